This is an optimization exercise on Yosys and OpenROAD, whose aim is small area, not a production implementation. RTL that was checked went through simulation tests only; none was proved equivalent to the original. The runs stand in the order in which they began. Some may have run side by side, so a run need not build on the results above it, and the first need not be the original design. Not every run is shown, and edits may drop behaviour that the tests do not exercise. For run 5, only the layout was checked, not whether the RTL still works. Power is estimated from default activity; no workload was simulated.

==> design/flow/design.v <==
`timescale 1ns / 1ns
module CPU (
    input [15:0] inst,
    input clk,
    input rst,
    input enable,
    input [15:0] data_in_memory,
    output reg read_write_memory,
    output reg [15:0] data_out_memory,
    output reg [8:0] addr,
    output reg [7:0] PC
);
    reg Z, N, C;
    reg [15:0] register_A;
    reg [15:0] register_B;
    reg Z_n, N_n, C_n;
    reg [15:0] A_n;
    reg [15:0] B_n;
    reg [7:0] PC_n;
    reg [15:0] register_temp;
    reg TempBranch;  
    wire [7:0] carry_matrix = 8'b11010100;
    always @(*) begin
        A_n = register_A;
        B_n = register_B;
        Z_n = Z;
        N_n = N;
        C_n = C;
        PC_n = PC + 1;
        register_temp = register_A;
        TempBranch = 0;
        read_write_memory = 0;
        addr = inst[8:0];
        data_out_memory = inst[11] ? register_B : register_A;
        case(inst[15:12])
            4'b0010:  
            begin
                if(inst[11]) begin
                    B_n = B_n + inst[7:0];
                end
                else begin
                    A_n = A_n + inst[7:0];
                end
                Z_n = A_n == 0;
                N_n = A_n[15];
                C_n = carry_matrix[{register_temp[15], B_n[15], A_n[15]}];
            end
            4'b0100:  
            begin
                A_n = A_n + B_n;
                Z_n = A_n == 0;
                N_n = A_n[15];
                C_n = carry_matrix[{register_temp[15], B_n[15], A_n[15]}];
            end
            4'b0101:  
            begin
                A_n = A_n - B_n;
                Z_n = A_n == 0;
                N_n = A_n[15];
                C_n = carry_matrix[{register_temp[15], B_n[15], A_n[15]}];
            end
            4'b0110:  
            begin
                A_n = A_n | B_n;
                Z_n = A_n == 0;
                N_n = A_n[15];
                C_n = carry_matrix[{register_temp[15], B_n[15], A_n[15]}];
            end
            4'b0111:  
            begin
                A_n = A_n & B_n;
                Z_n = A_n == 0;
                N_n = A_n[15];
                C_n = carry_matrix[{register_temp[15], B_n[15], A_n[15]}];
            end
            4'b1000:  
            begin
                A_n = A_n ^ B_n;
                Z_n = A_n == 0;
                N_n = A_n[15];
                C_n = carry_matrix[{register_temp[15], B_n[15], A_n[15]}];
            end
            4'b1001:  
            begin
                C_n = A_n[0];
                A_n = {1'b0, A_n[15:1]};
            end
            4'b1010:  
            begin
                B_n = A_n;
            end
            4'b1011:  
            begin
                A_n = B_n;
                B_n = register_temp;
            end
            4'b1100:  
            begin
                register_temp = A_n - B_n;
                Z_n = register_temp == 0;
                N_n = register_temp[15];
                C_n = carry_matrix[{A_n[15], B_n[15], register_temp[15]}];
            end
            4'b1101:  
            begin
                Z_n = inst[10] ? 1'b1 : Z_n;
                N_n = inst[9] ? 1'b1 : N_n;
                C_n = inst[8] ? 1'b1 : C_n;
            end
            4'b1110:  
            begin
                Z_n = inst[10] ? 1'b0 : Z_n;
                N_n = inst[9] ? 1'b0 : N_n;
                C_n = inst[8] ? 1'b0 : C_n;
            end
            4'b0000:  
            begin
                if(inst[11]) begin
                    if(inst[10]) begin
                        B_n = inst[9] ? {inst[7:0], 8'b00000000} : {8'b00000000, inst[7:0]};
                    end
                    else begin
                        B_n = data_in_memory;
                    end
                end
                else begin
                    if(inst[10]) begin
                        A_n = inst[9] ? {inst[7:0], 8'b00000000} : {8'b00000000, inst[7:0]};
                    end
                    else begin
                        A_n = data_in_memory;
                    end
                end
            end
            4'b0001:  
            begin
                read_write_memory = enable;
            end
            4'b0011:  
            begin
                if (inst[11] == 0) begin
                    if (inst[10] == Z |
                        inst[9] == N |
                        inst[8] == C) begin
                        TempBranch = 1;
                    end
                    else
                    if (inst[10] == 0 &&
                        inst[9] == 0 &&
                        inst[8] == 0) begin
                        TempBranch = 1;
                    end
                end
                else begin
                    if ((inst[10] == 1 && Z == 0) |
                        (inst[9] == 1 && N == 0) |
                        (inst[8] == 1 && C == 0)) begin
                        TempBranch = 1;
                    end
                    if (inst[10] == 1 &&
                        inst[9] == 1 &&
                        inst[8] == 1) begin
                        TempBranch = 1;
                    end
                end
                if (TempBranch == 1) begin
                    PC_n = inst[7:0];
                end
            end
            default: ;
        endcase
    end
    always @(posedge clk) begin
        if (rst) begin
            PC <= 0;
            register_A <= 0;
            register_B <= 0;
            Z <= 0;
            N <= 0;
            C <= 0;
        end
        else if (enable == 1'b1) begin
            PC <= PC_n;
            register_A <= A_n;
            register_B <= B_n;
            Z <= Z_n;
            N <= N_n;
            C <= C_n;
        end
    end
endmodule
==> design/flow/run.sh <==
#!/bin/bash
# synth_recipe.tcl (not shown) runs the flow's synth.tcl, then flattens the netlist and writes it again
# the make line also repeats each setting of config.mk as NAME=value (left out here)
make -C /OpenROAD-flow-scripts/flow DESIGN_CONFIG=/design/flow/config.mk WORK_HOME=/design/flow/orfs CLKGATE_MAP_FILE= SYNTH_SCRIPT=/design/flow/synth_recipe.tcl finish
==> design/flow/config.mk <==
export PLATFORM = sky130hd
export DESIGN_NAME = CPU
export DESIGN_NICKNAME = CPU
export VERILOG_FILES = /design/flow/design.v
export SDC_FILE = /design/flow/constraint.sdc
export NUM_CORES = 4
export LEC_CHECK = 0
export CAP_MARGIN = 20
export CORE_MARGIN = 2
export CORE_UTILIZATION = 40
export SLEW_MARGIN = 20
==> design/flow/constraint.sdc <==
create_clock -name core_clock -period 5.0 [get_ports {clk}]
set_input_delay 1.0000 -clock core_clock [delete_from_list [all_inputs] [get_ports {clk}]]
set_output_delay 1.0000 -clock core_clock [all_outputs]
set_load 0.01 [all_outputs]
==> impl_metrics.json, run 1 <==
{
  "drtIter0Drc": 1134,
  "slowest_delay_ns": 0.86,
  "yosysSeqAreaShare_pct": 12.22,
  "cts_resized": 0,
  "synth_edf_count": 0,
  "p_leak_nw": 2.836,
  "syn2layout_area_growth_pct": 13.46,
  "tightest_slew_ns": 0.9144,
  "first_pass_iters": 6,
  "routabilityCongestion": 1.041,
  "rsz0062_at_grt": "no",
  "outcome": "timing/DRC/antenna clean",
  "portBuffers": 68,
  "start_util_pct": 40.88,
  "worstPathMaxFanout": 18,
  "synthArstFlopShare_pct": 0,
  "root_buffer": "clkbuf_16",
  "synth_common_cells": "104 x nor2_1, 88 x o21ai_0, 81 x a21oi_1",
  "die_h_um": 136.7,
  "fin_tns_setup_ns": 0,
  "yosysUniqueCellTypes": 75,
  "worst_setup_path_end_kind": "output port",
  "path_cells": "clkdlybuf4s50_1 > inv_1 > nor2_1 > and3_1 > clkdlybuf4s50_1",
  "dieArea_mm2": 0.01870,
  "syn_inst": 1020,
  "grt_max_degree": 43,
  "cts_buffers": 5,
  "period_needed_ns": 4.104,
  "synth.most_common_cell": "nor2_1",
  "hold_violations": 0,
  "antenna_found_initial": 0,
  "wl_per_cell_um": 22.13,
  "ant_nets": 0,
  "nets": 1154,
  "setup.worst_path.start": "inst[12]",
  "worstPathArrival_ns": 3.10,
  "cts_sinks": 43,
  "synth_area_leaders": "ha_1 12%, dfxtp_1 12%, o21ai_0 6.3%",
  "vias_per_cell": 6.483,
  "cts_setup_buffers": 0,
  "gr-total-overflow": 0,
  "core_mm2": 0.01724,
  "power_density_mw_per_mm2": 181.9,
  "setup_viol": 0,
  "ys_warn_count": 1,
  "hold_path_startpoint": "PC[1]",
  "grt_pass1_wl_mm": 43.52,
  "min_path_type": "reg2reg",
  "cp_slowest_cell": "clkdlybuf4s50_1",
  "max_freq_mhz": 243.7,
  "n_antenna_cell": 0,
  "path_class": "in2out",
  "vias": 8246,
  "crit_path_start_kind": "input port",
  "dieWidth_um": 136.7,
  "placementRows": 48,
  "fin_util_pct": 46.39,
  "r2r_start": "register_A[2]",
  "dp_hpwl_mm": 21.87,
  "synth_top_area_share_pct": 12.25,
  "synth-main-ff-cell": "dfxtp_1",
  "relSlewSlack_pct": 37.46,
  "drt-total-wl_mm": 28.15,
  "synth_area_per_cell_um2": 6.909,
  "fin_worst_skew_ns": 0.007778,
  "post-route-period-util_pct": 82.09,
  "yosysTopAreaCell": "ha_1",
  "num-fill-cells": 1786,
  "crit_top_cell": "clkdlybuf4s50_1",
  "cts_buffer_depth": 2,
  "drv_slew": 0,
  "cp.required_ns": 4.00,
  "drc": 0,
  "io_pins": 69,
  "synth_area_mm2": 0.007047,
  "htree_levels": 2,
  "clock_latency_ns": 0.29,
  "clk_pin_slew_ns": 0.07,
  "ys_seq_elements": 43,
  "hold_buffers": 0,
  "grt_pass1_vias": 7465,
  "peakVddDrop_uv": 127.2,
  "cap_violations": 0,
  "drive_gt1_share_pct": 4.680,
  "p_total_mw": 1.455,
  "grtUsageTotal_pct": 30.10,
  "cts_tree": "yes"
}
[area by class of cell]
cell class	instances	area, um2	area share (%)
clock buffers	6	128.9	1.612
flip-flops and latches	43	860.8	10.77
multi-input cells	846	5630	70.42
clock inverters	2	12.51	0.1565
well taps	225	281.5	3.521
inverters	56	210.2	2.629
repair buffers	94	870.8	10.89
[per-stage QoR]
| stage | std cells | worst slack (ns) | instance area [um2] | hold slack (ns) |
|---|---|---|---|---|
| finish | 1272 | 0.8957 | 7995 | 0.5236 |
| global route | 1272 | 0.7543 | 7995 | 0.5415 |
| CTS | 1272 | 0.9122 | 7995 | 0.5223 |
| detailed placement | 1264 | 0.7477 | 7854 | 0.5092 |
| global placement | 1264 | 0.7703 | 7854 | 0.5085 |
| floorplan | 1020 | 1.663 | 7047 | 0.5054 |
[worst max-delay path: cells and delay by family]
kind / cells / cell delay, ns
buf+inv: 3 / 1.60
simple gates: 2 / 0.50
[worst paths after layout]
check | endpoint | slack, ns | cells after the start
worst min-delay path | PC[1] | 0.52 | 2
worst max register to register | register_A[14] | 0.91 | 10
worst min register to register | PC[1] | 0.52 | 2
worst max-delay path | read_write_memory | 0.90 | 5
[state kept, by name, summed over array words and instances, names as in the netlist]
register / cells
C: 1
register_A: 16
register_B: 16
N: 1
PC: 8
Z: 1
[metal layers]
metal	share of wire, %	up-vias	GRT usage [%]
met5	0	-	0
li1	-	3850	-
met3	9.5	54	5.741
met4	2.7	0	8.565
met2	44	460	46.50
met1	44	3882	42.41
[logic make-up (layout without fill, tap and decap cells)]
| kind of cell | Yosys count | in the layout | synth area share (%) |
|---|---|---|---|
| AOI/OAI and AO/OA | 386 | 386 | 37.04 |
| adders and majority gates | 73 | 73 | 13.39 |
| buffers and inverters | 131 | 158 | 7.972 |
| muxes | 6 | 6 | 0.8523 |
| and+or+nand+nor | 348 | 348 | 24.43 |
| DFF | 43 | 43 | 12.22 |
| xor gates and xnor gates | 33 | 33 | 4.102 |
[where the power goes]
| part | switching, mW | internal [mW] | leakage, nW |
|---|---|---|---|
| combinational | 0.439 | 0.281 | 2.42 |
| sequential | 0.0366 | 0.359 | 0.350 |
| clock | 0.154 | 0.185 | 0.0669 |
[cells in the final DEF (no fill, tap or decap), types with 8 or more instances in the layout]
| cell type | count |
|---|---|
| o211ai_1 | 18 |
| ha_1 | 69 |
| a221oi_1 | 17 |
| and3_1 | 9 |
| a21o_1 | 10 |
| a22oi_1 | 14 |
| o21a_1 | 8 |
| nand4_1 | 12 |
| o31ai_1 | 8 |
| nor4_1 | 10 |
| o21bai_1 | 11 |
| dfxtp_1 | 43 |
| clkdlybuf4s50_1 | 67 |
| xor2_1 | 8 |
| a31oi_1 | 14 |
| inv_1 | 56 |
| buf_4 | 26 |
| o21ai_0 | 88 |
| nor3_1 | 22 |
| a2111oi_0 | 14 |
| nand3_1 | 24 |
| nor2b_1 | 29 |
| nand2b_1 | 15 |
| a21oi_1 | 81 |
| nand2_1 | 80 |
| o22ai_1 | 9 |
| a211oi_1 | 29 |
| xnor2_1 | 25 |
| nor2_1 | 104 |
==> run 2: changes to the inputs <==
==> design/flow/design.v (replaced) <==
`timescale 1ns / 1ns
module CPU (
    input [15:0] inst,
    input clk,
    input rst,
    input enable,
    input [15:0] data_in_memory,
    output read_write_memory,
    output [15:0] data_out_memory,
    output [8:0] addr,
    output reg [7:0] PC
);
    reg Z, N, C;
    reg Z_lazy;
    reg [15:0] register_A;
    reg [15:0] register_B;
    wire [3:0] op = inst[15:12];
    wire [15:0] A = register_A;
    wire [15:0] B = register_B;
    wire is_ld   = op == 4'b0000;
    wire is_st   = op == 4'b0001;
    wire is_inc  = op == 4'b0010;
    wire is_br   = op == 4'b0011;
    wire is_add  = op == 4'b0100;
    wire is_sub  = op == 4'b0101;
    wire is_or   = op == 4'b0110;
    wire is_and  = op == 4'b0111;
    wire is_xor  = op == 4'b1000;
    wire is_shr  = op == 4'b1001;
    wire is_mov  = op == 4'b1010;
    wire is_exch = op == 4'b1011;
    wire is_cmp  = op == 4'b1100;
    wire is_set  = op == 4'b1101;
    wire is_clr  = op == 4'b1110;
    wire inc_b = is_inc & inst[11];
    wire arith = is_inc | is_add | is_sub | is_cmp;
    wire subm  = is_sub | is_cmp;
    wire logic_op = is_or | is_and | is_xor;
    wire flag_a = is_inc | is_add | is_sub | logic_op;    
    wire xB = ~rst & (is_st | is_inc) & inst[11];
    wire xS = ~rst & is_shr;
    wire xA = ~rst & ~(is_ld | is_exch | is_shr | ((is_st | is_inc) & inst[11]));
    wire [15:0] X = (B & {16{xB}}) | (A & {16{xA}}) | ({1'b0, A[15:1]} & {16{xS}});
    assign addr = inst[8:0];
    assign data_out_memory = X;
    assign read_write_memory = enable & is_st;
    wire yB  = ~rst & (is_add | logic_op | is_exch);
    wire yNB = ~rst & subm;
    wire yD  = ~rst & is_ld & ~inst[10];
    wire yIL = ~rst & (is_inc | is_ld & inst[10] & ~inst[9]);
    wire yIH = ~rst & is_ld & inst[10] & inst[9];
    wire [15:0] imm = {inst[7:0] & {8{yIH}}, inst[7:0] & {8{yIL}}};
    wire [15:0] Y = (B & {16{yB}}) | (~B & {16{yNB}}) | (data_in_memory & {16{yD}}) | imm;
    wire [15:0] p  = X ^ Y;
    wire [15:0] po = X | Y;       
    wire [15:0] g  = X & Y;       
    genvar i;
    wire [15:0] c;                
    wire [15:0] nc;               
    wire [8:0] cg;
    wire [8:0] ncg;
    assign cg[0] = yNB;
    generate for (i = 0; i < 8; i = i + 1) begin : gc
        wire gg = g[2*i+1] | (po[2*i+1] & g[2*i]);
        wire pp = po[2*i+1] & po[2*i];
        if (i % 2 == 0) begin
            if (i < 7) CPU_cy_e us (.p(pp), .g(gg), .ci(cg[i]), .nco(ncg[i+1]));
            CPU_cy_e ui (.p(po[2*i]), .g(g[2*i]), .ci(cg[i]), .nco(nc[2*i+1]));
            assign c[2*i] = cg[i];
        end else begin
            if (i < 7) CPU_cy_o us (.np(~pp), .ng(~gg), .nci(ncg[i]), .co(cg[i+1]));
            CPU_cy_o ui (.np(~po[2*i]), .ng(~g[2*i]), .nci(ncg[i]), .co(c[2*i+1]));
            assign nc[2*i] = ncg[i];
        end
    end endgenerate
    wire k_ar  = arith;
    wire k_or  = is_or;
    wire k_and = is_and;
    wire [15:0] F;
    generate for (i = 0; i < 16; i = i + 1) begin : gf
        if ((i % 4 == 0) || (i % 4 == 3))
            CPU_fb_e uf (.p(p[i]), .g(g[i]), .po(po[i]), .c(c[i]), .kar(k_ar), .kor(k_or), .kand(k_and), .f(F[i]));
        else
            CPU_fb_o uf (.p(p[i]), .g(g[i]), .po(po[i]), .nc(nc[i]), .kar(k_ar), .kor(k_or), .kand(k_and), .f(F[i]));
    end endgenerate
    wire wA = rst | enable & ((is_inc & ~inst[11]) | is_add | is_sub | logic_op | is_shr | is_exch | (is_ld & ~inst[11]));
    wire wB = rst | enable & (inc_b | is_mov | is_exch | (is_ld & inst[11]));
    wire [15:0] A_n = wA ? F : A;
    wire [15:0] B_n = wB ? ((is_exch & ~rst) ? A : F) : B;
    wire zA = A == 16'h0000;
    wire Zeff = Z_lazy ? zA : Z;
    wire zcmp = &p;                        
    wire s15 = F[15];
    wire a15 = A[15];
    wire b15 = B[15];
    reg Z_n, Zl_n, N0, N1, C0, C1;
    always @(*) begin
        Z_n = Z; Zl_n = Z_lazy;
        N0 = N; N1 = N; C0 = C; C1 = C;
        if (rst) begin
            Z_n = 1'b0; Zl_n = 1'b0;
            N0 = 1'b0; N1 = 1'b0; C0 = 1'b0; C1 = 1'b0;
        end
        else if (enable) begin
            Z_n = Zeff; Zl_n = 1'b0;
            if (flag_a) Zl_n = 1'b1;
            if (flag_a & ~inc_b | is_cmp) begin
                N0 = 1'b0; N1 = 1'b1;
                C0 = a15 | b15; C1 = a15 & b15;
            end
            if (inc_b) begin
                N0 = a15; N1 = a15;
                C0 = 1'b0; C1 = 1'b1;
            end
            if (is_cmp) Z_n = zcmp;
            if (is_shr) begin C0 = A[0]; C1 = A[0]; end
            if (is_set) begin
                if (inst[10]) Z_n = 1'b1;
                if (inst[9])  begin N0 = 1'b1; N1 = 1'b1; end
                if (inst[8])  begin C0 = 1'b1; C1 = 1'b1; end
            end
            if (is_clr) begin
                if (inst[10]) Z_n = 1'b0;
                if (inst[9])  begin N0 = 1'b0; N1 = 1'b0; end
                if (inst[8])  begin C0 = 1'b0; C1 = 1'b0; end
            end
        end
    end
    wire N_n, C_n;
    CPU_mx un (.s(s15), .a0(N0), .a1(N1), .y(N_n));
    CPU_mx uc (.s(s15), .a0(C0), .a1(C1), .y(C_n));
    wire t0 = (inst[10] == Zeff) | (inst[9] == N) | (inst[8] == C) | (inst[10:8] == 3'b000);
    wire t1 = (inst[10] & ~Zeff) | (inst[9] & ~N) | (inst[8] & ~C) | (inst[10:8] == 3'b111);
    wire taken = enable & is_br & (inst[11] ? t1 : t0);
    wire [7:0] pc_c;
    assign pc_c[0] = enable;
    generate for (i = 1; i < 8; i = i + 1) begin : gpc
        assign pc_c[i] = pc_c[i-1] & PC[i-1];
    end endgenerate
    wire [7:0] PC_n = rst ? 8'd0 : (taken ? inst[7:0] : PC ^ pc_c);
    always @(posedge clk) begin
        PC <= PC_n;
        register_A <= A_n;
        register_B <= B_n;
        Z <= Z_n;
        Z_lazy <= Zl_n;
        N <= N_n;
        C <= C_n;
    end
endmodule
module CPU_cy_e (input p, input g, input ci, output nco);
    assign nco = ~(g | (p & ci));
endmodule
module CPU_cy_o (input np, input ng, input nci, output co);
    assign co = ~(ng & (np | nci));
endmodule
module CPU_fb_e (input p, input g, input po, input c, input kar, input kor, input kand, output f);
    assign f = p ^ ((c & kar) | (g & kor) | (po & kand));
endmodule
module CPU_fb_o (input p, input g, input po, input nc, input kar, input kor, input kand, output f);
    assign f = p ^ ((~nc & kar) | (g & kor) | (po & kand));
endmodule
module CPU_mx (input s, input a0, input a1, output y);
    assign y = s ? a1 : a0;
endmodule
==> design/flow/flow/run.sh (new file) <==
#!/bin/bash
# Own layout flow: the standard flow (standard.sh) with
#  - synthesis through flow/synth.tcl (custom ABC script, no extract_fa),
#  - port buffers of sky130_fd_sc_hd__buf_1.
# Make's full output goes to flow_make.log; each ORFS step keeps its own log
# under orfs/logs/.
set -euo pipefail
W=$(pwd)
bash standard.sh "SYNTH_SCRIPT=$W/flow/synth.tcl" \
  "BUFFER_PORTS_ARGS=-buffer_cell sky130_fd_sc_hd__buf_1" \
  finish > "$W/flow_make.log" 2>&1
==> design/flow/flow/abc.script (new file) <==
strash; &get -n; &fraig -x; &put; scorr; dc2; dretime; strash; &get -n; &dch -f; &nf -R 1000; &put; dnsize
==> design/flow/flow/synth.tcl (new file) <==
# The standard synthesis (synth_recipe.tcl) with two changes: ABC maps
# with this folder's abc.script, and Yosys's extract_fa is skipped, so the
# adders stay plain gates for ABC to map.
set flow_dir [file dirname [file normalize [info script]]]
proc abc {args} {
  global flow_dir
  set i [lsearch -exact $args -script]
  if { $i >= 0 } { lset args [expr {$i + 1}] $flow_dir/abc.script }
  yosys abc {*}$args
}
proc extract_fa {args} {}
source [file dirname $flow_dir]/synth_recipe.tcl
==> design/flow/standard.sh (new file) <==
#!/bin/bash
# synth_recipe.tcl (not shown) runs the flow's synth.tcl, then flattens the netlist and writes it again
# the make line also repeats each setting of config.mk as NAME=value (left out here)
make -C /OpenROAD-flow-scripts/flow DESIGN_CONFIG=/design/flow/config.mk WORK_HOME=/design/flow/orfs CLKGATE_MAP_FILE= SYNTH_SCRIPT=/design/flow/synth_recipe.tcl "${@:-finish}"
--- a/design/flow/config.mk
+++ b/design/flow/config.mk
@@ -5,7 +5,10 @@
 export SDC_FILE = /design/flow/constraint.sdc
 export NUM_CORES = 4
 export LEC_CHECK = 0
+export ABC_AREA = 1
 export CAP_MARGIN = 20
 export CORE_MARGIN = 2
 export CORE_UTILIZATION = 40
+export GPL_TIMING_DRIVEN = 0
 export SLEW_MARGIN = 20
+export SYNTH_HIERARCHICAL = 1
removed: design/flow/run.sh
==> run 2 against run 1 <==
Net effect:
- maximum frequency down 14%
- non-clock buffer count up 5
- first-iteration DRC count down 67%
- design area down 44%
- power down 24%
- cell count down 49%
- register-to-register slack better by 0.42 ns
- synthesized cell count down 56%
- area after synthesis down 49%
==> impl_metrics.json, run 2 <==
{
  "ys_seq_elements": 44,
  "reg.largest.list": "register_A (16), register_B (16), PC (8)",
  "vias_per_cell": 6.021,
  "crit_top_cell": "a21oi_2",
  "first_pass_iters": 6,
  "antenna_found_initial": 0,
  "p_leak_nw": 1.600,
  "htree_levels": 2,
  "power_frac_seq_pct": 45.7,
  "yosysTopAreaCell": "edfxtp_1",
  "r2r_start": "register_A[1]",
  "min_path_type": "reg2reg",
  "grt_pass1_vias": 3571,
  "synth-main-ff-cell": "edfxtp_1",
  "cp_num_buf_inv": 2,
  "fin_worst_skew_ns": 0.01541,
  "worst_setup_path_end_kind": "flop",
  "post-route-period-util_pct": 95.79,
  "ant_nets": 0,
  "synth_area_leaders": "edfxtp_1 27%, dfxtp_1 6.7%, mux2_1 6.2%",
  "cp.required_ns": 5.07,
  "vias": 3926,
  "drive_gt1_share_pct": 13.60,
  "cap_violations": 0,
  "synth_common_cells": "56 x nand2_1, 56 x nor2_1, 40 x clkinv_1",
  "clkPwrFrac_pct": 24.3,
  "setup_viol": 0,
  "hold_violations": 0,
  "synth_area_per_cell_um2": 8.088,
  "period_needed_ns": 4.790,
  "placementRows": 34,
  "final_cell_mix": "62 x buf_1, 55 x nand2_1, 50 x nor2_1",
  "rsz0062_at_grt": "no",
  "gr-total-overflow": 0,
  "fin_util_pct": 51.45,
  "worstPathArrival_ns": 4.86,
  "ys_warn_count": 7,
  "cp_slowest_cell": "a222oi_1",
  "n_antenna_cell": 0,
  "grt_max_degree": 24,
  "drtIter0Drc": 377,
  "synthArstFlopShare_pct": 0,
  "synth_top_area_share_pct": 26.64,
  "peakVddDrop_uv": 157.1,
  "p_total_mw": 1.105,
  "synth_edf_count": 32,
  "io_pins": 69,
  "cts_tree": "yes",
  "setup.worst_path.start": "inst[15]",
  "power.switching_mw": 0.3885,
  "syn2layout_area_growth_pct": 24.38,
  "power_density_mw_per_mm2": 246.2,
  "final_common_cell": "buf_1",
  "start_util_pct": 41.36,
  "dp_hpwl_mm": 8.282,
  "cts_buffers": 5,
  "root_buffer": "clkbuf_8",
  "clk_pin_slew_ns": 0.10,
  "max_freq_mhz": 208.8,
  "die_h_um": 98.97,
  "grt_pass1_wl_mm": 18.71,
  "cts_buffer_depth": 2,
  "wl_per_cell_um": 18.60,
  "cp_top_family": "compound AO/OA/AOI/OAI gates",
  "routabilityCongestion": 0.8552,
  "cts_sinks": 44,
  "p_int_mw": 0.7161,
  "core_mm2": 0.008721,
  "yosysSeqAreaShare_pct": 33.30,
  "hold_path_startpoint": "Z_lazy",
  "grtUsageTotal_pct": 24.08,
  "hold_buffers": 0,
  "worstPathMaxFanout": 8,
  "outcome": "timing/DRC/antenna clean",
  "portBuffers": 68,
  "drv_slew": 0,
  "synth_area_mm2": 0.003607,
  "timing.hold.ws_ns": 0.5459,
  "tightest_slew_ns": 0.9711,
  "drc": 0,
  "drt-total-wl_mm": 12.13,
  "clock_latency_ns": 0.31,
  "relSlewSlack_pct": 35.22,
  "comb_power_share_pct": 30.0,
  "path_class": "in2reg",
  "yosysUniqueCellTypes": 41,
  "dieArea_mm2": 0.009794,
  "nets": 578,
  "crit_path_start_kind": "input port",
  "syn_inst": 446,
  "swShare_pct": 35.17,
  "path_cells": "buf_2 > nor2b_4 > a22oi_1 > a31oi_4 > buf_4 > a221o_1 > and2_0 > o21ai_0 > o21ai_1 > a21oi_2 > o21ai_1 > a21oi_2 > o21ai_2 > a21oi_2 > o21ai_0 > a222oi_1 > xnor2_2 > mux2_1",
  "dieWidth_um": 98.97,
  "slowest_delay_ns": 0.46
}
[run 2: changes by cell type in the layout (fill, tap and decap cells not counted), sizes merged, moves of 23 or more]
cell,change
clkdlybuf4s50,-67
a21oi,-57
inv,-55
nor2,-48
edfxtp,+32
buf,+69
a211oi,-23
clkinv,+39
dfxtp,-31
nand2,-24
o21ai,-64
ha,-69
[run 2: cell families after synthesis]
group / count (synthesis) / synth area share [%]
buf+inv: 49 / 6.035
mux: 21 / 6.521
simple gates: 175 / 22.44
flops: 44 / 33.30
xor+xnor: 23 / 5.585
compound gates: 134 / 26.12
[run 2: path summary, 6_finish.rpt]
check / endpoint / slack, ns / cells past startpoint
hold reg to reg: Z_lazy / 0.55 / 2
hold / removal: Z_lazy / 0.55 / 2
setup / recovery: register_B[15] / 0.21 / 18
setup reg to reg: register_B[15] / 1.33 / 15
[run 2: cell type report]
class                      count  area (um2)
sequential                    44        1201
clock inverter                 2       12.51
timing repair buffer          90       439.2
inverter                      40       150.1
buffer                         9       67.56
multi-input combinational    353        2387
clock buffer                   6       93.84
fill                         865        4234
tap                          108       135.1
[run 2: what timing repair did]
item / 4_1_cts / 5_1_grt
pin swaps: 10 / 7
setup endpoints to repair: 18 / 6
resized for setup: 32 / 15
buffers inserted: 18 / 3
[run 2: metrics by stage]
step	setup WS, ns	TNS (ns)	cells	area [um2]
after floorplan	0.01182	0	446	3642
after global placement	-1.469	-14.81	622	4033
after detailed placement	-1.515	-16.18	623	4056
after CTS	0.02924	0	649	4425
after global routing	0.005363	0	652	4487
final	0.2103	0	652	4487
[run 2: power by group through the flow]
stage	registers [mW]	logic, mW	clock network (mW)
global placement	0.511	0.294	0
detailed placement	0.513	0.300	0
finish	0.505	0.332	0.268
global route	0.513	0.366	0.283
CTS	0.504	0.322	0.269
floorplan	0.497	0.209	0
[run 2: layer usage]
layer / vias up / global-route usage [%] / wire length [um]
met3: 17 / 3.262 / 1058
li1: 1873 / - / -
met2: 181 / 38.72 / 5515
met1: 1855 / 34.04 / 5357
met4: 0 / 6.533 / 197
met5: - / 0 / 0
[run 2: per-module statistics from Yosys, one instance, submodules excluded]
module	times used	flip-flops and latches	cells
CPU_fb_o	8	0	3
CPU_cy_o	7	0	1
CPU_fb_e	8	0	2
CPU_cy_e	8	0	1
CPU	1	44	389
CPU_mx	2	0	1
[run 2: worst min-delay path, stage by stage (launching register included)]
cell and delay [ns]:
dfxtp_1 0.34, nor2_1 0.11, a311oi_1 0.06
==> run 3: changes to the inputs <==
==> design/flow/flow/run.sh (replaced) <==
#!/bin/bash
# Own layout flow: the standard flow (standard.sh) with
#  - synthesis through flow/synth.tcl (ABC script flow/abc.script, no
#    extract_fa),
#  - port buffers and pass-through buffers of sky130_fd_sc_hd__buf_1.
# Make's full output goes to flow_make.log; each ORFS step keeps its own log
# under orfs/logs/.
set -euo pipefail
W=$(pwd)
bash standard.sh "SYNTH_SCRIPT=$W/flow/synth.tcl" \
  "BUFFER_PORTS_ARGS=-buffer_cell sky130_fd_sc_hd__buf_1" \
  "MIN_BUF_CELL_AND_PORTS=sky130_fd_sc_hd__buf_1 A X" \
  finish > "$W/flow_make.log" 2>&1
==> design/flow/flow/abc.script (replaced) <==
strash
&get -n
&deepsyn -T 10
&put
dch -f
&get -n
&nf -R 1000
&put
--- a/design/flow/config.mk
+++ b/design/flow/config.mk
@@ -8,7 +8,8 @@
 export ABC_AREA = 1
 export CAP_MARGIN = 20
 export CORE_MARGIN = 2
-export CORE_UTILIZATION = 40
+export CORE_UTILIZATION = 60
 export GPL_TIMING_DRIVEN = 0
+export PLACE_DENSITY = 0.8
 export SLEW_MARGIN = 20
 export SYNTH_HIERARCHICAL = 1
==> run 3 against run 2 <==
Net effect:
- via count decreased by 1.2%
- design area decreased by 6.3%
- clock skew about the same
- sequential power about the same
- setup slack got worse by 0.10 ns
- largest cell class unchanged
- critical path depth increased by 3
- sequential share of layout area increased by 1.8 points
- global-route usage increased by 12 points
==> impl_metrics.json, run 3 <==
{
  "path_class": "in2reg",
  "crit_top_cell": "a21oi_2",
  "period_needed_ns": 4.894,
  "vias": 3879,
  "ys_seq_elements": 44,
  "setup_viol": 0,
  "wl_per_cell_um": 19.67,
  "synthArstFlopShare_pct": 0,
  "yosysUniqueCellTypes": 37,
  "worstPathMaxFanout": 8,
  "synth_top_area_share_pct": 28.09,
  "syn2layout_area_growth_pct": 22.90,
  "top_layer_used": "met4",
  "drt-total-wl_mm": 11.47,
  "relSlewSlack_pct": 32.96,
  "wl_met1_mm": 4.432,
  "timing.hold.ws_ns": 0.4698,
  "numPlacedInstances": 558,
  "pre_cts_slack_ns": -1.544,
  "worst_setup_path_end_kind": "flop",
  "vias_per_cell": 6.654,
  "reg.largest.list": "register_A (16), register_B (16), PC (8)",
  "die_h_um": 79.51,
  "min_path_cells": 1,
  "finalWorstSetupSlack_ns": 0.1055,
  "dieWidth_um": 79.51,
  "fin_tns_setup_ns": 0,
  "yosysTopAreaCell": "edfxtp_1",
  "timing.rr.end": "register_B[15]",
  "synth-main-ff-cell": "edfxtp_1",
  "tightest_slew_ns": 1.003,
  "io_pins": 69,
  "min_to": "Z",
  "start_util_pct": 62.12,
  "grt_max_degree": 18,
  "root_buffer": "clkbuf_8",
  "htree_levels": 2,
  "clock_latency_ns": 0.31,
  "final_common_cell": "buf_1",
  "antenna_found_initial": 0,
  "fin_worst_skew_ns": 0.01528,
  "grtUsageTotal_pct": 35.91,
  "crit_path_start_kind": "input port",
  "yosysSeqAreaShare_pct": 35.11,
  "worstRegToRegCells": 15,
  "synth_area_mm2": 0.003421,
  "ys_warn_count": 7,
  "synth.most_common_cell": "nor2_1",
  "portBuffers": 68,
  "drive_gt1_share_pct": 13.31,
  "syn_inst": 415,
  "n_antenna_cell": 0,
  "post-route-period-util_pct": 97.89,
  "dp_hpwl_mm": 7.727,
  "worstPathArrival_ns": 4.94,
  "nets": 545,
  "ff2ff_setup_slack_ns": 1.23,
  "final_cells": 583,
  "cp_slowest_cell": "a222oi_1",
  "gr-total-overflow": 0,
  "min_path_type": "reg2reg",
  "p_leak_nw": 1.478,
  "placementRows": 27,
  "outcome": "timing/DRC/antenna clean",
  "ant_nets": 0,
  "hold_path_startpoint": "Z",
  "synth_area_leaders": "edfxtp_1 28%, a222oi_1 7.0%, dfxtp_1 7.0%",
  "cts_buffers": 5,
  "clk_pin_slew_ns": 0.08,
  "cts_buffer_depth": 2,
  "max_freq_mhz": 204.3,
  "peakVddDrop_uv": 164.0,
  "dr_wl_met2_mm": 5.316,
  "synth_common_cells": "52 x nor2_1, 39 x clkinv_1, 39 x nand2_1",
  "synth_edf_count": 32,
  "routabilityCongestion": 0.9541,
  "core_mm2": 0.005507,
  "hold_violations": 0,
  "dieArea_mm2": 0.006321,
  "cap_violations": 0,
  "synth_area_per_cell_um2": 8.243,
  "drc": 0,
  "grt_pass1_vias": 3504,
  "cts_tree": "yes",
  "final_cell_mix": "71 x buf_1, 47 x nor2_1, 39 x clkinv_1",
  "cp.required_ns": 5.04,
  "first_pass_iters": 12,
  "cts_sinks": 44,
  "path_cells": "buf_2 > or2_4 > nor4_4 > a211o_1 > buf_4 > nor3b_4 > buf_4 > a22oi_1 > nand2_1 > and2_0 > nor2_1 > nor2_1 > a21oi_2 > o21ai_2 > a21oi_2 > o21ai_2 > a21oi_2 > o21ai_0 > a222oi_1 > xnor2_2 > mux2_1",
  "met3WireLength_mm": 1.338,
  "r2r_start": "register_A[1]",
  "grt_pass1_wl_mm": 17.52,
  "drv_slew": 0,
  "power_density_mw_per_mm2": 256.5,
  "slowest_delay_ns": 0.52,
  "drtIter0Drc": 598
}
run 3: cell count changes in the layout (fill, tap and decap cells not counted), sizes merged, moves of 4 or more:
cell / change
and2: +4
o211ai: -4
nand2: -17
nor2: -4
a211o: +5
a21o: -4
run 3: cells by family (layout without fill, tap and decap cells):
group | count (synthesis) | in the layout | share of synthesized area (%)
buf+inv | 48 | 144 | 5.267
simple gates | 155 | 155 | 21.32
mux | 18 | 18 | 5.925
compound gates | 127 | 127 | 26.48
flops | 44 | 44 | 35.11
xor+xnor | 23 | 23 | 5.889
run 3: Yosys stat by module, one instance, submodules excluded:
| module | flip-flops and latches | cell area [um2] |
|---|---|---|
| CPU_cy_o | 0 | 5.005 |
| CPU_fb_e | 0 | 18.77 |
| CPU_mx | 0 | 11.26 |
| CPU_fb_o | 0 | 22.52 |
| CPU | 44 | 2993 |
| CPU_cy_e | 0 | 5.005 |
run 3: worst max-delay path by stage:
stage,cells past startpoint,slack [ns],to,start
after floorplan,19,0.06,register_B[15],inst[14]
after global placement,19,-1.37,N,inst[15]
after detailed placement,20,-1.54,C,inst[12]
after CTS,20,0.03,register_B[15],inst[14]
after global routing,19,-0.03,register_B[15],inst[14]
final,21,0.11,register_B[15],inst[14]
run 3: power breakdown:
part	internal (mW)	switching (mW)	total (mW)
combinational	0.127	0.206	0.333
clock	0.100	0.140	0.240
sequential	0.458	0.0474	0.505
run 3: layout make-up:
class                      count  area, um2
tap                           72      90.09
multi-input combinational    323       2222
sequential                    44       1201
inverter                      39      146.4
fill                         418       1303
clock inverter                 3      20.02
buffer                         9      33.78
clock buffer                   5      68.82
timing repair buffer          88      421.7
run 3: repair_timing:
item | CTS | global route
gates resized for setup | 30 | 19
hold buffers | 0 | 0
setup buffers | 9 | 8
endpoints found under the setup margin | 16 | 6
hold endpoints to repair | 0 | 0
pin swaps | 8 | 11
run 3: per-stage QoR:
stage | cell area [um2] | util [%] | power, mW
finish | 4204 | 76.35 | 1.078
global route | 4204 | 76.35 | 1.123
CTS | 4089 | 74.26 | 1.055
detailed placement | 3851 | 69.94 | 0.8084
global placement | 3787 | 68.78 | 0.7883
floorplan | 3442 | - | 0.6989
run 3: worst max-delay path, delay by kind of cell:
kind	cells	cell delay (ns)
muxes	1	0.32
and+or+nand+nor	7	1.15
AOI/OAI and AO/OA	9	1.80
buffers and inverters	3	0.47
xor gates and xnor gates	1	0.19
run 3: layer usage:
metal | track usage (%) | vias up
met5 | 0 | -
met4 | 11.55 | 0
met3 | 7.692 | 42
met2 | 58.99 | 265
met1 | 47.18 | 1809
li1 | - | 1763
==> run 4: changes to the inputs <==
--- a/design/flow/design.v
+++ b/design/flow/design.v
@@ -37,24 +37,28 @@
     wire subm  = is_sub | is_cmp;
     wire logic_op = is_or | is_and | is_xor;
     wire flag_a = is_inc | is_add | is_sub | logic_op;    
-    wire xB = ~rst & (is_st | is_inc) & inst[11];
-    wire xS = ~rst & is_shr;
-    wire xA = ~rst & ~(is_ld | is_exch | is_shr | ((is_st | is_inc) & inst[11]));
-    wire [15:0] X = (B & {16{xB}}) | (A & {16{xA}}) | ({1'b0, A[15:1]} & {16{xS}});
+    wire xB = (is_st | is_inc) & inst[11];
+    wire xS = is_shr;
+    wire xA = ~(is_ld | is_exch | is_shr | ((is_st | is_inc) & inst[11]));
+    wire [15:0] X;
     assign addr = inst[8:0];
     assign data_out_memory = X;
     assign read_write_memory = enable & is_st;
-    wire yB  = ~rst & (is_add | logic_op | is_exch);
-    wire yNB = ~rst & subm;
-    wire yD  = ~rst & is_ld & ~inst[10];
-    wire yIL = ~rst & (is_inc | is_ld & inst[10] & ~inst[9]);
-    wire yIH = ~rst & is_ld & inst[10] & inst[9];
-    wire [15:0] imm = {inst[7:0] & {8{yIH}}, inst[7:0] & {8{yIL}}};
-    wire [15:0] Y = (B & {16{yB}}) | (~B & {16{yNB}}) | (data_in_memory & {16{yD}}) | imm;
-    wire [15:0] p  = X ^ Y;
-    wire [15:0] po = X | Y;       
-    wire [15:0] g  = X & Y;       
+    wire yB  = (is_add | logic_op | is_exch);
+    wire yNB = subm;
+    wire yD  = is_ld & ~inst[10];
+    wire yIL = (is_inc | is_ld & inst[10] & ~inst[9]);
+    wire yIH = is_ld & inst[10] & inst[9];
+    wire [15:0] imm = {inst[7:0], inst[7:0]};
+    wire [15:0] p, po, g;    
     genvar i;
+    generate for (i = 0; i < 16; i = i + 1) begin : gs
+        wire sh = (i == 15) ? 1'b0 : A[i+1];
+        wire yI = (i < 8) ? yIL : yIH;
+        CPU_op uo (.a(A[i]), .a1(sh), .b(B[i]), .d(data_in_memory[i]), .im(imm[i]),
+                   .xA(xA), .xB(xB), .yS(xS), .yB(yB), .yNB(yNB), .yD(yD), .yI(yI),
+                   .kill(rst), .x(X[i]), .p(p[i]), .po(po[i]), .g(g[i]));
+    end endgenerate
     wire [15:0] c;                
     wire [15:0] nc;               
     wire [8:0] cg;
@@ -73,9 +77,9 @@
             assign nc[2*i] = ncg[i];
         end
     end endgenerate
-    wire k_ar  = arith;
-    wire k_or  = is_or;
-    wire k_and = is_and;
+    wire k_ar  = arith & ~rst;
+    wire k_or  = is_or & ~rst;
+    wire k_and = is_and & ~rst;
     wire [15:0] F;
     generate for (i = 0; i < 16; i = i + 1) begin : gf
         if ((i % 4 == 0) || (i % 4 == 3))
@@ -129,15 +133,8 @@
     wire N_n, C_n;
     CPU_mx un (.s(s15), .a0(N0), .a1(N1), .y(N_n));
     CPU_mx uc (.s(s15), .a0(C0), .a1(C1), .y(C_n));
-    wire t0 = (inst[10] == Zeff) | (inst[9] == N) | (inst[8] == C) | (inst[10:8] == 3'b000);
-    wire t1 = (inst[10] & ~Zeff) | (inst[9] & ~N) | (inst[8] & ~C) | (inst[10:8] == 3'b111);
-    wire taken = enable & is_br & (inst[11] ? t1 : t0);
-    wire [7:0] pc_c;
-    assign pc_c[0] = enable;
-    generate for (i = 1; i < 8; i = i + 1) begin : gpc
-        assign pc_c[i] = pc_c[i-1] & PC[i-1];
-    end endgenerate
-    wire [7:0] PC_n = rst ? 8'd0 : (taken ? inst[7:0] : PC ^ pc_c);
+    wire [7:0] PC_n;
+    CPU_pcn upc (.PC(PC), .inst(inst), .Z(Zeff), .N(N), .C(C), .is_br(is_br), .enable(enable), .rst(rst), .PC_n(PC_n));
     always @(posedge clk) begin
         PC <= PC_n;
         register_A <= A_n;
@@ -163,3 +160,24 @@
 module CPU_mx (input s, input a0, input a1, output y);
     assign y = s ? a1 : a0;
 endmodule
+module CPU_pcn (input [7:0] PC, input [15:0] inst, input Z, input N, input C, input is_br, input enable, input rst, output [7:0] PC_n);
+    wire t0 = (inst[10] == Z) | (inst[9] == N) | (inst[8] == C) | (inst[10:8] == 3'b000);
+    wire t1 = (inst[10] & ~Z) | (inst[9] & ~N) | (inst[8] & ~C) | (inst[10:8] == 3'b111);
+    wire taken = enable & is_br & (inst[11] ? t1 : t0);
+    wire [7:0] pc_c;
+    assign pc_c[0] = enable;
+    genvar i;
+    generate for (i = 1; i < 8; i = i + 1) begin : gpc
+        assign pc_c[i] = pc_c[i-1] & PC[i-1];
+    end endgenerate
+    assign PC_n = rst ? 8'd0 : (taken ? inst[7:0] : PC ^ pc_c);
+endmodule
+module CPU_op (input a, input a1, input b, input d, input im,
+               input xA, input xB, input yS, input yB, input yNB, input yD, input yI,
+               input kill, output x, output p, output po, output g);
+    wire y = (b & yB) | (~b & yNB) | (d & yD) | (im & yI) | (a1 & yS);
+    assign x = (a & xA) | (b & xB);
+    assign p = (x ^ y) & ~kill;
+    assign po = x | y;
+    assign g = x & y;
+endmodule
--- a/design/flow/flow/synth.tcl
+++ b/design/flow/flow/synth.tcl
@@ -6,6 +6,8 @@
   global flow_dir
   set i [lsearch -exact $args -script]
   if { $i >= 0 } { lset args [expr {$i + 1}] $flow_dir/abc.script }
+  # weak _0 cells that have a _1 cell of the same area
+  foreach c {o21ai_0 and2_0 or2_0 a21boi_0} { lappend args -dont_use sky130_fd_sc_hd__$c }
   yosys abc {*}$args
 }
 proc extract_fa {args} {}
==> run 4 against run 3 <==
Net effect:
- sequential share of layout area fell by 0.39 points
- flip-flop and latch count did not move
- largest cell class unchanged
- critical endpoint unchanged
- still clean on timing, DRC and antenna
- non-clock buffer count rose by 3
- highest routed layer unchanged
==> impl_metrics.json, run 4 <==
{
  "ys_warn_count": 7,
  "core_mm2": 0.005507,
  "fin_worst_skew_ns": 0.01050,
  "timing.hold.ws_ns": 0.4963,
  "drc": 0,
  "routabilityCongestion": 0.9433,
  "multi_input_area_mm2": 0.002223,
  "synth_top_area_share_pct": 27.95,
  "clock_latency_ns": 0.30,
  "dp_hpwl_mm": 7.606,
  "antenna_found_initial": 0,
  "drt-total-wl_mm": 11.73,
  "period_needed_ns": 4.892,
  "yosysSeqAreaShare_pct": 34.93,
  "dieWidth_um": 79.70,
  "htree_levels": 2,
  "synth-main-ff-cell": "edfxtp_1",
  "n_antenna_cell": 0,
  "grt_max_degree": 25,
  "hold_violations": 0,
  "first_pass_iters": 10,
  "ys_seq_elements": 44,
  "max_freq_mhz": 204.4,
  "portBuffers": 68,
  "relSlewSlack_pct": 39.10,
  "fin_util_pct": 77.39,
  "worstRegToRegCells": 14,
  "tightest_slew_ns": 0.9058,
  "wl_per_cell_um": 21.03,
  "synth_area_mm2": 0.003438,
  "num-fill-cells": 398,
  "post-route-period-util_pct": 97.84,
  "start_util_pct": 62.44,
  "syn2layout_area_growth_pct": 23.94,
  "slowest_delay_ns": 0.46,
  "worstPathArrival_ns": 4.95,
  "root_buffer": "clkbuf_8",
  "synth_edf_count": 32,
  "cts_buffers": 5,
  "hold_buffers": 0,
  "grt_pass1_vias": 3502,
  "final_common_cell": "buf_1",
  "synth_common_cells": "38 x clkinv_1, 33 x a21oi_1, 32 x a222oi_1, 32 x edfxtp_1, 24 x nand2_1",
  "vias": 3933,
  "cp.depth": 19,
  "cts_buffer_depth": 2,
  "ant_nets": 0,
  "grtUsageTotal_pct": 35.29,
  "setup_viol": 0,
  "io_pins": 69,
  "drive_gt1_share_pct": 13.58,
  "drtIter0Drc": 780,
  "worstPathMaxFanout": 8,
  "power_density_mw_per_mm2": 279.3,
  "cp_num_buf_inv": 3,
  "regArea_mm2": 0.001201,
  "cp.required_ns": 5.05,
  "path_class": "in2reg",
  "nets": 520,
  "drv_slew": 0,
  "synth_area_per_cell_um2": 8.884,
  "yosysUniqueCellTypes": 39,
  "crit_path_start_kind": "input port",
  "peakVddDrop_uv": 239.6,
  "crit_top_cell": "a21oi_2",
  "p_leak_nw": 1.475,
  "die_h_um": 79.70,
  "cap_violations": 0,
  "synthArstFlopShare_pct": 0,
  "final_cell_mix": "72 x buf_1, 38 x clkinv_1, 32 x a222oi_1, 32 x edfxtp_1, 26 x a21oi_1",
  "grt_pass1_wl_mm": 17.35,
  "min_path_cells": 2,
  "yosysTopAreaCell": "edfxtp_1",
  "ff2ff_setup_slack_ns": 1.46,
  "outcome": "timing/DRC/antenna clean",
  "vias_per_cell": 7.048,
  "dieArea_mm2": 0.006352,
  "min_path_type": "reg2reg",
  "syn_inst": 387,
  "reg.largest.list": "register_A (16), register_B (16), PC (8)",
  "clk_pin_slew_ns": 0.09,
  "cts_sinks": 44,
  "gr-total-overflow": 0,
  "cp_top_family": "compound AO/OA/AOI/OAI gates",
  "cp_slowest_cell": "a222oi_1",
  "synth_area_leaders": "edfxtp_1 28%, a222oi_1 9.3%, dfxtp_1 7.0%",
  "path_cells": "buf_4 > or3_4 > buf_6 > nor3_4 > nor3_4 > buf_6 > a222oi_1 > nand3_1 > a21oi_2 > o21ai_2 > a21oi_2 > o21ai_2 > a21oi_2 > o21ai_2 > a21oi_2 > o21ai_1 > a222oi_1 > xnor2_2 > mux2_4",
  "cts_tree": "yes",
  "worst_setup_path_end_kind": "flop",
  "placementRows": 27,
  "synth.most_common_cell": "clkinv_1"
}
## run 4: path summary, 6_finish.rpt
| kind | startpoint | end |
|---|---|---|
| setup / recovery | inst[15] | register_B[15] |
| hold / removal | Z | Z |
| setup reg to reg | register_A[2] | register_B[15] |
| hold reg to reg | Z | Z |
## run 4: what timing repair did
action	4_1_cts	5_1_grt
setup buffers	7	13
pin swaps	9	19
setup endpoints to repair	20	6
gates resized for setup	15	19
hold endpoints to repair	0	0
## run 4: cells by family (layout without fill, tap and decap cells)
group / Yosys count / count (layout) / synth area share (%)
and+or+nand+nor: 113 / 113 / 17.40
DFF: 44 / 44 / 34.93
AOI/OAI and AO/OA: 126 / 126 / 26.27
other: 1 / 1 / 0.1091
xor gates and xnor gates: 22 / 22 / 5.604
muxes: 34 / 34 / 10.55
buffers and inverters: 47 / 146 / 5.131
## run 4: layout make-up
cell class	instances	area share [%]
plain buffers	9	0.7927
well taps	72	2.114
repair buffers	91	10.66
flip-flops and latches	44	28.19
clock inverters	1	0.2055
clock buffers	7	2.525
inverters	38	3.347
multi-input cells	296	52.17
## run 4: per-stage QoR
step           total power, mW  setup TNS [ns]  cell area (um2)  instances  setup WS (ns)
2_1_floorplan           0.7459               0             3471        387        0.02681
3_3_place_gp            0.8465          -18.44             3816        527         -1.473
3_5_place_dp            0.8638          -14.01             3875        530         -1.242
4_1_cts                  1.149               0             4100        545        0.01700
5_1_grt                  1.240         -0.3368             4262        558        -0.1150
6_report                 1.190               0             4262        558         0.1078
## run 4: metal layers
metal | up-vias | share of wire, % | global-route usage (%)
met3 | 67 | 12 | 5.656
met4 | 0 | 4.4 | 15.00
met5 | - | 0 | 0
met2 | 336 | 45 | 57.23
li1 | 1720 | - | -
met1 | 1810 | 38 | 46.73
## run 4: report_power, final
part / internal [mW] / switching (mW)
Combinational: 0.167 / 0.251
Sequential: 0.453 / 0.0435
Clock: 0.144 / 0.131
Total: 0.764 / 0.426
## run 4: worst min-delay path: stages, from the launching register on
cell and delay, ns:
dfxtp_1 0.33, nand2_1 0.06, o31ai_1 0.06
## run 4: per-module statistics from Yosys (local to each module, per instance)
module    flops+latches  times used
CPU_cy_o              0           7
CPU                  44           1
CPU_op                0          16
CPU_cy_e              0           8
CPU_fb_e              0           8
CPU_mx                0           2
CPU_pcn               0           1
CPU_fb_o              0           8
==> run 5: changes to the inputs <==
--- a/design/flow/design.v
+++ b/design/flow/design.v
@@ -94,7 +94,6 @@
     wire zA = A == 16'h0000;
     wire Zeff = Z_lazy ? zA : Z;
     wire zcmp = &p;                        
-    wire s15 = F[15];
     wire a15 = A[15];
     wire b15 = B[15];
     reg Z_n, Zl_n, N0, N1, C0, C1;
@@ -131,8 +130,13 @@
         end
     end
     wire N_n, C_n;
-    CPU_mx un (.s(s15), .a0(N0), .a1(N1), .y(N_n));
-    CPU_mx uc (.s(s15), .a0(C0), .a1(C1), .y(C_n));
+    wire q15 = p[15] ^ ((g[15] & k_or) | (po[15] & k_and));
+    wire Nq = q15 ? N1 : N0;
+    wire Cq = q15 ? C1 : C0;
+    wire Nk = (k_ar & q15) ? N0 : (k_ar ? N1 : Nq);
+    wire Ck = (k_ar & q15) ? C0 : (k_ar ? C1 : Cq);
+    CPU_mx un (.s(c[15]), .a0(Nq), .a1(Nk), .y(N_n));
+    CPU_mx uc (.s(c[15]), .a0(Cq), .a1(Ck), .y(C_n));
     wire [7:0] PC_n;
     CPU_pcn upc (.PC(PC), .inst(inst), .Z(Zeff), .N(N), .C(C), .is_br(is_br), .enable(enable), .rst(rst), .PC_n(PC_n));
     always @(posedge clk) begin
==> run 5 against run 4 <==
Net effect:
- still clean
- combinational power increased by 34%
- power increased by 15%
- setup slack improved by 0.0015 ns
- flip-flop and latch count stayed put
- die area increased by 1.9%
- clock-buffer cell count down 1
- first-iteration DRC count down 31%
- cell count increased by 1.3%
- clock power about the same
- clock skew increased by 0.0053 ns
- critical path type unchanged
- largest cell class unchanged
- highest routed layer unchanged
==> impl_metrics.json, run 5 <==
{
  "outcome": "timing/DRC/antenna clean",
  "reg.largest.list": "register_A (16), register_B (16), PC (8)",
  "grt_max_degree": 29,
  "relSlewSlack_pct": 35.12,
  "yosysTopAreaCell": "edfxtp_1",
  "post-route-period-util_pct": 97.81,
  "syn2layout_area_growth_pct": 22.82,
  "cap_violations": 0,
  "grt_pass1_wl_mm": 17.53,
  "first_pass_iters": 8,
  "cts_buffer_depth": 2,
  "endpoint": "register_B[14]",
  "start_util_pct": 62.94,
  "io_pins": 69,
  "cts_sinks": 44,
  "n_antenna_cell": 0,
  "clk_pin_slew_ns": 0.10,
  "core_mm2": 0.005574,
  "tightest_slew_ns": 0.9650,
  "drive_gt1_share_pct": 12.78,
  "crit_path_start_kind": "input port",
  "num-fill-cells": 404,
  "htree_levels": 2,
  "grtUsageTotal_pct": 35.92,
  "placementRows": 27,
  "vias_per_cell": 6.853,
  "p_leak_nw": 1.494,
  "vias": 3872,
  "hold_violations": 0,
  "setup.worst_path.start": "inst[15]",
  "wl_met1_mm": 4.371,
  "ant_nets": 0,
  "dieArea_mm2": 0.006475,
  "portBuffers": 68,
  "min_path_type": "reg2reg",
  "final_cell_mix": "72 x buf_1, 37 x clkinv_1, 32 x a222oi_1, 32 x edfxtp_1, 28 x a21oi_1",
  "yosysUniqueCellTypes": 41,
  "dieWidth_um": 80.47,
  "synth_area_leaders": "edfxtp_1 27%, a222oi_1 9.1%, dfxtp_1 6.8%",
  "clock_latency_ns": 0.32,
  "r2r_start": "register_A[2]",
  "nets": 527,
  "final_common_cell": "buf_1",
  "synth_common_cells": "38 x clkinv_1, 34 x a21oi_1, 32 x a222oi_1, 32 x edfxtp_1, 24 x nand2_1",
  "synth_top_area_share_pct": 27.39,
  "synth_area_mm2": 0.003508,
  "worstPathMaxFanout": 11,
  "fin_worst_skew_ns": 0.01576,
  "period_needed_ns": 4.891,
  "drv_slew": 0,
  "multi_input_area_mm2": 0.002286,
  "gr-total-overflow": 0,
  "synth.most_common_cell": "clkinv_1",
  "grt_pass1_vias": 3511,
  "path_class": "in2reg",
  "peakVddDrop_uv": 203.7,
  "met3WireLength_mm": 1.719,
  "wl_per_cell_um": 20.92,
  "routabilityCongestion": 0.9563,
  "worst_setup_path_end_kind": "flop",
  "root_buffer": "clkbuf_8",
  "max_freq_mhz": 204.5,
  "ys_seq_elements": 44,
  "top_layer_used": "met4",
  "synthArstFlopShare_pct": 0,
  "synth-main-ff-cell": "edfxtp_1",
  "power_density_mw_per_mm2": 318.1,
  "syn_inst": 395,
  "cp.required_ns": 5.08,
  "dp_hpwl_mm": 7.912,
  "worstRegToRegCells": 15,
  "timing.rr.end": "register_B[14]",
  "timing.hold.ws_ns": 0.4832,
  "hold_buffers": 0,
  "worstPathArrival_ns": 4.97,
  "ff2ff_setup_slack_ns": 1.46,
  "die_h_um": 80.47,
  "drtIter0Drc": 541,
  "ys_warn_count": 7,
  "setup_viol": 0,
  "regArea_mm2": 0.001201,
  "yosysSeqAreaShare_pct": 34.24,
  "antenna_found_initial": 0,
  "cts_tree": "yes",
  "synth_edf_count": 32,
  "synth_area_per_cell_um2": 8.882,
  "cts_buffers": 5,
  "fin_tns_setup_ns": 0,
  "drt-total-wl_mm": 11.82,
  "drc": 0,
  "min_path_cells": 2,
  "dr_wl_met2_mm": 5.190
}
==> run 5: per-layer routing <==
metal,vias to the layer above,GRT usage (%)
met1,1746,46.31
met4,0,17.63
met3,66,10.11
met5,-,0
met2,316,55.25
li1,1744,-
==> run 5: cell type report <==
class	count	area share, %
timing repair buffer	90	10.37
tap	72	2.091
sequential	44	27.87
clock buffer	6	2.178
multi-input combinational	304	53.05
buffer	9	0.7840
clock inverter	2	0.3484
inverter	38	3.310
==> run 5: logic make-up after synthesis <==
group / Yosys count / share of synthesized area (%)
AOI/OAI and AO/OA: 126 / 25.64
xor gates and xnor gates: 24 / 5.991
buffers and inverters: 47 / 5.029
DFF: 44 / 34.24
muxes: 37 / 11.27
other: 1 / 0.1069
and+or+nand+nor: 116 / 17.73
==> run 5: repair_timing <==
item                       CTS  global route
pin swaps                    6            20
setup endpoints to repair   17             7
setup buffers                8            10
gates resized for setup     14            15
==> run 5: per-module statistics from Yosys (local to each module, per instance) <==
module    flip-flops and latches  copies in the design  cell area (um2)  cells inside
CPU                           44                     1             2044           183
CPU_cy_e                       0                     8            5.005             1
CPU_cy_o                       0                     7            5.005             1
CPU_fb_e                       0                     8            18.77             2
CPU_fb_o                       0                     8            22.52             3
CPU_mx                         0                     2            11.26             1
CPU_op                         0                    16            48.80             7
CPU_pcn                        0                     1            255.2            43
==> run 5: where the power goes <==
group | internal [mW] | switching, mW | total (mW)
Sequential | 0.475 | 0.0591 | 0.534
Combinational | 0.231 | 0.331 | 0.562
Clock | 0.131 | 0.144 | 0.275
Total | 0.837 | 0.534 | 1.37
==> run 5: worst max-delay path: stages <==
cell	delay, ns
buf_4	0.15
or3_4	0.41
buf_4	0.16
nor3_4	0.23
nor3_4	0.10
a222oi_1	0.33
buf_4	0.18
nand3_2	0.09
a21o_1	0.24
a21oi_4	0.15
o21ai_2	0.09
a21oi_2	0.22
o21ai_2	0.10
a21oi_2	0.22
o21ai_2	0.11
a21oi_2	0.24
inv_2	0.04
a222oi_1	0.42
xnor2_1	0.17
mux2_1	0.30
==> run 5: how the worst min path moves through the flow <==
stage                     from  to  slack (ns)
after floorplan              Z   Z        0.44
after CTS                    Z   Z        0.48
after detailed placement     Z   Z        0.48
after global placement       Z   Z        0.46
after global routing         Z   Z        0.50
final                        Z   Z        0.48
==> run 5: per-stage QoR <==
stage	total power, mW	setup slack [ns]	cells	utilization, %	area [um2]
finish	1.371	0.1093	565	77.31	4309
global route	1.438	-0.05484	565	77.31	4309
CTS	1.318	0.009065	555	74.95	4178
detailed placement	1.030	-1.147	539	71.09	3963
global placement	1.008	-1.467	535	69.88	3895
floorplan	0.8811	0.03054	395	-	3550
==> run 6: changes to the inputs <==
--- a/design/flow/design.v
+++ b/design/flow/design.v
@@ -94,6 +94,7 @@
     wire zA = A == 16'h0000;
     wire Zeff = Z_lazy ? zA : Z;
     wire zcmp = &p;                        
+    wire s15 = F[15];
     wire a15 = A[15];
     wire b15 = B[15];
     reg Z_n, Zl_n, N0, N1, C0, C1;
@@ -130,13 +131,8 @@
         end
     end
     wire N_n, C_n;
-    wire q15 = p[15] ^ ((g[15] & k_or) | (po[15] & k_and));
-    wire Nq = q15 ? N1 : N0;
-    wire Cq = q15 ? C1 : C0;
-    wire Nk = (k_ar & q15) ? N0 : (k_ar ? N1 : Nq);
-    wire Ck = (k_ar & q15) ? C0 : (k_ar ? C1 : Cq);
-    CPU_mx un (.s(c[15]), .a0(Nq), .a1(Nk), .y(N_n));
-    CPU_mx uc (.s(c[15]), .a0(Cq), .a1(Ck), .y(C_n));
+    CPU_mx un (.s(s15), .a0(N0), .a1(N1), .y(N_n));
+    CPU_mx uc (.s(s15), .a0(C0), .a1(C1), .y(C_n));
     wire [7:0] PC_n;
     CPU_pcn upc (.PC(PC), .inst(inst), .Z(Zeff), .N(N), .C(C), .is_br(is_br), .enable(enable), .rst(rst), .PC_n(PC_n));
     always @(posedge clk) begin
==> design/flow/flow/run.sh (replaced) <==
#!/bin/bash
# Own layout flow: the standard flow (standard.sh) with
#  - synthesis through flow/synth.tcl (ABC script flow/abc.script, no
#    extract_fa),
#  - port buffers and pass-through buffers of sky130_fd_sc_hd__buf_1,
#  - synthesis buffers removed at floorplan instead of an early timing repair.
# Make's full output goes to flow_make.log; each ORFS step keeps its own log
# under orfs/logs/.
set -euo pipefail
W=$(pwd)
bash standard.sh "SYNTH_SCRIPT=$W/flow/synth.tcl" \
  "BUFFER_PORTS_ARGS=-buffer_cell sky130_fd_sc_hd__buf_1" \
  "MIN_BUF_CELL_AND_PORTS=sky130_fd_sc_hd__buf_1 A X" \
  REMOVE_ABC_BUFFERS=1 \
  finish > "$W/flow_make.log" 2>&1
==> run 6 against run 5 <==
Net effect:
- critical endpoint is now register_B[15]
- via count shrank 2.4%
- largest cell class unchanged
- clock-buffer cell count grew 1
- critical path type unchanged
- die area shrank 1.9%
==> impl_metrics.json, run 6 <==
{
  "dieWidth_um": 79.70,
  "post-route-period-util_pct": 96.55,
  "cts_sinks": 44,
  "path_class": "in2reg",
  "setup_viol": 0,
  "worst_setup_path_end_kind": "flop",
  "relSlewSlack_pct": 36.46,
  "clock_latency_ns": 0.31,
  "grtUsageTotal_pct": 34.93,
  "cts_buffer_depth": 2,
  "nets": 506,
  "worstPathArrival_ns": 4.89,
  "vias": 3778,
  "drv_slew": 0,
  "final_common_cell": "buf_1",
  "period_needed_ns": 4.828,
  "synth_area_mm2": 0.003438,
  "tightest_slew_ns": 0.9450,
  "worstPathMaxFanout": 8,
  "dp_hpwl_mm": 7.631,
  "vias_per_cell": 6.945,
  "min_path_type": "reg2reg",
  "reg.largest.list": "register_A (16), register_B (16), PC (8)",
  "final_cells": 544,
  "syn_inst": 387,
  "routabilityCongestion": 0.9397,
  "synth_area_leaders": "edfxtp_1 28%, a222oi_1 9.3%, dfxtp_1 7.0%",
  "max_freq_mhz": 207.1,
  "dieArea_mm2": 0.006352,
  "yosysUniqueCellTypes": 39,
  "start_util_pct": 62.44,
  "grt_pass1_vias": 3468,
  "wl_per_cell_um": 20.18,
  "ys_seq_elements": 44,
  "power_density_mw_per_mm2": 280.4,
  "antenna_found_initial": 0,
  "n_antenna_cell": 0,
  "htree_levels": 2,
  "synth_common_cells": "38 x clkinv_1, 33 x a21oi_1, 32 x a222oi_1, 32 x edfxtp_1, 24 x nand2_1",
  "gr-total-overflow": 0,
  "grt_pass1_wl_mm": 16.95,
  "die_h_um": 79.70,
  "yosysTopAreaCell": "edfxtp_1",
  "ant_nets": 0,
  "synthArstFlopShare_pct": 0,
  "drt-total-wl_mm": 10.98,
  "drc": 0,
  "cp.required_ns": 5.06,
  "hold_violations": 0,
  "drive_gt1_share_pct": 12.92,
  "numPlacedInstances": 524,
  "synth_edf_count": 32,
  "num-fill-cells": 382,
  "final_cell_mix": "63 x buf_1, 38 x clkinv_1, 32 x a222oi_1, 32 x edfxtp_1, 28 x a21oi_1",
  "ys_warn_count": 7,
  "yosysSeqAreaShare_pct": 34.93,
  "io_pins": 69,
  "placementRows": 27,
  "synth_area_per_cell_um2": 8.884,
  "core_mm2": 0.005507,
  "drtIter0Drc": 688,
  "p_leak_nw": 1.442,
  "fin_worst_skew_ns": 0.007406,
  "cts_tree": "yes",
  "crit_path_start_kind": "input port",
  "synth-main-ff-cell": "edfxtp_1",
  "clk_pin_slew_ns": 0.09,
  "portBuffers": 68,
  "cap_violations": 0,
  "syn2layout_area_growth_pct": 22.13,
  "outcome": "timing/DRC/antenna clean",
  "cts_buffers": 5,
  "peakVddDrop_uv": 230.0,
  "synth.most_common_cell": "clkinv_1",
  "root_buffer": "clkbuf_8",
  "synth_top_area_share_pct": 27.95,
  "final_area_mm2": 0.004199,
  "grt_max_degree": 25,
  "place_area_mm2": 0.003855,
  "first_pass_iters": 9
}
[run 6: cell types whose count changed in the layout (fill, tap and decap cells not counted), sizes merged, moves of 2 or more]
| cell | before | now |
|---|---|---|
| a211oi | 1 | 3 |
| a221oi | 3 | 0 |
| a31oi | 3 | 5 |
| and3 | 6 | 4 |
| buf | 98 | 85 |
| clkinv | 37 | 39 |
| inv | 3 | 0 |
| mux2 | 20 | 18 |
| nor3b | 18 | 16 |
| nor4 | 6 | 4 |
| o21ai | 19 | 16 |
| o31ai | 4 | 6 |
| xnor2 | 23 | 21 |
[run 6: power breakdown]
group	internal [mW]	leakage, nW	switching (mW)
logic	0.161	0.960	0.242
registers	0.453	0.423	0.0444
clock network	0.143	0.0596	0.134
total	0.758	1.44	0.420
[run 6: critical path, stage by stage]
cell and delay, ns:
buf_2 0.15, or3_4 0.42, nor2_4 0.15, and3_4 0.23
nor3_4 0.07, a222oi_1 0.36, nand3_1 0.21, a21o_1 0.24
a21oi_4 0.13, o21ai_2 0.08, a21oi_2 0.19, o21ai_2 0.10
a21oi_2 0.20, o21ai_2 0.10, a21oi_2 0.18, o21ai_1 0.09
a222oi_1 0.46, xnor2_2 0.20, mux2_4 0.31
[run 6: cells by family after synthesis]
logic type                share of synthesized area, %
AOI/OAI and AO/OA                                26.27
xor gates and xnor gates                         5.604
buffers and inverters                            5.131
DFF                                              34.93
muxes                                            10.55
other                                           0.1091
and+or+nand+nor                                  17.40
[run 6: what timing repair did]
item,in CTS,in global routing
buffers inserted,8,4
hold buffers,0,0
setup endpoints to repair,19,6
pin swaps,9,16
gates resized for setup,23,12
[run 6: routing by layer]
| metal | GRT usage [%] | routed length, um |
|---|---|---|
| met1 | 44.60 | 4049 |
| met2 | 55.63 | 4988 |
| met3 | 7.014 | 1413 |
| met4 | 18.62 | 527 |
| met5 | 0 | 0 |
[run 6: per-module statistics from Yosys, one instance, submodules excluded]
module | area [um2] | cells | copies in the design
CPU_fb_e | 18.77 | 2 | 8
CPU | 1974 | 175 | 1
CPU_mx | 11.26 | 1 | 2
CPU_pcn | 255.2 | 43 | 1
CPU_cy_o | 5.005 | 1 | 7
CPU_cy_e | 5.005 | 1 | 8
CPU_op | 48.80 | 7 | 16
CPU_fb_o | 22.52 | 3 | 8
[run 6: final cells by class]
cell class / instances / area (um2) / area share, %
flip-flops and latches: 44 / 1201 / 28.61
multi-input cells: 296 / 2223 / 52.95
clock inverters: 1 / 8.758 / 0.2086
inverters: 38 / 142.6 / 3.397
clock buffers: 7 / 107.6 / 2.563
repair buffers: 86 / 425.4 / 10.13
well taps: 72 / 90.09 / 2.145
[run 6: per-stage QoR]
step           utilization (%)  power, mW  setup TNS (ns)  hold slack, ns  worst slack (ns)
5_1_grt                  76.26      1.233        -0.02979          0.5389          -0.02979
6_report                 76.26      1.178               0          0.5182            0.1723
3_3_place_gp             68.10     0.8383          -55.05          0.4496            -2.366
2_1_floorplan                -     0.7379          -4.142          0.4331           -0.5884
4_1_cts                  74.71      1.153        -0.01153          0.4679          -0.01153
3_5_place_dp             70.01     0.8602          -16.57          0.4527            -1.377
[run 6: path summary, 6_finish.rpt]
path	from	cells past startpoint	slack [ns]	to
max	inst[14]	19	0.17	register_B[15]
min	Z	2	0.52	Z
max reg2reg	register_A[2]	14	1.45	register_B[15]
min reg2reg	Z	2	0.52	Z
==> run 7: changes to the inputs <==
--- a/design/flow/config.mk
+++ b/design/flow/config.mk
@@ -11,5 +11,6 @@
 export CORE_UTILIZATION = 60
 export GPL_TIMING_DRIVEN = 0
 export PLACE_DENSITY = 0.8
+export SETUP_SLACK_MARGIN = 0.03
 export SLEW_MARGIN = 20
 export SYNTH_HIERARCHICAL = 1
==> run 7 against run 6 <==
Net effect:
- clock power about the same
- maximum frequency down 0.33%
- cell count up 0.18%
- still clean on timing, DRC and antenna
- design area up 0.24%
- global-route usage unchanged
- clock skew down 0.0017 ns
- via count up 2.4%
==> impl_metrics.json, run 7 <==
{
  "outcome": "timing/DRC/antenna clean",
  "synthArstFlopShare_pct": 0,
  "cp.required_ns": 5.06,
  "synth_top_area_share_pct": 27.95,
  "grt_pass1_wl_mm": 16.95,
  "clkPwrFrac_pct": 23.5,
  "grt_pass1_vias": 3468,
  "synth_xor_xnor_area_share_pct": 5.604,
  "max_freq_mhz": 206.4,
  "power_frac_seq_pct": 42.1,
  "wl_per_cell_um": 20.77,
  "ff2ff_setup_slack_ns": 1.40,
  "vias_per_cell": 7.095,
  "yosysUniqueCellTypes": 39,
  "cts_tree": "yes",
  "tightest_slew_ns": 0.9382,
  "cts_buffer_depth": 2,
  "grtUsageTotal_pct": 34.93,
  "synth.most_common_cell": "clkinv_1",
  "n_antenna_cell": 0,
  "p_int_mw": 0.7588,
  "hold_buffers": 0,
  "first_pass_iters": 9,
  "die_h_um": 79.70,
  "drive_gt1_share_pct": 13.11,
  "syn2layout_area_growth_pct": 22.42,
  "synth_top_family_by_area": "compound AO/OA/AOI/OAI gates",
  "drtIter0Drc": 632,
  "setup_viol": 0,
  "core_mm2": 0.005507,
  "power.switching_mw": 0.4258,
  "syn_inst": 387,
  "nets": 507,
  "io_pins": 69,
  "antenna_found_initial": 0,
  "synth_compound_area_share_pct": 26.27,
  "synth_fa_ha_area_share_pct": 0,
  "timing.hold.ws_ns": 0.5235,
  "cap_violations": 0,
  "swShare_pct": 35.94,
  "crit_path_start_kind": "input port",
  "ys_warn_count": 7,
  "min_path_type": "reg2reg",
  "synth-simple-area-share_pct": 17.39,
  "synth_area_per_cell_um2": 8.884,
  "drt-total-wl_mm": 11.32,
  "ys_seq_elements": 44,
  "grt_max_degree": 25,
  "yosysSeqAreaShare_pct": 34.93,
  "hold_violations": 0,
  "htree_levels": 2,
  "dp_hpwl_mm": 7.631,
  "yosysTopAreaCell": "edfxtp_1",
  "synth_common_cells": "38 x clkinv_1, 33 x a21oi_1, 32 x a222oi_1, 32 x edfxtp_1, 24 x nand2_1",
  "gr-total-overflow": 0,
  "placementRows": 27,
  "relSlewSlack_pct": 36.92,
  "dieArea_mm2": 0.006352,
  "power_density_mw_per_mm2": 281.4,
  "dieWidth_um": 79.70,
  "final_common_cell": "buf_1",
  "drc": 0,
  "reg.largest.list": "register_A (16), register_B (16), PC (8)",
  "drv_slew": 0,
  "synth_edf_count": 32,
  "final_cell_mix": "63 x buf_1, 38 x clkinv_1, 32 x a222oi_1, 32 x edfxtp_1, 28 x a21oi_1",
  "fin_worst_skew_ns": 0.005719,
  "slowest_delay_ns": 0.46,
  "comb_power_share_pct": 34.4,
  "vias": 3867,
  "cts_sinks": 44,
  "period_needed_ns": 4.844,
  "fin_util_pct": 76.44,
  "path_class": "in2reg",
  "peakVddDrop_uv": 224.5,
  "worstPathArrival_ns": 4.91,
  "worstPathMaxFanout": 8,
  "path_cells": "buf_4 > or3_4 > nor2_4 > and3_4 > nor3_4 > a222oi_1 > nand3_1 > a21o_1 > a21oi_4 > o21ai_2 > a21oi_2 > o21ai_2 > a21oi_2 > o21ai_2 > a21oi_2 > o21ai_1 > a222oi_1 > xnor2_2 > mux2_4",
  "worst_setup_path_end_kind": "flop",
  "synth_area_mm2": 0.003438,
  "synth.area.mux_share_pct": 10.55,
  "ant_nets": 0,
  "cts_buffers": 5,
  "cp_slowest_cell": "a222oi_1",
  "root_buffer": "clkbuf_8",
  "clock_latency_ns": 0.31,
  "post-route-period-util_pct": 96.88,
  "clk_pin_slew_ns": 0.09,
  "synth_area_leaders": "edfxtp_1 28%, a222oi_1 9.3%, dfxtp_1 7.0%",
  "p_leak_nw": 1.448,
  "start_util_pct": 62.44,
  "synth-main-ff-cell": "edfxtp_1",
  "routabilityCongestion": 0.9397,
  "portBuffers": 68
}
==> run 7: cell types whose count changed in the layout (fill, tap and decap cells not counted), sizes merged <==
cell,change
buf,+1
==> run 7: stage by stage <==
| step | area [um2] | TNS [ns] | cells | power (mW) | worst slack (ns) |
|---|---|---|---|---|---|
| final | 4209 | 0 | 545 | 1.185 | 0.1561 |
| after CTS | 4114 | -0.01153 | 540 | 1.153 | -0.01153 |
| after global placement | 3750 | -55.05 | 518 | 0.8383 | -2.366 |
| after global routing | 4209 | -0.06318 | 545 | 1.237 | -0.05863 |
| after detailed placement | 3855 | -16.57 | 524 | 0.8602 | -1.377 |
| after floorplan | 3405 | -4.142 | 378 | 0.7379 | -0.5884 |
==> run 7: cell families (layout without fill, tap and decap cells) <==
kind of cell | Yosys count | in the layout
AOI/OAI and AO/OA | 126 | 126
other | 1 | 1
DFF | 44 | 44
and+or+nand+nor | 113 | 113
buffers and inverters | 47 | 133
muxes | 34 | 34
xor gates and xnor gates | 22 | 22
==> run 7: metal layers <==
metal	global-route usage [%]	vias up	share of wire [%]
met3	7.014	69	13
met1	44.60	1788	36
met4	18.62	0	5.4
li1	-	1696	-
met5	0	-	0
met2	55.63	314	46
==> run 7: final timing paths <==
kind,from,to,cells after the start
worst max-delay path,inst[14],register_B[15],19
worst min-delay path,PC[7],PC[7],2
worst max register to register,register_A[2],register_B[15],14
worst min register to register,PC[7],PC[7],2
==> run 7: power by group through the flow <==
| stage | sequential, mW | clock [mW] | combinational, mW |
|---|---|---|---|
| 3_5_place_dp | 0.505 | 0 | 0.355 |
| 5_1_grt | 0.504 | 0.293 | 0.439 |
| 2_1_floorplan | 0.492 | 0 | 0.246 |
| 6_report | 0.498 | 0.279 | 0.407 |
| 3_3_place_gp | 0.503 | 0 | 0.335 |
| 4_1_cts | 0.496 | 0.283 | 0.375 |
==> run 7: timing repair <==
action                     in CTS  in global routing
setup endpoints to repair      19                  6
resized for setup              23                 14
pin swaps                       9                 17
buffers inserted                8                  5
==> run 7: critical path: cells and delay by family <==
kind	cells	cell delay, ns
AOI/OAI and AO/OA	11	2.15
xor gates and xnor gates	1	0.20
buffers and inverters	1	0.15
muxes	1	0.31
and+or+nand+nor	5	1.07
==> run 7: area by class of cell <==
type,instances,area [um2]
Multi-Input combinational cell,296,2223
Clock inverter,1,8.758
Clock buffer,7,107.6
Sequential cell,44,1201
Timing Repair Buffer,87,435.4
Inverter,38,142.6
Fill cell,377,1297
Tap cell,72,90.09
==> run 7: Yosys stat by module (local to each module, per instance) <==
module    cell area [um2]  copies in the design  flip-flops and latches
CPU_cy_e            5.005                     8                       0
CPU_op              48.80                    16                       0
CPU_mx              11.26                     2                       0
CPU_fb_e            18.77                     8                       0
CPU_pcn             255.2                     1                       0
CPU_fb_o            22.52                     8                       0
CPU_cy_o            5.005                     7                       0
CPU                  1974                     1                      44
==> run 8: changes to the inputs <==
--- a/design/flow/config.mk
+++ b/design/flow/config.mk
@@ -8,9 +8,9 @@
 export ABC_AREA = 1
 export CAP_MARGIN = 20
 export CORE_MARGIN = 2
-export CORE_UTILIZATION = 60
+export CORE_UTILIZATION = 50
 export GPL_TIMING_DRIVEN = 0
-export PLACE_DENSITY = 0.8
+export PLACE_DENSITY = 0.7
 export SETUP_SLACK_MARGIN = 0.03
 export SLEW_MARGIN = 20
 export SYNTH_HIERARCHICAL = 1
==> run 8 against run 7 <==
Net effect:
- still clean on timing, DRC and antenna
- clock power rose by 9.0%
- clock skew rose by 0.0079 ns
- core utilization fell by 13 points
- critical path depth did not move
- die area rose by 19%
- setup slack got worse by 0.0056 ns
- first-iteration DRC count fell by 4.3%
- power rose by 4.7%
- critical endpoint unchanged
==> impl_metrics.json, run 8 <==
{
  "rsz0062_at_grt": "no",
  "hold_buffers": 0,
  "tightest_slew_ns": 0.9580,
  "dieWidth_um": 87.05,
  "dieArea_mm2": 0.007577,
  "ys_warn_count": 7,
  "clk_pin_slew_ns": 0.08,
  "n_antenna_cell": 0,
  "hold_violations": 0,
  "path_class": "in2reg",
  "outcome": "timing/DRC/antenna clean",
  "grt_pass1_wl_mm": 17.31,
  "vias_per_cell": 6.698,
  "wl_per_cell_um": 19.92,
  "regArea_mm2": 0.001201,
  "routabilityCongestion": 0.9137,
  "swShare_pct": 34.91,
  "crit_path_start_kind": "input port",
  "fin_tns_setup_ns": 0,
  "htree_levels": 2,
  "cp.required_ns": 5.06,
  "dp_hpwl_mm": 7.861,
  "worstPathArrival_ns": 4.91,
  "worst_setup_path_end_kind": "flop",
  "synthArstFlopShare_pct": 0,
  "yosysSeqAreaShare_pct": 34.83,
  "multi_input_area_mm2": 0.002256,
  "synth_area_mm2": 0.003448,
  "syn2layout_area_growth_pct": 23.22,
  "cts_sinks": 44,
  "placementRows": 30,
  "clkPwrFrac_pct": 24.5,
  "io_pins": 69,
  "grtUsageTotal_pct": 29.66,
  "period_needed_ns": 4.849,
  "drc": 0,
  "drtIter0Drc": 605,
  "synth.most_common_cell": "clkinv_1",
  "final_cell_mix": "64 x buf_1, 38 x clkinv_1, 33 x nand2_1",
  "relSlewSlack_pct": 36.13,
  "yosysUniqueCellTypes": 39,
  "fin_worst_skew_ns": 0.01362,
  "die_h_um": 87.05,
  "synth_common_cells": "38 x clkinv_1, 33 x nand2_1, 32 x a21oi_1, 32 x a222oi_1, 32 x edfxtp_1",
  "synth-main-ff-cell": "edfxtp_1",
  "cts_buffers": 5,
  "power_density_mw_per_mm2": 291.8,
  "yosysTopAreaCell": "edfxtp_1",
  "setup_viol": 0,
  "drv_slew": 0,
  "nets": 511,
  "min_path_type": "reg2reg",
  "clock_latency_ns": 0.31,
  "vias": 3731,
  "drt-total-wl_mm": 11.09,
  "root_buffer": "clkbuf_8",
  "place_area_mm2": 0.003876,
  "syn_inst": 391,
  "ant_nets": 0,
  "synth_area_per_cell_um2": 8.819,
  "first_pass_iters": 7,
  "ys_seq_elements": 44,
  "cts_buffer_depth": 2,
  "p_leak_nw": 1.480,
  "max_freq_mhz": 206.2,
  "synth_edf_count": 32,
  "comb_power_share_pct": 35.0,
  "peakVddDrop_uv": 133.3,
  "drive_gt1_share_pct": 12.37,
  "cts_tree": "yes",
  "p_int_mw": 0.8069,
  "final_area_mm2": 0.004249,
  "power.switching_mw": 0.4328,
  "grt_max_degree": 23,
  "core_mm2": 0.006719,
  "gr-total-overflow": 0,
  "synth_top_area_share_pct": 27.87,
  "power_frac_seq_pct": 40.5,
  "antenna_found_initial": 0,
  "p_total_mw": 1.240,
  "cap_violations": 0,
  "grt_pass1_vias": 3454,
  "reg.largest.list": "register_A (16), register_B (16), PC (8)",
  "synth_area_leaders": "edfxtp_1 28%, a222oi_1 9.3%, dfxtp_1 7.0%",
  "portBuffers": 68,
  "final_common_cell": "buf_1",
  "post-route-period-util_pct": 96.99,
  "start_util_pct": 51.32,
  "num-fill-cells": 582,
  "worstPathMaxFanout": 12
}
-- run 8: cell types whose count changed after synthesis, sizes merged, moves of 2 or more --
cell	previous run	this run
a31oi	5	3
and2	6	4
nand2	24	33
nand3	20	18
nor2	16	19
o21ai	16	13
-- run 8: final cells by class --
cell class / count / area share (%)
Multi-Input combinational cell: 300 / 53.09
Sequential cell: 44 / 28.27
Timing Repair Buffer: 87 / 9.953
Inverter: 38 / 3.357
Tap cell: 80 / 2.356
Clock buffer: 7 / 2.267
Clock inverter: 1 / 0.7067
-- run 8: cell families after synthesis --
kind of cell	after synthesis	share of synthesized area, %
AND/OR/NAND/NOR	124	18.72
AO/OA/AOI/OAI	119	25.11
buffers and inverters	47	5.116
flip-flops	44	34.83
multiplexers	34	10.52
XOR/XNOR	22	5.588
other	1	0.1087
-- run 8: power groups by stage --
stage	logic [mW]	registers, mW	clock network, mW
finish	0.434	0.502	0.304
global route	0.473	0.510	0.323
CTS	0.399	0.501	0.308
detailed placement	0.375	0.510	0
global placement	0.357	0.508	0
floorplan	0.262	0.495	0
-- run 8: routing by layer --
layer / share of wire (%) / GRT usage (%) / vias up
met5: 0 / 0 / -
met4: 3.5 / 12.36 / 0
met3: 12 / 8.057 / 45
met2: 46 / 48.51 / 246
met1: 39 / 36.83 / 1737
li1: - / - / 1703
-- run 8: what timing repair did --
item	in CTS	in global routing
hold endpoints to repair	0	0
gates resized for setup	22	12
setup buffers	8	5
pin swaps	11	15
setup endpoints to repair	20	8
-- run 8: critical path, cell delays in order --
cell	delay (ns)
clkbuf_4	0.17
or3_4	0.42
nor2_4	0.13
and3_4	0.20
nor3_2	0.09
a222oi_1	0.37
nand3_1	0.22
a21o_1	0.25
a21oi_4	0.16
o21ai_4	0.10
a21oi_4	0.18
o21ai_2	0.10
a21oi_2	0.20
o21ai_2	0.11
a21oi_2	0.18
o21ai_1	0.09
a222oi_1	0.46
xnor2_2	0.18
mux2_4	0.30
-- run 8: Yosys stat by module, one instance, submodules excluded, a selection --
module | times used | cell area [um2]
CPU_cy_o | 7 | 5.005
CPU_fb_e | 8 | 18.77
CPU_pcn | 1 | 255.2
CPU_op | 16 | 48.80
CPU_cy_e | 8 | 5.005
CPU | 1 | 1984
-- run 8: metrics by stage --
stage	util, %	cells	hold slack [ns]	setup WS (ns)
detailed placement	57.69	536	0.4535	-1.345
floorplan	-	382	0.4331	-0.5886
global route	63.24	557	0.5350	0.006072
finish	63.24	557	0.4741	0.1506
global placement	56.11	530	0.4496	-2.620
CTS	61.81	552	0.4665	0.07039
-- run 8: final timing paths --
path / to / from / slack, ns / cells after the start
worst max-delay path: register_B[15] / inst[12] / 0.15 / 19
worst min-delay path: Z / Z / 0.47 / 2
worst max register to register: register_B[15] / register_A[2] / 1.40 / 14
worst min register to register: Z / Z / 0.47 / 2
==> run 9: changes to the inputs <==
--- a/design/flow/design.v
+++ b/design/flow/design.v
@@ -73,7 +73,7 @@
             assign c[2*i] = cg[i];
         end else begin
             if (i < 7) CPU_cy_o us (.np(~pp), .ng(~gg), .nci(ncg[i]), .co(cg[i+1]));
-            CPU_cy_o ui (.np(~po[2*i]), .ng(~g[2*i]), .nci(ncg[i]), .co(c[2*i+1]));
+            CPU_ci_o ui (.p(po[2*i]), .g(g[2*i]), .nci(ncg[i]), .co(c[2*i+1]));
             assign nc[2*i] = ncg[i];
         end
     end endgenerate
@@ -157,6 +157,9 @@
 module CPU_fb_o (input p, input g, input po, input nc, input kar, input kor, input kand, output f);
     assign f = p ^ ((~nc & kar) | (g & kor) | (po & kand));
 endmodule
+module CPU_ci_o (input p, input g, input nci, output co);
+    assign co = g | (p & ~nci);
+endmodule
 module CPU_mx (input s, input a0, input a1, output y);
     assign y = s ? a1 : a0;
 endmodule
--- a/design/flow/config.mk
+++ b/design/flow/config.mk
@@ -8,9 +8,9 @@
 export ABC_AREA = 1
 export CAP_MARGIN = 20
 export CORE_MARGIN = 2
-export CORE_UTILIZATION = 50
+export CORE_UTILIZATION = 60
 export GPL_TIMING_DRIVEN = 0
-export PLACE_DENSITY = 0.7
+export PLACE_DENSITY = 0.8
 export SETUP_SLACK_MARGIN = 0.03
 export SLEW_MARGIN = 20
 export SYNTH_HIERARCHICAL = 1
==> run 9 against run 8 <==
Net effect:
- synthesized cell count decreased by 2.0%
- non-clock buffer count is 8 higher
- first-iteration DRC count rose by 12%
- still clean on timing, DRC and antenna
- clock skew decreased by 0.0016 ns
- area after synthesis is 0.29% lower
- design area up 0.15%
- power is 1.5% higher
- sequential power increased by 2%
- critical path depth up 2
- global-route usage is 6.5 points higher
- wire length up 4.4%
- clock power down about 10%
- critical path type unchanged
- critical endpoint unchanged
==> impl_metrics.json, run 9 <==
{
  "cts_sinks": 44,
  "final_area_mm2": 0.004255,
  "synth_edf_count": 32,
  "power.switching_mw": 0.4743,
  "drt-total-wl_mm": 11.58,
  "p_int_mw": 0.7846,
  "cap_violations": 0,
  "power_density_mw_per_mm2": 295.8,
  "timing.hold.ws_ns": 0.4887,
  "fin_tns_setup_ns": 0,
  "swShare_pct": 37.68,
  "synthArstFlopShare_pct": 0,
  "dieWidth_um": 79.70,
  "synth_common_cells": "38 x a21oi_1, 32 x a222oi_1, 32 x clkinv_1, 32 x edfxtp_1, 26 x nand2_1",
  "ys_warn_count": 7,
  "tightest_slew_ns": 0.9427,
  "placementRows": 27,
  "peakVddDrop_uv": 229.9,
  "dieArea_mm2": 0.006352,
  "synth-main-ff-cell": "edfxtp_1",
  "synth.most_common_cell": "a21oi_1",
  "grt_pass1_vias": 3663,
  "final_common_cell": "buf_1",
  "relSlewSlack_pct": 37.15,
  "final_cell_mix": "63 x buf_1, 32 x clkinv_1, 32 x a222oi_1, 32 x edfxtp_1, 29 x a21oi_1",
  "syn2layout_area_growth_pct": 23.76,
  "vias": 3855,
  "comb_power_share_pct": 37.6,
  "numPlacedInstances": 520,
  "grt_max_degree": 29,
  "start_util_pct": 62.44,
  "drive_gt1_share_pct": 15.93,
  "htree_levels": 2,
  "max_freq_mhz": 204.6,
  "core_mm2": 0.005507,
  "nets": 511,
  "cts_tree": "yes",
  "hold_violations": 0,
  "root_buffer": "clkbuf_8",
  "min_path_type": "reg2reg",
  "yosysSeqAreaShare_pct": 34.93,
  "drtIter0Drc": 676,
  "syn_inst": 383,
  "cts_buffers": 5,
  "cp.required_ns": 5.07,
  "final_cells": 549,
  "first_pass_iters": 7,
  "synth_area_mm2": 0.003438,
  "power_frac_seq_pct": 40.7,
  "die_h_um": 79.70,
  "post-route-period-util_pct": 97.74,
  "setup_viol": 0,
  "grtUsageTotal_pct": 36.16,
  "synth_top_area_share_pct": 27.95,
  "antenna_found_initial": 0,
  "p_leak_nw": 1.524,
  "fin_util_pct": 77.28,
  "io_pins": 69,
  "n_antenna_cell": 0,
  "regArea_mm2": 0.001201,
  "cts_buffer_depth": 2,
  "portBuffers": 68,
  "drc": 0,
  "hold_buffers": 0,
  "drv_slew": 0,
  "gr-total-overflow": 0,
  "clkPwrFrac_pct": 21.7,
  "crit_path_start_kind": "input port",
  "reg.largest.list": "register_A (16), register_B (16), PC (8)",
  "multi_input_area_mm2": 0.002267,
  "worst_setup_path_end_kind": "flop",
  "num-fill-cells": 390,
  "path_class": "in2reg",
  "vias_per_cell": 7.022,
  "period_needed_ns": 4.887,
  "wl_per_cell_um": 21.10,
  "fin_worst_skew_ns": 0.01201,
  "worstPathArrival_ns": 4.96,
  "routabilityCongestion": 0.9169,
  "grt_pass1_wl_mm": 17.72,
  "clock_latency_ns": 0.31,
  "ff2ff_setup_slack_ns": 1.20,
  "outcome": "timing/DRC/antenna clean",
  "yosysTopAreaCell": "edfxtp_1",
  "clk_pin_slew_ns": 0.10,
  "dp_hpwl_mm": 7.621,
  "synth_area_per_cell_um2": 8.977,
  "yosysUniqueCellTypes": 42,
  "ant_nets": 0,
  "synth_area_leaders": "edfxtp_1 28%, a222oi_1 9.3%, dfxtp_1 7.0%",
  "place_area_mm2": 0.003829,
  "worstPathMaxFanout": 11,
  "ys_seq_elements": 44
}
run 9: path summary, 6_finish.rpt:
check | from | endpoint | cells after the start
worst max-delay path | inst[12] | register_B[15] | 21
worst min-delay path | Z | Z | 2
worst min register to register | Z | Z | 2
worst max register to register | register_A[4] | register_B[15] | 14
run 9: layout make-up:
cell class | count | share of cell area, %
Clock buffer | 6 | 2.205
Multi-Input combinational cell | 298 | 53.28
Tap cell | 72 | 2.117
Inverter | 32 | 2.823
Timing Repair Buffer | 95 | 11.06
Sequential cell | 44 | 28.23
Clock inverter | 2 | 0.2940
run 9: kinds of logic after synthesis:
logic type	synth area share, %
compound gates	26.35
xor+xnor	5.604
buf+inv	4.476
flops	34.93
mux	10.55
other cells	0.1091
simple gates	17.98
run 9: power by group through the flow:
stage / sequential, mW / combinational [mW] / clock, mW
6_report: 0.513 / 0.473 / 0.273
5_1_grt: 0.519 / 0.507 / 0.288
4_1_cts: 0.510 / 0.430 / 0.272
3_5_place_dp: 0.518 / 0.388 / 0
3_3_place_gp: 0.516 / 0.367 / 0
2_1_floorplan: 0.503 / 0.274 / 0
run 9: metal layers:
layer / vias to the layer above / share of wire [%] / GRT usage, %
li1: 1703 / - / -
met1: 1767 / 37 / 44.87
met2: 303 / 45 / 59.24
met3: 82 / 12 / 6.561
met4: 0 / 6.0 / 20.00
met5: - / 0 / 0
run 9: per-module statistics from Yosys (local to each module, per instance):
module / cells / copies in the design / area [um2]
CPU: 167 / 1 / 1949
CPU_op: 7 / 16 / 48.80
CPU_cy_o: 1 / 3 / 5.005
CPU_pcn: 43 / 1 / 255.2
CPU_fb_e: 2 / 8 / 18.77
CPU_ci_o: 2 / 4 / 11.26
CPU_fb_o: 3 / 8 / 22.52
CPU_cy_e: 1 / 8 / 5.005
CPU_mx: 1 / 2 / 11.26
run 9: critical path, stage by stage:
cell and delay (ns):
clkbuf_4 0.17, nand2b_4 0.21, nand2b_1 0.10, nand2_1 0.14
and3_4 0.22, buf_4 0.16, buf_4 0.16, mux2i_1 0.25
nand3_2 0.17, a21oi_2 0.21, o21ai_2 0.11, a21oi_2 0.21
o21ai_2 0.11, a21oi_2 0.22, o21ai_2 0.12, a21oi_2 0.18
clkinv_1 0.08, a21o_1 0.18, a222oi_1 0.45, xnor2_2 0.19
mux2_4 0.30
run 9: stage by stage:
step                power [mW]  setup slack [ns]
global route             1.313           -0.1060
detailed placement      0.9051            -1.579
floorplan               0.7763           -0.5736
global placement        0.8829            -2.319
finish                   1.259            0.1129
CTS                      1.212           0.04103
run 9: what timing repair did:
item                                    4_1_cts  5_1_grt
buffers inserted                             11       11
resized for setup                            29       11
endpoints found under the setup margin       21        7
pin swaps                                    10       16
==> run 10: changes to the inputs <==
--- a/design/flow/config.mk
+++ b/design/flow/config.mk
@@ -8,9 +8,9 @@
 export ABC_AREA = 1
 export CAP_MARGIN = 20
 export CORE_MARGIN = 2
-export CORE_UTILIZATION = 60
+export CORE_UTILIZATION = 50
 export GPL_TIMING_DRIVEN = 0
-export PLACE_DENSITY = 0.8
+export PLACE_DENSITY = 0.7
 export SETUP_SLACK_MARGIN = 0.03
 export SLEW_MARGIN = 20
 export SYNTH_HIERARCHICAL = 1
==> run 10 against run 9 <==
Net effect:
- largest cell class unchanged
- largest power group unchanged
- wire length fell by 1.5%
- sequential power is essentially flat
- global-route usage is 6.7 points lower
- register-to-register slack improved by 0.06 ns
- maximum frequency is 1.5% higher
- still clean on timing, DRC and antenna
- cell count grew 2.4%
- hold slack improved by 0.0011 ns
==> impl_metrics.json, run 10 <==
{
  "outcome": "timing/DRC/antenna clean",
  "grtUsageMet3_pct": 4.929,
  "met2_usage_pct": 48.58,
  "finalWorstSetupSlack_ns": 0.1834,
  "synthArstFlopShare_pct": 0,
  "cts_sinks": 44,
  "cts_tree": "yes",
  "dp_hpwl_mm": 7.642,
  "root_buffer": "clkbuf_8",
  "cap_violations": 0,
  "fin_util_pct": 64.15,
  "vias": 3817,
  "power_density_mw_per_mm2": 294.1,
  "drc": 0,
  "fin_worst_skew_ns": 0.009956,
  "worst_setup_path_end_kind": "flop",
  "gr-total-overflow": 0,
  "cts_buffer_depth": 2,
  "synth-main-ff-cell": "edfxtp_1",
  "pre_cts_slack_ns": -1.599,
  "drive_gt1_share_pct": 17.01,
  "start_util_pct": 51.17,
  "max_freq_mhz": 207.6,
  "relSlewSlack_pct": 19.10,
  "cts_buffers": 5,
  "setup_viol": 0,
  "wl_per_cell_um": 20.29,
  "post-route-period-util_pct": 96.33,
  "timing.hold.ws_ns": 0.4898,
  "grt_pass1_vias": 3483,
  "worstPathMaxFanout": 9,
  "place_area_mm2": 0.003844,
  "grtUsageTotal_pct": 29.43,
  "synth_common_cells": "38 x a21oi_1, 32 x a222oi_1, 32 x clkinv_1, 32 x edfxtp_1, 26 x nand2_1",
  "yosysUniqueCellTypes": 42,
  "yosysSeqAreaShare_pct": 34.93,
  "final_cell_mix": "63 x buf_1, 32 x a222oi_1, 32 x edfxtp_1",
  "die_h_um": 86.93,
  "cp.required_ns": 5.07,
  "io_pins": 69,
  "min_path_type": "reg2reg",
  "nets": 516,
  "ys_warn_count": 7,
  "grt_max_degree": 29,
  "drt-total-wl_mm": 11.40,
  "n_antenna_cell": 0,
  "portBuffers": 68,
  "clock_latency_ns": 0.32,
  "hold_violations": 0,
  "syn2layout_area_growth_pct": 25.36,
  "num-fill-cells": 576,
  "fin_tns_setup_ns": 0,
  "first_pass_iters": 8,
  "numPlacedInstances": 529,
  "vias_per_cell": 6.792,
  "p_total_mw": 1.268,
  "drtIter0Drc": 516,
  "clk_pin_slew_ns": 0.10,
  "syn_inst": 383,
  "period_needed_ns": 4.817,
  "synth_area_per_cell_um2": 8.977,
  "ys_seq_elements": 44,
  "synth_area_leaders": "edfxtp_1 28%, a222oi_1 9.3%, dfxtp_1 7.0%",
  "grt_pass1_wl_mm": 17.35,
  "synth_edf_count": 32,
  "antenna_found_initial": 0,
  "reg.largest.list": "register_A (16), register_B (16), PC (8)",
  "dieWidth_um": 86.93,
  "htree_levels": 2,
  "synth.most_common_cell": "a21oi_1",
  "final_cells": 562,
  "crit_path_start_kind": "input port",
  "p_leak_nw": 1.559,
  "synth_top_area_share_pct": 27.95,
  "placementRows": 30,
  "path_class": "in2reg",
  "synth_area_mm2": 0.003438,
  "gr-usage-met1_pct": 38.52,
  "yosysTopAreaCell": "edfxtp_1",
  "ant_nets": 0,
  "grt_most_used_layer": "met2",
  "hold_buffers": 0,
  "worstPathArrival_ns": 4.89,
  "rsz0062_at_grt": "no",
  "drv_slew": 0,
  "final_common_cell": "buf_1",
  "core_mm2": 0.006719,
  "tightest_slew_ns": 1.209,
  "routabilityCongestion": 0.9016,
  "final_area_mm2": 0.004310,
  "dieArea_mm2": 0.007556,
  "peakVddDrop_uv": 159.2
}
## run 10: final timing paths
| kind | from | end | slack, ns | cells after the start |
|---|---|---|---|---|
| min | Z | Z | 0.49 | 2 |
| max reg2reg | register_A[2] | register_B[15] | 1.26 | 16 |
| min reg2reg | Z | Z | 0.49 | 2 |
| max | inst[15] | register_B[15] | 0.18 | 20 |
## run 10: cell type report
type | instances | area (um2) | share of cell area (%)
Timing Repair Buffer | 100 | 508.0 | 11.79
Multi-Input combinational cell | 298 | 2272 | 52.71
Tap cell | 80 | 100.1 | 2.322
Clock buffer | 6 | 93.84 | 2.177
Inverter | 32 | 120.1 | 2.787
Clock inverter | 2 | 15.01 | 0.3483
Sequential cell | 44 | 1201 | 27.87
## run 10: metal layers
metal,up-vias,share of wire [%]
met1,1795,39
met2,267,46
met5,-,0
li1,1711,-
met4,0,3.0
met3,44,12
## run 10: cell families (layout without fill, tap and decap cells)
family / after synthesis / in the layout / share of synthesized area [%]
AOI/OAI and AO/OA: 125 / 125 / 26.35
xor gates and xnor gates: 22 / 22 / 5.604
buffers and inverters: 41 / 140 / 4.476
DFF: 44 / 44 / 34.93
muxes: 34 / 34 / 10.55
other: 1 / 1 / 0.1091
and+or+nand+nor: 116 / 116 / 17.98
## run 10: report_power, final
| part | leakage [nW] | switching, mW | internal, mW | total (mW) |
|---|---|---|---|---|
| registers | 0.431 | 0.0524 | 0.461 | 0.513 |
| logic | 1.07 | 0.270 | 0.202 | 0.471 |
| clock network | 0.0573 | 0.152 | 0.131 | 0.283 |
## run 10: critical path, cell delays in order
cell and delay, ns:
clkbuf_4 0.16, or2_4 0.29, or3_4 0.41, nand2_4 0.09, a21oi_4 0.09, a22oi_2 0.25
nand3_2 0.14, a21o_1 0.24, a21oi_4 0.13, o21ai_2 0.09, a21oi_2 0.19, o21ai_2 0.10
a21oi_2 0.20, o21ai_2 0.11, a21oi_2 0.19, inv_2 0.04, a21o_1 0.16, a222oi_1 0.48
xnor2_2 0.21, mux2_4 0.31
## run 10: per-module statistics from Yosys, one instance, submodules excluded
module,copies in the design,cell area (um2)
CPU,1,1949
CPU_fb_o,8,22.52
CPU_cy_e,8,5.005
CPU_cy_o,3,5.005
CPU_pcn,1,255.2
CPU_fb_e,8,18.77
CPU_op,16,48.80
CPU_mx,2,11.26
CPU_ci_o,4,11.26
## run 10: repair_timing
action	CTS	global route
setup buffers	11	15
setup endpoints to repair	21	6
resized for setup	27	18
pin swaps	13	16
hold endpoints to repair	0	0

## port drivers added, routing unchanged
Ports are ideal in the flow. The routed layouts listed here were re-timed in OpenROAD. Step 1 assumes that a clkbuf_16 drives the clock port and a buf_2 every other input. Step 2 also shifts input and output timing later by t, the mid clock arrival at the registers, as if the neighbouring blocks saw the same clock. a / b / c = ideal ports / drivers / drivers and shift; a / b = the first two.
run | t (ns) | slack for setup (ns) | hold WS [ns] | worst data-port slew with drivers (ns)
run 1 | 0.329 | 0.896 / 0.872 / 0.724 | 0.524 / 0.524 / 0.524 | 0.03
run 2 | 0.335 | 0.210 / 0.222 / -0.113 | 0.546 / 0.546 / 0.546 | 0.04
run 3 | 0.330 | 0.106 / 0.115 / -0.215 | 0.470 / 0.470 / 0.470 | 0.04
run 4 | 0.323 | 0.108 / 0.104 / -0.219 | 0.496 / 0.496 / 0.496 | 0.04
run 5 | 0.337 | 0.109 / 0.117 / -0.220 | 0.483 / 0.483 / 0.483 | 0.04
run 6 | 0.335 | 0.172 / 0.168 / -0.167 | 0.518 / 0.518 / 0.518 | 0.05
run 7 | 0.336 | 0.156 / 0.135 / -0.201 | 0.524 / 0.524 / 0.524 | 0.05
run 8 | 0.333 | 0.151 / 0.160 / -0.173 | 0.474 / 0.474 / 0.474 | 0.03
run 9 | 0.337 | 0.113 / 0.122 / -0.215 | 0.489 / 0.489 / 0.489 | 0.05
run 10 | 0.341 | 0.183 / 0.194 / -0.147 | 0.490 / 0.490 / 0.490 | 0.04
Met with ideal ports but missed after step 2: setup timing in 9 of these runs. For run 7, which loses most, drivers alone change the setup slack by -0.021 ns; drivers and shift together by -0.357 ns.
